This is an optimization exercise on Yosys and OpenROAD, whose aim is small area, not a production implementation. The RTL was checked by simulation tests, not by an equivalence proof against the original design. Order is by start time. A run may have started before the one above it ended, and the first run may already hold edits. The series may have gaps, and a smaller design here may also do less where the tests do not look. The clock cells of runs 9 to 13 come from the design's own scripts or RTL, not from TritonCTS. The clock input has no modelled driver; a real chip could not lean on it and would need a root buffer or a full tree.

===== design/flow/design.v =====
module debounce
#(
    parameter CLK_FREQ = 100_000_000,
    parameter STABLE_TIME_MS = 20
)
(
    input  wire clk,
    input  wire reset,
    input  wire button_in,
    output wire button_out
);
    localparam integer COUNTER_MAX  = (CLK_FREQ / 1000) * STABLE_TIME_MS;
    localparam integer COUNTER_BITS = $clog2(COUNTER_MAX);
    reg [1:0] sync_regs;
    always @(posedge clk or posedge reset) begin
        if (reset)
            sync_regs <= 2'b00;
        else
            sync_regs <= {sync_regs[0], button_in};
    end
    wire synchronized_in = sync_regs[1];
    reg [COUNTER_BITS-1:0] debounce_counter;
    reg debounced_state;
    always @(posedge clk or posedge reset) begin
        if (reset) begin
            debounce_counter <= 0;
            debounced_state  <= 0;
        end else begin
            if (synchronized_in != debounced_state) begin
                if (debounce_counter >= COUNTER_MAX) begin
                    debounced_state  <= synchronized_in;
                    debounce_counter <= 0;
                end else begin
                    debounce_counter <= debounce_counter + 1;
                end
            end else begin
                debounce_counter <= 0;
            end
        end
    end
    reg prev_debounced_state;
    always @(posedge clk or posedge reset) begin
        if (reset)
            prev_debounced_state <= 0;
        else
            prev_debounced_state <= debounced_state;
    end
    assign button_out = debounced_state && !prev_debounced_state;
endmodule  
`timescale 1ns / 1ps
module digital_watch_fsm
#(
    parameter CLK_FREQ = 2_000,            
    parameter LED_BLINK_RATE = 400,        
    parameter REFRESH_BITS = 10            
)
(
    input  wire clk,
    input  wire reset,
    input  wire btn_mode,   
    input  wire btn_start,  
    input  wire btn_pause,  
    input  wire btn_lap,    
    input  wire btn_set,    
    output wire [6:0] seg,  
    output wire [7:0] an,   
    output wire led,
    output wire [13:0] led1,        
    output wire mode_led    
);
    localparam IDLE    = 2'b00;
    localparam RUNNING = 2'b01;
    localparam PAUSED  = 2'b10;
    localparam TIME_UP = 2'b11;
    reg [1:0] state, next_state;
    localparam MODE_STOPWATCH = 1'b0;
    localparam MODE_TIMER     = 1'b1;
    wire mode;  
    assign mode = btn_mode;   
    reg [5:0] minutes, seconds;
    reg [5:0] lap_minutes, lap_seconds;
    reg set_mode_active;
    reg set_field;  
    reg [5:0] set_minutes, set_seconds;
    reg [11:0] timer_preset_value;
    wire start_tick, pause_tick, lap_tick, set_tick;
    debounce #(.CLK_FREQ(CLK_FREQ)) db_start (.clk(clk), .reset(reset), .button_in(btn_start), .button_out(start_tick));
    debounce #(.CLK_FREQ(CLK_FREQ)) db_pause (.clk(clk), .reset(reset), .button_in(btn_pause), .button_out(pause_tick));
    debounce #(.CLK_FREQ(CLK_FREQ)) db_lap   (.clk(clk), .reset(reset), .button_in(btn_lap),   .button_out(lap_tick));
    debounce #(.CLK_FREQ(CLK_FREQ)) db_set   (.clk(clk), .reset(reset), .button_in(btn_set),   .button_out(set_tick));
    always @(posedge clk or posedge reset) begin
        if (reset)
            state <= IDLE;
        else
            state <= next_state;
    end
    always @(*) begin
        next_state = state;
        case (state)
            IDLE: begin
                if (start_tick && !set_mode_active)
                    next_state = RUNNING;
            end
            RUNNING: begin
                if (pause_tick)
                    next_state = PAUSED;
                else if (mode == MODE_TIMER && minutes == 0 && seconds == 0)
                    next_state = TIME_UP;
            end
            PAUSED: begin
                if (start_tick)
                    next_state = RUNNING;
            end
            TIME_UP: begin
                if (start_tick)
                    next_state = IDLE;
            end
        endcase
    end
    always @(posedge clk or posedge reset) begin
        if (reset) begin
            set_mode_active <= 1'b0;
            set_field <= 1'b0;
            set_minutes <= 6'd0;
            set_seconds <= 6'd0;
            timer_preset_value <= 12'd0;
        end
        else if (set_tick) begin
            if (~set_mode_active) begin
                set_minutes <= minutes;
                set_seconds <= seconds;
                set_field <= 1'b0;  
            end 
            else begin
                timer_preset_value <= (set_minutes * 60) + set_seconds;
            end
            set_mode_active <= ~set_mode_active;
        end
        else if (set_mode_active && lap_tick) begin
            set_field <= ~set_field;  
        end
        else if (set_mode_active) begin
            if (start_tick) begin
                if (set_field == 1'b0) begin
                    set_minutes <= (set_minutes == 59) ? 0 : set_minutes + 1'b1;
                end else begin
                    if (set_seconds == 59) begin
                        set_seconds <= 0;
                        set_minutes <= (set_minutes == 59) ? 0 : set_minutes + 1'b1;
                    end else begin
                        set_seconds <= set_seconds + 1'b1;
                    end
                end
            end
            else if (pause_tick) begin
                if (set_field == 1'b0) begin
                    set_minutes <= (set_minutes == 0) ? 59 : set_minutes - 1'b1;
                end else begin
                    if (set_seconds == 0) begin
                        set_seconds <= 59;
                        set_minutes <= (set_minutes == 0) ? 59 : set_minutes - 1'b1;
                    end else begin
                        set_seconds <= set_seconds - 1'b1;
                    end
                end
            end
        end
    end
    reg [26:0] one_sec_counter;
    wire one_sec_tick;
    always @(posedge clk or posedge reset) begin
        if (reset)
            one_sec_counter <= 0;
        else if (one_sec_counter == CLK_FREQ - 1)
            one_sec_counter <= 0;
        else
            one_sec_counter <= one_sec_counter + 1'b1;
    end
    assign one_sec_tick = (one_sec_counter == CLK_FREQ - 1);
    always @(posedge clk or posedge reset) begin
        if (reset) begin
            minutes <= 0;
            seconds <= 0;
        end
        else if (!set_mode_active && mode == MODE_TIMER && set_tick) begin
            minutes <= set_minutes;
            seconds <= set_seconds;
        end
        else if (state == IDLE && start_tick && mode == MODE_TIMER) begin
            minutes <= set_minutes;
            seconds <= set_seconds;
        end
        else if (state == RUNNING && one_sec_tick && !set_mode_active) begin
            if (mode == MODE_STOPWATCH) begin
                if (seconds == 59) begin
                    seconds <= 0;
                    minutes <= (minutes == 59) ? 0 : minutes + 1'b1;
                end else seconds <= seconds + 1'b1;
            end 
            else begin
                if (minutes == 0 && seconds == 0) begin
                    minutes <= 0;
                    seconds <= 0;
                end
                else if (seconds == 0) begin
                    seconds <= 59;
                    minutes <= minutes - 1'b1;
                end
                else seconds <= seconds - 1'b1;
            end
        end
    end
    always @(posedge clk or posedge reset) begin
        if (reset) begin
            lap_minutes <= 0;
            lap_seconds <= 0;
        end
        else if (lap_tick && mode == MODE_STOPWATCH && !set_mode_active) begin
            lap_minutes <= minutes;
            lap_seconds <= seconds;
        end
    end
    reg [24:0] blink_timer;
    reg led_reg;
    always @(posedge clk or posedge reset) begin
        if (reset) begin
            blink_timer <= 0;
            led_reg <= 0;
        end 
        else if (state == TIME_UP) begin
            if (blink_timer >= LED_BLINK_RATE) begin
                blink_timer <= 0;
                led_reg <= ~led_reg;
            end else blink_timer <= blink_timer + 1'b1;
        end 
        else begin
            blink_timer <= 0;
            led_reg <= 0;
        end
    end
    assign led = led_reg;
    assign led1[0] = led_reg;
    assign led1[1] = led_reg;
    assign led1[2] = led_reg;
    assign led1[3] = led_reg;
    assign led1[4] = led_reg;
    assign led1[5] = led_reg;
    assign led1[6] = led_reg;
    assign led1[7] = led_reg;
    assign led1[8] = led_reg;
    assign led1[9] = led_reg;
    assign led1[10] = led_reg;
    assign led1[11] = led_reg;
    assign led1[12] = led_reg;
    assign led1[13] = led_reg;
    assign mode_led = mode;   
    wire [3:0] sec_tens  = seconds / 10;
    wire [3:0] sec_units = seconds % 10;
    wire [3:0] min_tens  = minutes / 10;
    wire [3:0] min_units = minutes % 10;
    wire [3:0] lap_sec_tens  = lap_seconds / 10;
    wire [3:0] lap_sec_units = lap_seconds % 10;
    wire [3:0] lap_min_tens  = lap_minutes / 10;
    wire [3:0] lap_min_units = lap_minutes % 10;
    wire [3:0] set_sec_tens  = set_seconds / 10;
    wire [3:0] set_sec_units = set_seconds % 10;
    wire [3:0] set_min_tens  = set_minutes / 10;
    wire [3:0] set_min_units = set_minutes % 10;
    reg [REFRESH_BITS-1:0] refresh_counter;
    always @(posedge clk or posedge reset)
        if (reset) refresh_counter <= 0;
        else refresh_counter <= refresh_counter + 1'b1;
    wire [2:0] anode_selector = refresh_counter[REFRESH_BITS-1:REFRESH_BITS-3];
    wire blink_flag = refresh_counter[REFRESH_BITS-1];
    reg [7:0] current_anode;
    reg [3:0] data_to_display;
    reg [6:0] current_segments;
    localparam AN0 = 8'b11111110, AN1 = 8'b11111101, AN2 = 8'b11111011, AN3 = 8'b11110111,
               AN4 = 8'b11101111, AN5 = 8'b11011111, AN6 = 8'b10111111, AN7 = 8'b01111111;
    always @(*) begin
        current_anode = 8'b11111111;
        data_to_display = 4'hF;
        if (set_mode_active) begin
            case (anode_selector)
                3'd0: begin current_anode = AN0; data_to_display = (set_field && blink_flag) ? 4'hF : set_sec_units; end
                3'd1: begin current_anode = AN1; data_to_display = (set_field && blink_flag) ? 4'hF : set_sec_tens; end
                3'd2: begin current_anode = AN2; data_to_display = (!set_field && blink_flag) ? 4'hF : set_min_units; end
                3'd3: begin current_anode = AN3; data_to_display = (!set_field && blink_flag) ? 4'hF : set_min_tens; end
                default: ;
            endcase
        end else begin
            case (anode_selector)
                3'd0: begin 
                        current_anode = AN0; 
                        data_to_display = sec_units; 
                      end
                3'd1: begin 
                        current_anode = AN1; 
                        data_to_display = sec_tens; 
                      end
                3'd2: begin 
                        current_anode = AN2; 
                        data_to_display = min_units; 
                      end
                3'd3: begin 
                        current_anode = AN3; 
                        data_to_display = min_tens; 
                      end
                3'd4: begin 
                        current_anode = AN4; 
                        data_to_display = lap_sec_units; 
                      end
                3'd5: begin 
                        current_anode = AN5; 
                        data_to_display = lap_sec_tens; 
                      end
                3'd6: begin 
                        current_anode = AN6; 
                        data_to_display = lap_min_units; 
                      end
                3'd7: begin 
                        current_anode = AN7; 
                        data_to_display = lap_min_tens; 
                      end
            endcase
        end
    end
    always @(*) begin
        case (data_to_display)
            4'd0: current_segments = 7'b1000000;
            4'd1: current_segments = 7'b1111001;
            4'd2: current_segments = 7'b0100100;
            4'd3: current_segments = 7'b0110000;
            4'd4: current_segments = 7'b0011001;
            4'd5: current_segments = 7'b0010010;
            4'd6: current_segments = 7'b0000010;
            4'd7: current_segments = 7'b1111000;
            4'd8: current_segments = 7'b0000000;
            4'd9: current_segments = 7'b0010000;
            default: current_segments = 7'b1111111;
        endcase
    end
    assign seg = current_segments;
    assign an  = current_anode;
endmodule

===== design/flow/run.sh =====
#!/bin/bash
# synth_recipe.tcl (not shown) runs the flow's synth.tcl, then flattens the netlist and writes it again
# the make line also repeats each setting of config.mk as NAME=value (left out here)
make -C /OpenROAD-flow-scripts/flow DESIGN_CONFIG=/design/flow/config.mk WORK_HOME=/design/flow/orfs CLKGATE_MAP_FILE= SYNTH_SCRIPT=/design/flow/synth_recipe.tcl finish

===== design/flow/config.mk =====
export PLATFORM = sky130hd
export DESIGN_NAME = digital_watch_fsm
export DESIGN_NICKNAME = digital_watch_fsm
export VERILOG_FILES = /design/flow/design.v
export SDC_FILE = /design/flow/constraint.sdc
export NUM_CORES = 4
export LEC_CHECK = 0
export CAP_MARGIN = 20
export CORE_MARGIN = 2
export CORE_UTILIZATION = 40
export SLEW_MARGIN = 20

===== design/flow/constraint.sdc =====
create_clock -name core_clock -period 10.0 [get_ports {clk}]
set_input_delay 2.0000 -clock core_clock [delete_from_list [all_inputs] [get_ports {clk}]]
set_output_delay 2.0000 -clock core_clock [all_outputs]
set_load 0.01 [all_outputs]

==> results.yml, run 1 <==
die:
  dieWidth_um: 154
  die_h_um: 154
  start_util: 0.410
  rows: 54
  dieArea_um2: 23700
  io-pin-count: 38
  coreArea_um2: 22000
worst_setup_path:
  worstPathArrival_ns: 5.58
  path_depth: 15
  r2r_start: "one_sec_counter[24]"
  crit_buf_inv: 2
  crit_required_ns: 8.00
  path_cells: "inv_1 -> ha_1 -> or2_2 -> ha_1 -> a2111oi_1 -> nand2_1 -> xnor2_1 -> ha_1 -> o21bai_1 -> o21a_1 -> a211oi_1 -> a31o_1 -> mux2_2 -> o21a_1 -> clkdlybuf4s50_1"
  critPathMaxFanout: 12
  crit_path_start_kind: "flop"
  cp-end-kind: "output pin"
  crit_family: "compound AO/OA/AOI/OAI gates"
  cpMostUsedCell: "ha_1"
  worstSetupStartpoint: "set_minutes[4]"
  cp_slowest_cell: "a2111oi_1"
  ff2ff_path_depth: 6
  slowest_delay_ns: 0.78
  worst-setup-path-type: "reg -> out"
grt:
  grt_util_all_layers: 0.177
  grt_pass1_wl_um: 34600
  grt_max_degree: 76
  grt_pass1_vias: 6825
  antenna_found_initial: 0
  overflow: 0
clock_tree:
  cts_resized: 0
  cts_tree: "built"
  clock-sinks: 143
  cts_hold_buf: 0
  clk_pin_slew_ns: 0.06
  cts-buffers-inserted: 17
  cts-root-buf: "clkbuf_16"
  cts-htree-levels: 4
  post_cts_buffers: 0
  clockBufferDepth: 2
  clk_latency_ns: 0.42
sta:
  period_needed_ns: 7.58
  rsz0062_at_grt: "false"
  worstMarginPinSlew_ns: 0.994
  hold_violations: 0
  slew_headroom: 0.332
  maxSlewViolCount: 0
  period_share: 0.758
  fin_skew_ns: 0.00642
  fmax_mhz: 132
  fin_setup_tns_ns: 0
  final-setup-viol-count: 0
final_layout:
  largest_reg_flops: 27
  nets: 1047
  diodes: 0
  largest_register: "one_sec_counter"
  reg.largest.list: "one_sec_counter: 27 flops, blink_timer: 25 flops, refresh_counter: 10 flops"
  fin_cells: 1289
  drive_gt1_frac: 0.0882
  synthToLayoutAreaGrowth_pct: 12.3
logic_synthesis:
  synth_seq_cells: 143
  netlist_instances: 979
  yosysTopAreaCell: "dfrtp_1"
  seq_area_frac_synth: 0.397
  yosysUniqueCellTypes: 89
  synth_top_area_frac: 0.397
  synth_area_per_cell_um2: 9.20
  ys_warn_count: 2
  synth-edff-count: 0
  ys_async_sr_fraction: 1.00
  synth_ff_type: "dfrtp_1"
  synth.cell_area_um2: 9010
  synth.area.top_cells: "dfrtp_1, ha_1, xnor2_1, nor2_1, o21ai_0"
worst_hold_path:
  hp-start: "db_lap.sync_regs[0]"
  hp-class: "reg -> reg"
  min_path_cells: 0
run_status:
  status: "finished clean"
place:
  dp.cells: 1257
  io_buffers: 37
  dpl.hpwl_um: 14100
  place_congestion: 0.860
flow_run:
  drv_cap: 0
routing:
  totalWireLength_um: 20100
  first_pass_iters: 7
  wire_per_inst_um: 15.6
  viasPerCell: 5.56
  drt-initial-drc-count: 414
  final_antenna_net_count: 0
  dr_total_vias: 7163
  drc: 0
## cell usage after synthesis (15+ instances only)
cell type  count
a31oi_1       17
nor3_1        22
nand3_1       46
xor2_1        24
ha_1          44
mux2i_1       16
a21oi_1       35
nand2_1       81
nor2_1        89
buf_4         15
mux2_2        19
dfrtp_1      143
clkbuf_1      33
inv_1         39
xnor2_1       52
o21ai_0       62
## cells by family (layout without fill, tap and decap cells)
kind of cell,Yosys count,count (layout),share of synthesized area
compound gates,240,240,0.184
other cells,1,16,0.000416
mux,39,39,0.0490
simple gates,331,331,0.180
fa+ha+maj,44,44,0.0611
xor+xnor,76,76,0.0739
flops,143,143,0.397
buf+inv,105,120,0.0536
## worst paths after layout
kind                                       end  slack [ns]
min in group asynchronous  one_sec_counter[15]        2.05
setup / recovery                        seg[0]        2.42
setup reg to reg                    minutes[2]        6.56
max in group asynchronous       set_seconds[5]        6.58
hold / removal             db_lap.sync_regs[1]        0.35
hold reg to reg            db_lap.sync_regs[1]        0.35
## final cells by class
type	count	area (um2)
Clock buffer	18	429
Clock inverter	14	159
Fill cell	2059	11800
Inverter	43	166
Multi-Input combinational cell	746	5000
Sequential cell	143	3580
Tap cell	280	350
Timing Repair Buffer	45	430
## cells in the final DEF, fill, tap and decap left out, types with 9 or more instances in the layout
cell / instances
a21oi_1: 35
a31oi_1: 17
and3_1: 14
clkbuf_16: 17
clkdlybuf4s50_1: 37
conb_1: 16
dfrtp_1: 143
ha_1: 44
inv_1: 38
mux2_2: 19
mux2i_1: 16
nand2_1: 81
nand3_1: 46
nand4_1: 14
nor2_1: 89
nor2b_1: 11
nor3_1: 22
o211ai_1: 12
o21a_1: 9
o21ai_0: 62
o22ai_1: 14
xnor2_1: 52
xor2_1: 24
## per-layer routing
layer / GRT usage / vias to the layer above / wire length, um
li1: - / 3520 / -
met1: 0.253 / 3453 / 9870
met2: 0.273 / 163 / 9020
met3: 0.0341 / 27 / 897
met4: 0.0534 / 0 / 312
met5: 0 / - / 0
## stage by stage
stage / cell area, um2 / util / setup WS (ns) / hold slack, ns
floorplan: 9060 / - / 3.94 / 0.331
global placement: 9530 / 0.434 / 3.09 / 0.333
detailed placement: 9530 / 0.434 / 2.92 / 0.342
CTS: 10100 / 0.461 / 2.45 / 0.356
global route: 10100 / 0.461 / 2.10 / 0.367
finish: 10100 / 0.461 / 2.42 / 0.351
Power of run 1 is not shown: the default activity estimate is doubtful for this run.
==> run 2: changes to the inputs <==
==> design/flow/design.v (replaced) <==
module debounce
#(
    parameter CLK_FREQ = 100_000_000,
    parameter STABLE_TIME_MS = 20
)
(
    input  wire clk,
    input  wire reset,
    input  wire button_in,
    output wire button_out
);
    localparam integer COUNTER_MAX = (CLK_FREQ / 1000) * STABLE_TIME_MS;
    function [5:0] lfsr6;
        input [5:0] v;
        lfsr6 = {v[4:0], ~(v[5] ^ v[4])};
    endfunction
    function [5:0] lfsr6_n;
        input integer n;
        integer k;
        begin
            lfsr6_n = 6'd0;
            for (k = 0; k < n % 63; k = k + 1)
                lfsr6_n = lfsr6(lfsr6_n);
        end
    endfunction
    localparam [5:0] TERM = lfsr6_n(COUNTER_MAX);
    reg sync0, sync1, debounced_state, prev_debounced_state;
    reg [5:0] debounce_counter;
    always @(posedge clk or posedge reset)
        if (reset) sync0 <= 1'b0;
        else       sync0 <= button_in;
    always @(posedge clk)
        sync1 <= sync0;
    always @(posedge clk or posedge reset)
        if (reset)
            debounced_state <= 1'b0;
        else if (sync1 != debounced_state && debounce_counter == TERM)
            debounced_state <= sync1;
    always @(posedge clk)
        if (sync1 == debounced_state || debounce_counter == TERM)
            debounce_counter <= 6'd0;
        else
            debounce_counter <= lfsr6(debounce_counter);
    always @(posedge clk)
        prev_debounced_state <= debounced_state;
    assign button_out = debounced_state && !prev_debounced_state;
endmodule
`timescale 1ns / 1ps
module digital_watch_fsm
#(
    parameter CLK_FREQ = 2_000,            
    parameter LED_BLINK_RATE = 400,        
    parameter REFRESH_BITS = 10            
)
(
    input  wire clk,
    input  wire reset,
    input  wire btn_mode,
    input  wire btn_start,
    input  wire btn_pause,
    input  wire btn_lap,
    input  wire btn_set,
    output wire [6:0] seg,
    output wire [7:0] an,
    output wire led,
    output wire [13:0] led1,
    output wire mode_led
);
    localparam IDLE    = 2'b00;
    localparam RUNNING = 2'b01;
    localparam PAUSED  = 2'b10;
    localparam TIME_UP = 2'b11;
    wire mode = btn_mode;    
    reg [1:0] state;
    reg [5:0] minutes, seconds;
    reg [5:0] lap_minutes, lap_seconds;
    reg set_mode_active;
    reg set_field;           
    reg [5:0] set_minutes, set_seconds;
    wire start_tick, pause_tick, lap_tick, set_tick;
    debounce #(.CLK_FREQ(CLK_FREQ)) db_start (.clk(clk), .reset(reset), .button_in(btn_start), .button_out(start_tick));
    debounce #(.CLK_FREQ(CLK_FREQ)) db_pause (.clk(clk), .reset(reset), .button_in(btn_pause), .button_out(pause_tick));
    debounce #(.CLK_FREQ(CLK_FREQ)) db_lap   (.clk(clk), .reset(reset), .button_in(btn_lap),   .button_out(lap_tick));
    debounce #(.CLK_FREQ(CLK_FREQ)) db_set   (.clk(clk), .reset(reset), .button_in(btn_set),   .button_out(set_tick));
    function [6:0] lfsr7;
        input [6:0] v;
        lfsr7 = {v[5:0], ~(v[6] ^ v[5])};
    endfunction
    function [6:0] lfsr7_n;
        input integer n;
        integer k;
        begin
            lfsr7_n = 7'd0;
            for (k = 0; k < n % 127; k = k + 1)
                lfsr7_n = lfsr7(lfsr7_n);
        end
    endfunction
    localparam integer PRE_MOD = CLK_FREQ / 16;           
    localparam [6:0] PRE_LAST = lfsr7_n(PRE_MOD - 1);
    reg [REFRESH_BITS-1:0] refresh_counter;
    always @(posedge clk or posedge reset)
        if (reset) refresh_counter <= 0;
        else       refresh_counter <= refresh_counter + 1'b1;
    reg [6:0] pre_counter;
    always @(posedge clk or posedge reset)
        if (reset)                       pre_counter <= 7'd0;
        else if (pre_counter == PRE_LAST) pre_counter <= 7'd0;
        else                             pre_counter <= lfsr7(pre_counter);
    wire one_sec_tick = (pre_counter == PRE_LAST) && (&refresh_counter[3:0]);
    reg [1:0] next_state;
    wire time_zero = (minutes == 6'd0) && (seconds == 6'd0);
    always @(*) begin
        next_state = state;
        case (state)
            IDLE:    if (start_tick && !set_mode_active) next_state = RUNNING;
            RUNNING: if (pause_tick) next_state = PAUSED;
                     else if (mode && time_zero) next_state = TIME_UP;
            PAUSED:  if (start_tick) next_state = RUNNING;
            TIME_UP: if (start_tick) next_state = IDLE;
        endcase
    end
    always @(posedge clk or posedge reset)
        if (reset) state <= IDLE;
        else       state <= next_state;
    always @(posedge clk or posedge reset)
        if (reset) set_mode_active <= 1'b0;
        else if (set_tick) set_mode_active <= ~set_mode_active;
    always @(posedge clk)
        if (set_tick) set_field <= 1'b0;
        else if (set_mode_active && lap_tick) set_field <= ~set_field;
    wire [5:0] op_min = set_mode_active ? set_minutes : minutes;
    wire [5:0] op_sec = set_mode_active ? set_seconds : seconds;
    wire up     = set_mode_active ? start_tick : !mode;
    wire sec_en = !set_mode_active || set_field;
    wire sec_wrap = up ? (op_sec == 6'd59) : (op_sec == 6'd0);
    wire min_wrap = up ? (op_min == 6'd59) : (op_min == 6'd0);
    wire [5:0] sec_step = sec_wrap ? (up ? 6'd0 : 6'd59) : (up ? op_sec + 6'd1 : op_sec - 6'd1);
    wire [5:0] min_step = min_wrap ? (up ? 6'd0 : 6'd59) : (up ? op_min + 6'd1 : op_min - 6'd1);
    wire [5:0] res_sec = sec_en ? sec_step : op_sec;
    wire [5:0] res_min = (!sec_en || sec_wrap) ? min_step : op_min;
    wire set_step  = set_mode_active && !set_tick && !lap_tick && (start_tick || pause_tick);
    wire time_load = mode && ((!set_mode_active && set_tick) || (state == IDLE && start_tick));
    wire time_step = state == RUNNING && one_sec_tick && !set_mode_active && !(mode && time_zero);
    always @(posedge clk or posedge reset)
        if (reset) begin
            set_minutes <= 6'd0;
            set_seconds <= 6'd0;
        end else if (set_tick && !set_mode_active) begin
            set_minutes <= minutes;
            set_seconds <= seconds;
        end else if (set_step) begin
            set_minutes <= res_min;
            set_seconds <= res_sec;
        end
    always @(posedge clk or posedge reset)
        if (reset) begin
            minutes <= 6'd0;
            seconds <= 6'd0;
        end else if (time_load) begin
            minutes <= set_minutes;
            seconds <= set_seconds;
        end else if (time_step) begin
            minutes <= res_min;
            seconds <= res_sec;
        end
    always @(posedge clk or posedge reset)
        if (reset) begin
            lap_minutes <= 6'd0;
            lap_seconds <= 6'd0;
        end else if (lap_tick && !mode && !set_mode_active) begin
            lap_minutes <= minutes;
            lap_seconds <= seconds;
        end
    function [8:0] lfsr9;
        input [8:0] v;
        lfsr9 = {v[7:0], ~(v[8] ^ v[4])};
    endfunction
    function [8:0] lfsr9_n;
        input integer n;
        integer k;
        begin
            lfsr9_n = 9'd0;
            for (k = 0; k < n % 511; k = k + 1)
                lfsr9_n = lfsr9(lfsr9_n);
        end
    endfunction
    localparam [8:0] BLINK_LAST = lfsr9_n(LED_BLINK_RATE);
    reg [8:0] blink_timer;   
    reg led_reg;
    always @(posedge clk)
        if (state != TIME_UP || blink_timer == BLINK_LAST) blink_timer <= 9'd0;
        else                                               blink_timer <= lfsr9(blink_timer);
    always @(posedge clk or posedge reset)
        if (reset)                  led_reg <= 1'b0;
        else if (state != TIME_UP)  led_reg <= 1'b0;
        else if (blink_timer == BLINK_LAST) led_reg <= ~led_reg;
    assign led  = led_reg;
    assign led1 = {14{led_reg}};
    assign mode_led = mode;
    wire [2:0] digit = refresh_counter[REFRESH_BITS-1:REFRESH_BITS-3];
    reg [5:0] value;
    always @(*)
        case ({set_mode_active, digit[2:1]})
            3'b000:  value = seconds;
            3'b001:  value = minutes;
            3'b010:  value = lap_seconds;
            3'b011:  value = lap_minutes;
            3'b100:  value = set_seconds;
            3'b101:  value = set_minutes;
            default: value = 6'bxxxxxx;
        endcase
    wire blank = set_mode_active && digit[2];
    wire [3:0] tens  = value / 10;
    wire [3:0] units = value % 10;
    wire [3:0] data_to_display = digit[0] ? tens : units;
    reg [6:0] segments;
    always @(*)
        case (data_to_display)
            4'd0: segments = 7'b1000000;
            4'd1: segments = 7'b1111001;
            4'd2: segments = 7'b0100100;
            4'd3: segments = 7'b0110000;
            4'd4: segments = 7'b0011001;
            4'd5: segments = 7'b0010010;
            4'd6: segments = 7'b0000010;
            4'd7: segments = 7'b1111000;
            4'd8: segments = 7'b0000000;
            4'd9: segments = 7'b0010000;
            default: segments = 7'bxxxxxxx;
        endcase
    assign seg = blank ? 7'b1111111 : segments;
    assign an  = blank ? 8'b11111111 : ~(8'b00000001 << digit);
endmodule
--- a/design/flow/config.mk
+++ b/design/flow/config.mk
@@ -7,2 +7,3 @@
 export LEC_CHECK = 0
+export ABC_AREA = 1
 export CAP_MARGIN = 20
==> run 2 against run 1 <==
Still clean on timing, DRC and antenna; critical path depth grew 16; via count is 34% lower; wire length shrank 35%; cell count shrank 28%; sequential share of layout area is 2.3 points higher; register-to-register slack barely moved; synthesized cell count is 26% lower; critical path type unchanged; largest cell class unchanged.
==> results.yml, run 2 <==
logic_synthesis:
  yosys-top-cells-count: "nand2_1, inv_1, nor2_1, dfrtp_1, nand3_1"
  ys_warn_count: 2
  yosysUniqueCellTypes: 50
  netlist_instances: 726
  synth.cell_area_um2: 5790
  yosysTopAreaCell: "dfrtp_1"
  seq_area_frac_synth: 0.426
  synth-edff-count: 0
  synth_top_area_frac: 0.281
  synth.area.top_cells: "dfrtp_1, dfxtp_1, nand2_1, inv_1, nor2_1"
  ys_async_sr_fraction: 0.607
  synth_seq_cells: 107
  yosysMostFrequentCell: "nand2_1"
  synth_ff_type: "dfrtp_1"
  synth_area_per_cell_um2: 7.98
flow_run:
  drv_cap: 0
clock_tree:
  cts-root-buf: "clkbuf_16"
  cts-buffers-inserted: 9
  cts_hold_buf: 0
  clk_pin_slew_ns: 0.08
  clockBufferDepth: 2
  clk_latency_ns: 0.36
  cts_resized: 0
  post_cts_buffers: 0
  cts_tree: "built"
  clock-sinks: 107
  cts-htree-levels: 3
final_layout:
  fillers: 1368
  nets: 774
  multiInputGateArea_um2: 2680
  area.sequential_um2: 2470
  largest_reg_flops: 10
  reg.largest.list: "refresh_counter: 10 flops, blink_timer: 9 flops, pre_counter: 7 flops"
  synthToLayoutAreaGrowth_pct: 12.9
  diodes: 0
  final_cell_mix: "nand2_1, inv_1, nor2_1"
  drive_gt1_frac: 0.0774
  largest_register: "refresh_counter"
  final_common_cell: "nand2_1"
worst_setup_path:
  slowest_delay_ns: 0.67
  crit_family: "simple AND/OR/NAND/NOR gates"
  cp-end-kind: "output pin"
  crit_path_start_kind: "flop"
  ff2ff_path_depth: 15
  crit_buf_inv: 9
  worstPathArrival_ns: 5.22
  worst-setup-path-type: "reg -> out"
  critPathMaxFanout: 19
  crit_required_ns: 8.00
  path_depth: 31
  cpMostUsedCell: "nand2_1"
  cp_slowest_cell: "dfrtp_1"
sta:
  period_share: 0.722
  hold_violations: 0
  fin_setup_tns_ns: 0
  fmax_mhz: 138
  final-setup-viol-count: 0
  rsz0062_at_grt: "false"
  worstMarginPinSlew_ns: 1.14
  maxSlewViolCount: 0
  period_needed_ns: 7.22
  slew_headroom: 0.239
  fin_skew_ns: 0.00803
routing:
  wire_per_inst_um: 14.1
  totalWireLength_um: 13100
  final_antenna_net_count: 0
  first_pass_iters: 5
  drt-initial-drc-count: 325
  dr_total_vias: 4759
  drc: 0
  viasPerCell: 5.12
die:
  dieArea_um2: 15500
  rows: 43
  dieWidth_um: 124
  start_util: 0.414
  io-pin-count: 38
  coreArea_um2: 14000
  die_h_um: 124
worst_hold_path:
  min_path_cells: 0
  hp-class: "reg -> reg"
run_status:
  status: "finished clean"
grt:
  grt_max_degree: 66
  overflow: 0
  grt_util_all_layers: 0.171
  antenna_found_initial: 0
  grt_pass1_wl_um: 22000
  grt_pass1_vias: 4553
place:
  io_buffers: 37
  place_congestion: 0.954
  dpl.hpwl_um: 9660
run 2: kinds of logic after synthesis:
kind of cell / count (synthesis) / share of synthesized area
AOI/OAI and AO/OA: 99 / 0.114
xor gates and xnor gates: 23 / 0.0348
adders and majority gates: 23 / 0.0523
buffers and inverters: 153 / 0.112
DFF: 107 / 0.426
and+or+nand+nor: 321 / 0.261
run 2: per-layer routing:
metal / share of wire / vias to the layer above / routed length, um / global-route usage
met5: 0 / - / 0 / 0
met4: 0.013 / 0 / 175 / 0.0516
met3: 0.058 / 16 / 760 / 0.0365
met2: 0.47 / 143 / 6140 / 0.281
met1: 0.46 / 2220 / 6010 / 0.226
li1: - / 2380 / - / -
run 2: final cells by class:
type                            count  area share
Clock buffer                       10      0.0382
Clock inverter                      6      0.0122
Timing Repair Buffer               40      0.0600
Multi-Input combinational cell    466       0.409
Tap cell                          180      0.0344
Sequential cell                   107       0.377
Inverter                          120      0.0688
run 2: worst paths after layout:
path	startpoint	end	slack [ns]
max in group asynchronous	reset	minutes[1]	7.24
max reg2reg	set_mode_active	set_minutes[5]	6.57
max	set_mode_active	seg[3]	2.78
min	db_start.sync0	db_start.sync1	0.34
min in group asynchronous	reset	db_pause.sync0	2.20
min reg2reg	db_start.sync0	db_start.sync1	0.34
run 2: stage by stage:
stage                     setup WS, ns   util  cells  hold WS (ns)  cell area [um2]
after CTS                         2.79  0.468    929         0.344             6540
after global placement            3.38  0.444    913         0.327             6210
after floorplan                   4.51      -    726         0.324             5790
final                             2.78  0.468    929         0.343             6540
after detailed placement          3.19  0.444    913         0.327             6210
after global routing              2.33  0.468    929         0.352             6540
Power of run 2 is not shown: the default activity estimate is doubtful for this run.
==> run 3: changes to the inputs <==
--- a/design/flow/config.mk
+++ b/design/flow/config.mk
@@ -10,3 +10,4 @@
 export CORE_MARGIN = 2
-export CORE_UTILIZATION = 40
+export CORE_UTILIZATION = 60
+export CTS_BUF_LIST = sky130_fd_sc_hd__clkbuf_4 sky130_fd_sc_hd__clkbuf_8
 export SLEW_MARGIN = 20
==> run 3 against run 2 <==
Still clean on timing, DRC and antenna; utilization is 22 points higher; global-route usage is 9.1 points higher; wire length is 2.5% lower; cell area is 3.0% lower; count of clock-buffer cells in the layout stayed put; via count is 1.7% higher; critical endpoint unchanged.
==> results.yml, run 3 <==
run_status:
  status: "finished clean"
sta:
  maxSlewViolCount: 0
  fin_skew_ns: 0.0133
  final-setup-viol-count: 0
  worstMarginPinSlew_ns: 1.10
  hold_violations: 0
  fin_setup_tns_ns: 0
  period_share: 0.765
  rsz0062_at_grt: "false"
  period_needed_ns: 7.65
  fmax_mhz: 131
  slew_headroom: 0.266
worst_setup_path:
  worst-setup-path-type: "reg -> out"
  slowest_delay_ns: 1.09
  crit_required_ns: 8.00
  cp-end-kind: "output pin"
  crit_path_start_kind: "flop"
  cp_slowest_cell: "dfrtp_1"
  critPathMaxFanout: 36
  worstPathArrival_ns: 5.65
  cpMostUsedCell: "nand2_1"
final_layout:
  largest_reg_flops: 10
  diodes: 0
  synthToLayoutAreaGrowth_pct: 9.52
  drive_gt1_frac: 0.0775
  nets: 773
  final_cell_mix: "nand2_1, inv_1, nor2_1"
  final_common_cell: "nand2_1"
  reg.largest.list: "refresh_counter: 10 flops, blink_timer: 9 flops, pre_counter: 7 flops"
  largest_register: "refresh_counter"
logic_synthesis:
  yosysTopAreaCell: "dfrtp_1"
  ys_async_sr_fraction: 0.607
  synth-edff-count: 0
  synth_area_per_cell_um2: 7.98
  synth_seq_cells: 107
  ys_warn_count: 2
  synth.area.top_cells: "dfrtp_1, dfxtp_1, nand2_1, inv_1, nor2_1"
  yosysMostFrequentCell: "nand2_1"
  synth_ff_type: "dfrtp_1"
  synth.cell_area_um2: 5790
  yosysUniqueCellTypes: 50
  yosys-top-cells-count: "nand2_1, inv_1, nor2_1, dfrtp_1, nand3_1"
  synth_top_area_frac: 0.281
  netlist_instances: 726
  seq_area_frac_synth: 0.426
clock_tree:
  clock-sinks: 107
  cts-htree-levels: 3
  clockBufferDepth: 2
  post_cts_buffers: 0
  cts_resized: 0
  cts-buffers-inserted: 9
  clk_pin_slew_ns: 0.11
  cts-root-buf: "clkbuf_8"
  cts_hold_buf: 0
  clk_latency_ns: 0.38
  cts_tree: "built"
grt:
  antenna_found_initial: 0
  grt_pass1_wl_um: 21300
  grt_max_degree: 66
  overflow: 0
  grt_pass1_vias: 4538
  grt_util_all_layers: 0.262
routing:
  first_pass_iters: 6
  drt-initial-drc-count: 452
  totalWireLength_um: 12800
  drc: 0
  viasPerCell: 5.52
  dr_total_vias: 4841
  final_antenna_net_count: 0
  wire_per_inst_um: 14.5
die:
  dieArea_um2: 10500
  io-pin-count: 38
  start_util: 0.624
  die_h_um: 102
  dieWidth_um: 102
  rows: 35
  coreArea_um2: 9280
worst_hold_path:
  hp-class: "reg -> reg"
place:
  place_congestion: 0.958
  io_buffers: 37
  dpl.hpwl_um: 9480
flow_run:
  drv_cap: 0
run 3: cell counts after synthesis:
Identical to the previous run, type by type.
run 3: layer usage:
layer	track usage	share of wire	wire length, um	vias up
met3	0.0506	0.065	826	26
met4	0.0903	0.018	230	0
met2	0.443	0.49	6270	147
met5	0	0	0	-
met1	0.337	0.43	5420	2283
li1	-	-	-	2385
run 3: per-stage QoR:
stage                     setup WS [ns]  std cells  hold slack, ns  area, um2  utilization
after floorplan                    4.51        726           0.324       5790            -
after CTS                          2.43        877           0.353       6340        0.683
after global placement             3.08        861           0.326       6140        0.661
after detailed placement           2.85        861           0.327       6140        0.661
after global routing               1.89        877           0.365       6350        0.684
final                              2.35        877           0.352       6350        0.684
run 3: critical path, delay by kind of cell, from the launching register on:
family                   cells  cell delay, ns
buffers and inverters        8            1.33
adder cells (fa/ha/maj)      3            0.77
flip-flops                   1            1.09
AND/OR/NAND/NOR             18            1.92
AO/OA/AOI/OAI                1            0.16
run 3: cell families after synthesis:
kind of cell / Yosys count / share of synthesized area
AO/OA/AOI/OAI: 99 / 0.114
XOR/XNOR: 23 / 0.0348
adder cells (fa/ha/maj): 23 / 0.0523
buffers and inverters: 153 / 0.112
flip-flops: 107 / 0.426
AND/OR/NAND/NOR: 321 / 0.261
run 3: final cells by class:
cell class | instances | area (um2)
fillers | 778 | 2940
multi-input cells | 466 | 2680
flip-flops and latches | 107 | 2470
inverters | 120 | 450
repair buffers | 39 | 385
well taps | 129 | 161
clock buffers | 10 | 138
clock inverters | 6 | 62.6
run 3: path summary, 6_finish.rpt:
kind | startpoint | to | slack, ns | depth (start not counted)
worst max-delay path | set_mode_active | seg[3] | 2.35 | 30
min in group asynchronous | reset | refresh_counter[1] | 2.16 | 3
worst min-delay path | db_pause.sync0 | db_pause.sync1 | 0.35 | 0
worst max register to register | set_mode_active | minutes[5] | 6.07 | 12
max in group asynchronous | reset | minutes[2] | 7.30 | 3
worst min register to register | db_pause.sync0 | db_pause.sync1 | 0.35 | 0
Power of run 3 is not shown: the default activity estimate is doubtful for this run.
==> run 4: changes to the inputs <==
--- a/design/flow/design.v
+++ b/design/flow/design.v
@@ -74,3 +74,2 @@
     reg [1:0] state;
-    reg [5:0] minutes, seconds;
     reg [5:0] lap_minutes, lap_seconds;
@@ -78,3 +77,2 @@
     reg set_field;           
-    reg [5:0] set_minutes, set_seconds;
     wire start_tick, pause_tick, lap_tick, set_tick;
@@ -110,3 +108,3 @@
     reg [1:0] next_state;
-    wire time_zero = (minutes == 6'd0) && (seconds == 6'd0);
+    wire time_zero;
     always @(*) begin
@@ -124,2 +122,3 @@
         else       state <= next_state;
+    reg [5:0] act_min, act_sec, oth_min, oth_sec;
     always @(posedge clk or posedge reset)
@@ -130,25 +129,29 @@
         else if (set_mode_active && lap_tick) set_field <= ~set_field;
-    wire [5:0] op_min = set_mode_active ? set_minutes : minutes;
-    wire [5:0] op_sec = set_mode_active ? set_seconds : seconds;
-    wire up     = set_mode_active ? start_tick : !mode;
-    wire sec_en = !set_mode_active || set_field;
-    wire sec_wrap = up ? (op_sec == 6'd59) : (op_sec == 6'd0);
-    wire min_wrap = up ? (op_min == 6'd59) : (op_min == 6'd0);
-    wire [5:0] sec_step = sec_wrap ? (up ? 6'd0 : 6'd59) : (up ? op_sec + 6'd1 : op_sec - 6'd1);
-    wire [5:0] min_step = min_wrap ? (up ? 6'd0 : 6'd59) : (up ? op_min + 6'd1 : op_min - 6'd1);
-    wire [5:0] res_sec = sec_en ? sec_step : op_sec;
-    wire [5:0] res_min = (!sec_en || sec_wrap) ? min_step : op_min;
-    wire set_step  = set_mode_active && !set_tick && !lap_tick && (start_tick || pause_tick);
-    wire time_load = mode && ((!set_mode_active && set_tick) || (state == IDLE && start_tick));
-    wire time_step = state == RUNNING && one_sec_tick && !set_mode_active && !(mode && time_zero);
+    wire sm  = set_mode_active;
+    wire up     = sm ? start_tick : !mode;
+    wire sec_en = !sm || set_field;
+    wire [5:0] res_sec, res_min;
+    wire sec_carry;
+    mod60_step u_sec (.v(act_sec), .up(up), .en(sec_en), .res(res_sec), .carry(sec_carry));
+    mod60_step u_min (.v(act_min), .up(up), .en(!sec_en || sec_carry), .res(res_min), .carry());
+    wire act_zero = (act_min == 6'd0) && (act_sec == 6'd0);
+    wire oth_zero = (oth_min == 6'd0) && (oth_sec == 6'd0);
+    assign time_zero = sm ? oth_zero : act_zero;
+    wire ldm   = mode && state == IDLE && start_tick;        
+    wire tstep = state == RUNNING && one_sec_tick && !(mode && act_zero);
+    wire sstep = (start_tick || pause_tick) && !lap_tick;
+    wire act_from_oth = sm ? (set_tick && !ldm) : (!set_tick && ldm);
+    wire act_from_res = !set_tick && (sm ? sstep : (!ldm && tstep));
+    wire oth_from_res = !sm && set_tick && !mode && tstep;
+    wire oth_from_act = sm ? (set_tick || ldm) : (set_tick && !mode && !tstep);
     always @(posedge clk or posedge reset)
         if (reset) begin
-            set_minutes <= 6'd0;
-            set_seconds <= 6'd0;
-        end else if (set_tick && !set_mode_active) begin
-            set_minutes <= minutes;
-            set_seconds <= seconds;
-        end else if (set_step) begin
-            set_minutes <= res_min;
-            set_seconds <= res_sec;
+            act_min <= 6'd0;
+            act_sec <= 6'd0;
+        end else if (act_from_oth) begin
+            act_min <= oth_min;
+            act_sec <= oth_sec;
+        end else if (act_from_res) begin
+            act_min <= res_min;
+            act_sec <= res_sec;
         end
@@ -156,10 +159,10 @@
         if (reset) begin
-            minutes <= 6'd0;
-            seconds <= 6'd0;
-        end else if (time_load) begin
-            minutes <= set_minutes;
-            seconds <= set_seconds;
-        end else if (time_step) begin
-            minutes <= res_min;
-            seconds <= res_sec;
+            oth_min <= 6'd0;
+            oth_sec <= 6'd0;
+        end else if (oth_from_act) begin
+            oth_min <= act_min;
+            oth_sec <= act_sec;
+        end else if (oth_from_res) begin
+            oth_min <= res_min;
+            oth_sec <= res_sec;
         end
@@ -169,5 +172,5 @@
             lap_seconds <= 6'd0;
-        end else if (lap_tick && !mode && !set_mode_active) begin
-            lap_minutes <= minutes;
-            lap_seconds <= seconds;
+        end else if (lap_tick && !mode && !sm) begin
+            lap_minutes <= act_min;
+            lap_seconds <= act_sec;
         end
@@ -202,10 +205,7 @@
     always @(*)
-        case ({set_mode_active, digit[2:1]})
-            3'b000:  value = seconds;
-            3'b001:  value = minutes;
-            3'b010:  value = lap_seconds;
-            3'b011:  value = lap_minutes;
-            3'b100:  value = set_seconds;
-            3'b101:  value = set_minutes;
-            default: value = 6'bxxxxxx;
+        case (digit[2:1])
+            2'b00:   value = act_sec;
+            2'b01:   value = act_min;
+            2'b10:   value = lap_seconds;
+            default: value = lap_minutes;
         endcase
@@ -233 +233,23 @@
 endmodule
+module mod60_step (
+    input  wire [5:0] v,
+    input  wire up,
+    input  wire en,
+    output wire [5:0] res,
+    output wire carry
+);
+    wire [5:0] p = up ? v : ~v;
+    wire [6:0] t;
+    assign t[0] = en;
+    genvar i;
+    generate
+        for (i = 0; i < 6; i = i + 1) begin : g
+            assign t[i+1] = t[i] & p[i];
+        end
+    endgenerate
+    wire [5:0] n = v ^ t[5:0];
+    wire wrap_up = &n[5:2] & ~n[0];
+    wire wrap_dn = t[6];
+    assign res = {n[5:3] & {3{~wrap_up}}, n[2] & ~wrap_up & ~wrap_dn, n[1:0]};
+    assign carry = wrap_up | wrap_dn;
+endmodule
==> design/flow/flow/run.sh (new file) <==
#!/bin/bash
# Standard flow, with three changes:
#  - after the standard synthesis, the combinational logic is re-mapped by ABC
#    with an area-oriented script (flip-flops, their names and cells untouched);
#  - port buffers use the smallest buffer cell;
#  - clock tree options from flow/cts_args.txt (no dummy loads).
# Each tool's output goes to a log file of its own in the work folder.
set -euo pipefail
W=$PWD
R=$W/orfs/results/$FLOW_PLATFORM/digital_watch_fsm/base
bash standard.sh $R/1_2_yosys.v > $W/synth.log 2>&1
cp $R/1_2_yosys.v $W/standard_netlist.v
RS_IN=$W/standard_netlist.v RS_OUT=$W/resynth.v RS_ABC=$W/flow/area.abc \
  yosys -c $W/flow/resynth.tcl > $W/resynth.log 2>&1
cp $W/resynth.v $R/1_2_yosys.v
bash standard.sh "BUFFER_PORTS_ARGS=-buffer_cell sky130_fd_sc_hd__buf_1" \
  "CTS_ARGS=$(cat $W/flow/cts_args.txt)" finish > $W/layout.log 2>&1
==> design/flow/flow/area.abc (new file) <==
strash; &get -n; &fraig -x; &put; scorr; dc2; dretime; strash; dc2; &get -n; &dch -f; &nf -R 1000 -p; &put
==> design/flow/flow/cts_args.txt (new file) <==
-sink_clustering_enable -repair_clock_nets -dont_use_dummy_load -buf_list {sky130_fd_sc_hd__clkbuf_4 sky130_fd_sc_hd__clkbuf_8}
==> design/flow/flow/resynth.tcl (new file) <==
# Re-map the combinational logic of the standard synthesis netlist for area.
# Flip-flops (and their instance names and cell types) are kept as they are.
set lib $::env(FLOW_HOME)/platforms/sky130hd/lib/sky130_fd_sc_hd__tt_025C_1v80.lib
set du {-dont_use sky130_fd_sc_hd__probe_p_8 -dont_use sky130_fd_sc_hd__probec_p_8 -dont_use sky130_fd_sc_hd__lpflow_bleeder_1 -dont_use sky130_fd_sc_hd__lpflow_clkbufkapwr_1 -dont_use sky130_fd_sc_hd__lpflow_clkbufkapwr_16 -dont_use sky130_fd_sc_hd__lpflow_clkbufkapwr_2 -dont_use sky130_fd_sc_hd__lpflow_clkbufkapwr_4 -dont_use sky130_fd_sc_hd__lpflow_clkbufkapwr_8 -dont_use sky130_fd_sc_hd__lpflow_clkinvkapwr_1 -dont_use sky130_fd_sc_hd__lpflow_clkinvkapwr_16 -dont_use sky130_fd_sc_hd__lpflow_clkinvkapwr_2 -dont_use sky130_fd_sc_hd__lpflow_clkinvkapwr_4 -dont_use sky130_fd_sc_hd__lpflow_clkinvkapwr_8 -dont_use sky130_fd_sc_hd__lpflow_decapkapwr_12 -dont_use sky130_fd_sc_hd__lpflow_decapkapwr_3 -dont_use sky130_fd_sc_hd__lpflow_decapkapwr_4 -dont_use sky130_fd_sc_hd__lpflow_decapkapwr_6 -dont_use sky130_fd_sc_hd__lpflow_decapkapwr_8 -dont_use sky130_fd_sc_hd__lpflow_inputiso0n_1 -dont_use sky130_fd_sc_hd__lpflow_inputiso0p_1 -dont_use sky130_fd_sc_hd__lpflow_inputiso1n_1 -dont_use sky130_fd_sc_hd__lpflow_inputiso1p_1 -dont_use sky130_fd_sc_hd__lpflow_inputisolatch_1 -dont_use sky130_fd_sc_hd__lpflow_isobufsrc_1 -dont_use sky130_fd_sc_hd__lpflow_isobufsrc_16 -dont_use sky130_fd_sc_hd__lpflow_isobufsrc_2 -dont_use sky130_fd_sc_hd__lpflow_isobufsrc_4 -dont_use sky130_fd_sc_hd__lpflow_isobufsrc_8 -dont_use sky130_fd_sc_hd__lpflow_isobufsrckapwr_16 -dont_use sky130_fd_sc_hd__lpflow_lsbuf_lh_hl_isowell_tap_1 -dont_use sky130_fd_sc_hd__lpflow_lsbuf_lh_hl_isowell_tap_2 -dont_use sky130_fd_sc_hd__lpflow_lsbuf_lh_hl_isowell_tap_4 -dont_use sky130_fd_sc_hd__lpflow_lsbuf_lh_isowell_4 -dont_use sky130_fd_sc_hd__lpflow_lsbuf_lh_isowell_tap_1 -dont_use sky130_fd_sc_hd__lpflow_lsbuf_lh_isowell_tap_2 -dont_use sky130_fd_sc_hd__lpflow_lsbuf_lh_isowell_tap_4 -dont_use sky130_fd_sc_hd__fill_1 -dont_use sky130_fd_sc_hd__fill_2 -dont_use sky130_fd_sc_hd__fill_4 -dont_use sky130_fd_sc_hd__fill_8 }
yosys read_liberty -ignore_miss_func $lib
yosys read_verilog $::env(RS_IN)
yosys hierarchy -top $::env(FLOW_TOP)
yosys setattr -mod -set keep_hierarchy 1 sky130_fd_sc_hd__df*
yosys flatten
yosys opt -purge
yosys tee -o resynth_before.txt stat -liberty $lib
yosys abc -liberty $lib {*}$du -script $::env(RS_ABC)
yosys opt_clean -purge
yosys hilomap -singleton -hicell sky130_fd_sc_hd__conb_1 HI -locell sky130_fd_sc_hd__conb_1 LO
yosys insbuf -buf sky130_fd_sc_hd__buf_1 A X
yosys splitnets
yosys opt_clean -purge
yosys tee -o resynth_after.txt stat -liberty $lib
yosys select $::env(FLOW_TOP)
yosys write_verilog -noattr -noexpr -nohex -nodec -selected $::env(RS_OUT)
==> design/flow/standard.sh (new file) <==
#!/bin/bash
# synth_recipe.tcl (not shown) runs the flow's synth.tcl, then flattens the netlist and writes it again
# the make line also repeats each setting of config.mk as NAME=value (left out here)
make -C /OpenROAD-flow-scripts/flow DESIGN_CONFIG=/design/flow/config.mk WORK_HOME=/design/flow/orfs CLKGATE_MAP_FILE= SYNTH_SCRIPT=/design/flow/synth_recipe.tcl "${@:-finish}"
--- a/design/flow/config.mk
+++ b/design/flow/config.mk
@@ -11,3 +11,2 @@
 export CORE_UTILIZATION = 60
-export CTS_BUF_LIST = sky130_fd_sc_hd__clkbuf_4 sky130_fd_sc_hd__clkbuf_8
 export SLEW_MARGIN = 20
removed: design/flow/run.sh
==> run 4 against run 3 <==
Still clean; wire length is 26% lower; synthesized cell count decreased by 34%; cell count fell by 30%; hold slack lost 0.017 ns; flip-flop and latch count stayed put; cell area down 20%; register-to-register slack got worse by 0.72 ns; first-iteration DRC count fell by 41%; fmax increased by 19%; setup slack improved by 1.2 ns; critical path depth is 10 lower; critical path type unchanged; highest routed layer unchanged.
==> results.yml, run 4 <==
grt:
  grt_pass1_vias: 3281
  grt_util_all_layers: 0.233
  antenna_found_initial: 0
  grt_pass1_wl_um: 15700
  grt_max_degree: 66
  overflow: 0
worst_hold_path:
  hp-start: "db_lap.sync0"
  hp-class: "reg -> reg"
  min_path_cells: 0
  whs_endpoint: "db_lap.sync1"
worst_setup_path:
  path_cells: "nor2b_1 -> nand2_1 -> o211ai_1 -> a21oi_1 -> xor2_1 -> nor2_1 -> nor2_1 -> o21ai_0 -> xnor2_1 -> nor2b_1 -> o21ai_0 -> nor2b_1 -> o22ai_1 -> o21ai_0 -> nand2b_1 -> o21ai_0 -> nand2_1 -> nand2_1 -> nand2_1 -> buf_1"
  cp_slowest_cell: "dfrtp_1"
  crit_required_ns: 8.00
  crit_family: "compound AO/OA/AOI/OAI gates"
  cp-end-kind: "output pin"
  crit_buf_inv: 1
  critPathMaxFanout: 15
  r2r_slack_ns: 5.35
  worstPathArrival_ns: 4.44
  reg2reg_to: "oth_min[5]"
  worst-setup-path-type: "reg -> out"
  ff2ff_path_depth: 18
  r2r_start: "set_mode_active"
  slowest_delay_ns: 0.61
  crit_path_start_kind: "flop"
logic_synthesis:
  ys_warn_count: 2
  synth_area_per_cell_um2: 9.79
  synth.cell_area_um2: 4680
  netlist_instances: 478
routing:
  drt-initial-drc-count: 266
  viasPerCell: 5.75
  wire_per_inst_um: 15.3
  drc: 0
  dr_total_vias: 3537
  totalWireLength_um: 9410
  first_pass_iters: 5
  final_antenna_net_count: 0
sta:
  period_share: 0.644
  hold_violations: 0
  slew_headroom: 0.367
  worstMarginPinSlew_ns: 0.946
  hold-worst-slack_ns: 0.335
  fin_setup_tns_ns: 0
  fin_skew_ns: 0.0318
  fmax_mhz: 155
  final-setup-viol-count: 0
  rsz0062_at_grt: "false"
  maxSlewViolCount: 0
  period_needed_ns: 6.44
clock_tree:
  clk_latency_ns: 0.36
  cts-htree-levels: 3
  clock-sinks: 107
  cts-root-buf: "clkbuf_8"
  cts_tree: "built"
  clk_pin_slew_ns: 0.10
  cts_hold_buf: 0
  post_cts_buffers: 0
  cts_resized: 0
  cts-buffers-inserted: 9
  clockBufferDepth: 2
final_layout:
  drive_gt1_frac: 0.0292
  final_common_cell: "dfrtp_1"
  final_cell_mix: "dfrtp_1, nand2_1, nor2_1, dfxtp_1, buf_1"
  synthToLayoutAreaGrowth_pct: 7.91
  final_area_um2: 5050
  diodes: 0
  reg.largest.list: "refresh_counter: 10 flops, blink_timer: 9 flops, pre_counter: 7 flops"
  fin_cells: 615
  largest_reg_flops: 10
  largest_register: "refresh_counter"
  nets: 522
die:
  io-pin-count: 38
  dieWidth_um: 92.3
  coreArea_um2: 7650
  dieArea_um2: 8530
  start_util: 0.612
  die_h_um: 92.3
  rows: 32
place:
  placed_cell_area_um2: 4930
  dp.cells: 606
  io_buffers: 37
  dpl.hpwl_um: 6520
  place_congestion: 0.850
run_status:
  status: "finished clean"
flow_run:
  drv_cap: 0
[run 4: per-stage QoR]
step / setup WS [ns] / utilization
6_report: 3.56 / 0.661
5_1_grt: 3.11 / 0.661
4_1_cts: 3.64 / 0.661
3_5_place_dp: 4.04 / 0.644
3_3_place_gp: 4.25 / 0.644
2_1_floorplan: 4.46 / -
[run 4: metal layers]
metal	vias up	wire (um)	global-route usage
li1	1731	-	-
met3	10	405	0.0391
met5	-	0	0
met4	0	129	0.0896
met2	101	4360	0.367
met1	1695	4520	0.325
[run 4: worst max path at each step]
stage / start / endpoint / cells past startpoint
after floorplan: btn_mode / oth_min[5] / 16
after global placement: btn_mode / oth_min[5] / 18
after detailed placement: refresh_counter[8] / seg[3] / 20
after CTS: refresh_counter[8] / seg[3] / 20
after global routing: refresh_counter[8] / seg[3] / 20
final: refresh_counter[8] / seg[3] / 20
[run 4: final cells by class]
class	count	area [um2]
Fill cell	625	2590
Sequential cell	107	2470
Multi-Input combinational cell	345	2120
Timing Repair Buffer	41	169
Tap cell	102	128
Clock buffer	9	124
Inverter	11	41.3
Power of run 4 is not shown: the default activity estimate is doubtful for this run.
==> run 5: changes to the inputs <==
==> design/flow/flow/cts_args.txt (replaced) <==
-sink_clustering_enable -repair_clock_nets -dont_use_dummy_load -buf_list {sky130_fd_sc_hd__clkbuf_8 sky130_fd_sc_hd__clkbuf_16} -sink_clustering_size 30 -sink_clustering_max_diameter 100
==> run 5 against run 4 <==
Still clean; fmax unchanged; synthesized area did not move; flip-flop and latch count unchanged; sequential share of layout area is the same; non-clock buffer count is the same; utilization is the same; register-to-register slack about the same.
==> results.yml, run 5 <==
run_status:
  status: "finished clean"
clock_tree:
  cts-root-buf: "clkbuf_8"
  clockBufferDepth: 2
  cts-buffers-inserted: 9
  cts_resized: 0
  cts_tree: "built"
  clock-sinks: 107
  clk_pin_slew_ns: 0.10
  clk_latency_ns: 0.36
  cts_hold_buf: 0
  cts-htree-levels: 3
  post_cts_buffers: 0
final_layout:
  drive_gt1_frac: 0.0292
  diodes: 0
  largest_register: "refresh_counter"
  nets: 522
  final_cell_mix: "dfrtp_1, nand2_1, nor2_1, dfxtp_1, buf_1"
  final_common_cell: "dfrtp_1"
  post-route-util: 0.661
  largest_reg_flops: 10
  synthToLayoutAreaGrowth_pct: 7.91
  final_area_um2: 5050
  fillers: 625
  reg.largest.list: "refresh_counter: 10 flops, blink_timer: 9 flops, pre_counter: 7 flops"
routing:
  final_antenna_net_count: 0
  drt-initial-drc-count: 266
  first_pass_iters: 5
  dr_total_vias: 3537
  totalWireLength_um: 9410
  wire_per_inst_um: 15.3
  viasPerCell: 5.75
  drc: 0
sta:
  period_share: 0.644
  fin_skew_ns: 0.0318
  rsz0062_at_grt: "false"
  period_needed_ns: 6.44
  slew_headroom: 0.367
  hold_violations: 0
  final-setup-viol-count: 0
  fin_setup_tns_ns: 0
  maxSlewViolCount: 0
  fmax_mhz: 155
  worstMarginPinSlew_ns: 0.946
die:
  die_h_um: 92.3
  coreArea_um2: 7650
  dieWidth_um: 92.3
  start_util: 0.612
  rows: 32
  io-pin-count: 38
  dieArea_um2: 8530
grt:
  grt_util_all_layers: 0.233
  antenna_found_initial: 0
  grt_max_degree: 66
  grt_pass1_vias: 3281
  grt_pass1_wl_um: 15700
  overflow: 0
worst_setup_path:
  cp-end-kind: "output pin"
  crit_path_start_kind: "flop"
  worst-setup-path-type: "reg -> out"
  worstPathArrival_ns: 4.44
  critPathMaxFanout: 15
  crit_required_ns: 8.00
place:
  dpl.hpwl_um: 6520
  place_congestion: 0.850
  placed_cell_area_um2: 4930
  io_buffers: 37
worst_hold_path:
  hp-class: "reg -> reg"
logic_synthesis:
  netlist_instances: 478
  synth_area_per_cell_um2: 9.79
  synth.cell_area_um2: 4680
  ys_warn_count: 2
flow_run:
  drv_cap: 0
-- run 5: cell counts in the layout (fill, tap and decap cells not counted) --
Identical to the previous run, type by type.
-- run 5: routing by layer --
metal,up-vias,share of wire,GRT usage
met5,-,0,0
met4,0,0.014,0.0896
met3,10,0.043,0.0391
met2,101,0.46,0.367
met1,1695,0.48,0.325
li1,1731,-,-
-- run 5: worst paths after layout --
| kind | from | to | slack (ns) | cells after the start |
|---|---|---|---|---|
| setup / recovery | refresh_counter[8] | seg[3] | 3.56 | 20 |
| setup reg to reg | set_mode_active | oth_min[5] | 5.35 | 18 |
| hold reg to reg | db_lap.sync0 | db_lap.sync1 | 0.34 | 0 |
| max in group asynchronous | reset | db_set.debounced_state | 7.59 | 3 |
| min in group asynchronous | reset | led_reg | 1.85 | 3 |
| hold / removal | db_lap.sync0 | db_lap.sync1 | 0.34 | 0 |
-- run 5: metrics by stage --
stage | worst slack (ns) | cells | hold slack, ns
after CTS | 3.64 | 615 | 0.342
after global routing | 3.11 | 615 | 0.340
final | 3.56 | 615 | 0.335
after global placement | 4.25 | 606 | 0.330
after floorplan | 4.46 | 478 | 0.324
after detailed placement | 4.04 | 606 | 0.330
-- run 5: critical path, cell delays in order (launching register included) --
cell and delay (ns):
dfrtp_1 0.61, nor2b_1 0.36, nand2_1 0.09, o211ai_1 0.11
a21oi_1 0.10, xor2_1 0.19, nor2_1 0.17, nor2_1 0.06
o21ai_0 0.38, xnor2_1 0.14, nor2b_1 0.19, o21ai_0 0.36
nor2b_1 0.18, o22ai_1 0.08, o21ai_0 0.39, nand2b_1 0.18
o21ai_0 0.13, nand2_1 0.12, nand2_1 0.06, nand2_1 0.06
buf_1 0.15
-- run 5: final cells by class --
class / instances / area [um2] / share of cell area
clock buffer: 9 / 124 / 0.0245
tap: 102 / 128 / 0.0253
multi-input combinational: 345 / 2120 / 0.420
inverter: 11 / 41.3 / 0.00817
timing repair buffer: 41 / 169 / 0.0334
sequential: 107 / 2470 / 0.488
Power of run 5 is not shown: the default activity estimate is doubtful for this run.
==> run 6: changes to the inputs <==
--- a/design/flow/design.v
+++ b/design/flow/design.v
@@ -82,17 +82,4 @@
     debounce #(.CLK_FREQ(CLK_FREQ)) db_set   (.clk(clk), .reset(reset), .button_in(btn_set),   .button_out(set_tick));
-    function [6:0] lfsr7;
-        input [6:0] v;
-        lfsr7 = {v[5:0], ~(v[6] ^ v[5])};
-    endfunction
-    function [6:0] lfsr7_n;
-        input integer n;
-        integer k;
-        begin
-            lfsr7_n = 7'd0;
-            for (k = 0; k < n % 127; k = k + 1)
-                lfsr7_n = lfsr7(lfsr7_n);
-        end
-    endfunction
-    localparam integer PRE_MOD = CLK_FREQ / 16;           
-    localparam [6:0] PRE_LAST = lfsr7_n(PRE_MOD - 1);
+    localparam [6:0] PRE_FIRST = 7'b1010100;
+    localparam [6:0] PRE_LAST  = 7'b1101010;
     reg [REFRESH_BITS-1:0] refresh_counter;
@@ -102,7 +89,7 @@
     reg [6:0] pre_counter;
-    always @(posedge clk or posedge reset)
-        if (reset)                       pre_counter <= 7'd0;
-        else if (pre_counter == PRE_LAST) pre_counter <= 7'd0;
-        else                             pre_counter <= lfsr7(pre_counter);
-    wire one_sec_tick = (pre_counter == PRE_LAST) && (&refresh_counter[3:0]);
+    wire pre_last = (pre_counter == PRE_LAST);
+    always @(posedge clk or posedge reset)
+        if (reset) pre_counter <= PRE_FIRST;
+        else       pre_counter <= {pre_counter[5:0], ~(pre_counter[6] ^ pre_counter[5]) ^ pre_last};
+    wire one_sec_tick = pre_last && (&refresh_counter[3:0]);
     reg [1:0] next_state;
@@ -212,5 +199,6 @@
     wire blank = set_mode_active && digit[2];
-    wire [3:0] tens  = value / 10;
-    wire [3:0] units = value % 10;
-    wire [3:0] data_to_display = digit[0] ? tens : units;
+    wire [4:0] half  = value[5:1];
+    wire [2:0] tens  = half / 5;
+    wire [2:0] rem5  = half % 5;
+    wire [3:0] data_to_display = digit[0] ? {1'b0, tens} : {rem5, value[0]};
     reg [6:0] segments;
==> design/flow/flow/cts_args.txt (replaced) <==
-sink_clustering_enable -repair_clock_nets -dont_use_dummy_load -buf_list {sky130_fd_sc_hd__clkbuf_4 sky130_fd_sc_hd__clkbuf_8}
==> run 6 against run 5 <==
Still clean; synthesized cell count shrank 4.8%; first-iteration DRC count decreased by 27%; global-route usage up 0.11 points; clock skew hardly changed.
==> results.yml, run 6 <==
final_layout:
  nets: 497
  synthToLayoutAreaGrowth_pct: 7.70
  largest_register: "refresh_counter"
  final_cell_mix: "dfrtp_1, dfxtp_1, buf_1"
  diodes: 0
  largest_reg_flops: 10
  fin_cells: 590
  final_common_cell: "dfrtp_1"
  fillers: 640
  reg.largest.list: "refresh_counter: 10 flops, blink_timer: 9 flops, pre_counter: 7 flops"
  drive_gt1_frac: 0.0369
grt:
  grt_max_degree: 66
  grt_pass1_vias: 3354
  grt_util_all_layers: 0.234
  antenna_found_initial: 0
  grt_pass1_wl_um: 15900
  overflow: 0
clock_tree:
  post_cts_buffers: 0
  clk_pin_slew_ns: 0.09
  clockBufferDepth: 2
  cts-buffers-inserted: 9
  cts_hold_buf: 0
  cts_resized: 0
  clk_latency_ns: 0.36
  cts-root-buf: "clkbuf_8"
  cts-htree-levels: 3
  clock-sinks: 107
  cts_tree: "built"
worst_setup_path:
  crit_required_ns: 8.00
  worstPathArrival_ns: 4.54
  worst-setup-path-type: "reg -> out"
  crit_path_start_kind: "flop"
  cp-end-kind: "output pin"
  critPathMaxFanout: 15
place:
  dpl.hpwl_um: 6420
  io_buffers: 37
  dp.cells: 581
  place_congestion: 0.899
  dp_slack_ns: 3.64
sta:
  fin_setup_tns_ns: 0
  rsz0062_at_grt: "false"
  final-setup-viol-count: 0
  period_share: 0.654
  fmax_mhz: 153
  period_needed_ns: 6.54
  fin_ws_ns: 3.46
  hold_violations: 0
  slew_headroom: 0.280
  fin_skew_ns: 0.0315
  maxSlewViolCount: 0
  worstMarginPinSlew_ns: 1.08
logic_synthesis:
  ys_warn_count: 2
  netlist_instances: 455
  synth.cell_area_um2: 4650
  synth_area_per_cell_um2: 10.2
routing:
  wire_per_inst_um: 15.3
  totalWireLength_um: 9050
  dr_total_vias: 3398
  drc: 0
  drt-initial-drc-count: 193
  first_pass_iters: 4
  final_antenna_net_count: 0
  viasPerCell: 5.76
die:
  io-pin-count: 38
  coreArea_um2: 7610
  dieArea_um2: 8470
  die_h_um: 92.0
  dieWidth_um: 92.0
  start_util: 0.611
  rows: 32
flow_run:
  drv_cap: 0
run_status:
  status: "finished clean"
worst_hold_path:
  hp-class: "reg -> reg"
==> run 6: cell type report <==
cell class | instances | area [um2] | share of cell area
multi-input cells | 326 | 2100 | 0.420
repair buffers | 39 | 154 | 0.0307
inverters | 7 | 26.3 | 0.00525
clock buffers | 9 | 124 | 0.0247
well taps | 102 | 128 | 0.0255
flip-flops and latches | 107 | 2470 | 0.494
==> run 6: final timing paths <==
path                               startpoint             end  slack (ns)  cells past startpoint
min                            db_pause.sync0  db_pause.sync1        0.35                      0
max reg2reg                   set_mode_active      act_min[3]        5.15                     15
min reg2reg                    db_pause.sync0  db_pause.sync1        0.35                      0
max in group asynchronous               reset      act_min[0]        7.60                      3
max                        refresh_counter[9]          seg[0]        3.46                     20
min in group asynchronous               reset        state[0]        1.85                      3
==> run 6: routing by layer <==
metal	share of wire	vias up	track usage
met5	0	-	0
met1	0.46	1617	0.314
met4	0.014	0	0.0920
li1	-	1680	-
met2	0.47	91	0.387
met3	0.052	10	0.0337
==> run 6: worst max-delay path, stage by stage, from the launching register on <==
cell and delay (ns):
dfrtp_1 0.59, nor2_1 0.43, a22oi_1 0.13, a21oi_1 0.30, o21ai_0 0.18, nor2_1 0.11, a21oi_1 0.07, nor2b_1 0.15
o21ai_0 0.36, xor2_1 0.15, nor2_1 0.22, nor2b_1 0.09, or2_0 0.24, nand2b_1 0.11, a21oi_1 0.07, a21oi_1 0.26
nand2b_1 0.17, nand2_1 0.07, a21o_1 0.16, o21ai_0 0.16, buf_1 0.18
==> run 6: through the flow <==
step	utilization	area [um2]	hold slack, ns
final	0.658	5010	0.345
after CTS	0.658	5010	0.350
after detailed placement	0.642	4880	0.329
after global routing	0.658	5010	0.354
after floorplan	-	4650	0.324
after global placement	0.641	4880	0.326
Power of run 6 is not shown: the default activity estimate is doubtful for this run.
==> run 7: changes to the inputs <==
--- a/design/flow/config.mk
+++ b/design/flow/config.mk
@@ -8,5 +8,5 @@
 export ABC_AREA = 1
-export CAP_MARGIN = 20
+export CAP_MARGIN = 0
 export CORE_MARGIN = 2
 export CORE_UTILIZATION = 60
-export SLEW_MARGIN = 20
+export SLEW_MARGIN = 0
==> run 7 against run 6 <==
Non-clock buffer count unchanged; flip-flop and latch count is the same; cell count unchanged; utilization barely moved; sequential share of layout area hardly changed; wire length is 1.2% lower; first-iteration DRC count decreased by 28%; global-route usage shrank 0.29 points; cell area hardly changed; critical path type unchanged.
==> results.yml, run 7 <==
run_status:
  status: "finished clean"
routing:
  dr_total_vias: 3395
  final_antenna_net_count: 0
  drc: 0
  totalWireLength_um: 8940
  drt-initial-drc-count: 139
  wire_per_inst_um: 15.2
  viasPerCell: 5.75
  first_pass_iters: 4
die:
  dieWidth_um: 92.0
  io-pin-count: 38
  dieArea_um2: 8470
  coreArea_um2: 7610
  start_util: 0.611
  die_h_um: 92.0
  rows: 32
final_layout:
  largest_reg_flops: 10
  largest_register: "refresh_counter"
  drive_gt1_frac: 0.0348
  final_cell_mix: "dfrtp_1, dfxtp_1, buf_1"
  fillers: 644
  final_common_cell: "dfrtp_1"
  synthToLayoutAreaGrowth_pct: 7.62
  diodes: 0
  nets: 497
  reg.largest.list: "refresh_counter: 10 flops, blink_timer: 9 flops, pre_counter: 7 flops"
sta:
  hold_violations: 0
  maxSlewViolCount: 0
  fin_skew_ns: 0.0290
  worstMarginPinSlew_ns: 1.22
  rsz0062_at_grt: "false"
  final-setup-viol-count: 0
  period_needed_ns: 6.45
  fmax_mhz: 155
  period_share: 0.645
  slew_headroom: 0.164
  fin_setup_tns_ns: 0
clock_tree:
  cts_resized: 0
  clk_latency_ns: 0.36
  cts-root-buf: "clkbuf_8"
  cts-buffers-inserted: 9
  post_cts_buffers: 0
  clk_pin_slew_ns: 0.08
  cts_tree: "built"
  clockBufferDepth: 2
  cts_hold_buf: 0
  cts-htree-levels: 3
  clock-sinks: 107
worst_setup_path:
  cp_slowest_cell: "dfrtp_1"
  path_depth: 20
  critPathMaxFanout: 15
  cp-end-kind: "output pin"
  slowest_delay_ns: 0.57
  r2r_start: "set_mode_active"
  path_cells: "nor2_1 -> a22oi_1 -> a21oi_1 -> o21ai_0 -> nor2_1 -> a21oi_1 -> nor2b_1 -> o21ai_0 -> xor2_1 -> nor2_1 -> nor2b_1 -> or2_0 -> nand2b_1 -> a21oi_1 -> a21oi_1 -> nand2b_1 -> nand2_1 -> a21o_1 -> o21ai_0 -> buf_1"
  cpMostUsedCell: "a21oi_1"
  ff2ff_path_depth: 15
  worstSetupEndpoint: "seg[0]"
  crit_path_start_kind: "flop"
  crit_required_ns: 8.00
  reg2reg_to: "act_min[2]"
  crit_family: "compound AO/OA/AOI/OAI gates"
  crit_buf_inv: 1
  worstSetupStartpoint: "refresh_counter[8]"
  r2r_slack_ns: 4.86
  worstPathArrival_ns: 4.45
  worst-setup-path-type: "reg -> out"
logic_synthesis:
  synth.cell_area_um2: 4650
  synth_area_per_cell_um2: 10.2
  ys_warn_count: 2
  netlist_instances: 455
grt:
  grt_pass1_vias: 3317
  grt_max_degree: 66
  grt_pass1_wl_um: 15500
  grt_util_all_layers: 0.231
  antenna_found_initial: 0
  overflow: 0
flow_run:
  drv_cap: 0
place:
  dpl.hpwl_um: 6400
  io_buffers: 37
  place_congestion: 0.899
worst_hold_path:
  hp-start: "db_pause.sync0"
  hp-class: "reg -> reg"
-- run 7: cell type report --
type / instances / area (um2) / share of cell area
inverters: 7 / 26.3 / 0.00525
clock buffers: 9 / 124 / 0.0248
flip-flops and latches: 107 / 2470 / 0.494
multi-input cells: 326 / 2100 / 0.420
repair buffers: 39 / 154 / 0.0308
well taps: 102 / 128 / 0.0255
-- run 7: how the worst min path moves through the flow --
| stage | to | depth (start not counted) |
|---|---|---|
| after floorplan | db_lap.sync1 | 0 |
| after global placement | db_lap.sync1 | 0 |
| after detailed placement | db_lap.sync1 | 0 |
| after CTS | db_pause.sync1 | 0 |
| after global routing | db_pause.sync1 | 0 |
| final | db_pause.sync1 | 0 |
-- run 7: metal layers --
metal,track usage,share of wire,vias up
li1,-,-,1672
met5,0,0,-
met2,0.387,0.47,91
met4,0.0871,0.018,0
met3,0.0435,0.055,14
met1,0.301,0.45,1618
-- run 7: per-stage QoR --
step	instances	setup WS (ns)	hold slack, ns	cell area [um2]	utilization
finish	590	3.55	0.350	5000	0.658
global route	590	3.05	0.358	5000	0.658
global placement	581	3.57	0.326	4880	0.641
detailed placement	581	3.40	0.329	4880	0.641
floorplan	455	4.12	0.324	4650	-
CTS	590	3.54	0.352	5000	0.658
Power of run 7 is not shown: the default activity estimate is doubtful for this run.
==> run 8: changes to the inputs <==
==> design/flow/flow/area.abc (replaced) <==
strash; dc2; &get -n; &dch -f; &put; amap
==> run 8 against run 7 <==
Still clean on timing, DRC and antenna; non-clock buffer count is 1 higher; hold slack lost 0.034 ns; clock skew grew 0.017 ns; wire length rose by 11%; utilization is 1.4 points higher; critical path depth grew 3; critical path type unchanged; critical endpoint is now seg[5].
==> results.yml, run 8 <==
worst_setup_path:
  slowest_delay_ns: 0.47
  crit_required_ns: 8.00
  cp-end-kind: "output pin"
  crit_path_start_kind: "flop"
  worst-setup-path-type: "reg -> out"
  worstPathArrival_ns: 5.56
  critPathMaxFanout: 10
  ff2ff_path_depth: 20
  path_cells: "clkinv_1 -> nor2_1 -> clkinv_1 -> o21ai_0 -> clkinv_1 -> nor2b_1 -> nor2b_1 -> nand2_1 -> o21a_1 -> nand2_1 -> a32oi_1 -> a21oi_1 -> nor2b_1 -> nor2_1 -> nor2_1 -> nor2_1 -> nor2_1 -> o32ai_1 -> clkinv_1 -> o21ai_0 -> clkinv_1 -> o31ai_1 -> buf_1"
  cp_slowest_cell: "dfrtp_1"
final_layout:
  largest_reg_flops: 10
  post-route-util: 0.672
  final_area_um2: 4920
  synthToLayoutAreaGrowth_pct: 7.72
  reg.largest.list: "refresh_counter: 10 flops, blink_timer: 9 flops, pre_counter: 7 flops"
  final_common_cell: "nor2_1"
  fillers: 597
  nets: 561
  drive_gt1_frac: 0.0290
  largest_register: "refresh_counter"
  final_cell_mix: "nor2_1, dfrtp_1, nand2_1"
  diodes: 0
routing:
  first_pass_iters: 5
  viasPerCell: 5.90
  dr_total_vias: 3839
  final_antenna_net_count: 0
  drt-initial-drc-count: 348
  totalWireLength_um: 9890
  wire_per_inst_um: 15.2
  drc: 0
die:
  dieWidth_um: 91.3
  start_util: 0.623
  io-pin-count: 38
  coreArea_um2: 7330
  die_h_um: 91.3
  dieArea_um2: 8330
  rows: 31
sta:
  period_needed_ns: 7.56
  slew_headroom: 0.238
  fin_skew_ns: 0.0459
  final-setup-viol-count: 0
  rsz0062_at_grt: "false"
  maxSlewViolCount: 0
  hold_violations: 0
  fmax_mhz: 132
  worstMarginPinSlew_ns: 1.14
  fin_ws_ns: 2.44
  fin_setup_tns_ns: 0
  period_share: 0.756
grt:
  grt_max_degree: 66
  antenna_found_initial: 0
  grt_util_all_layers: 0.253
  grt_pass1_vias: 3643
  grt_pass1_wl_um: 16800
  overflow: 0
logic_synthesis:
  synth_area_per_cell_um2: 8.82
  synth.cell_area_um2: 4570
  ys_warn_count: 2
  netlist_instances: 518
clock_tree:
  post_cts_buffers: 0
  clk_pin_slew_ns: 0.11
  cts-buffers-inserted: 9
  clock-sinks: 107
  cts_tree: "built"
  clockBufferDepth: 2
  cts_resized: 0
  cts-htree-levels: 3
  cts_hold_buf: 0
  clk_latency_ns: 0.38
  cts-root-buf: "clkbuf_8"
place:
  dp_slack_ns: 3.03
  dpl.hpwl_um: 7060
  placed_cell_area_um2: 4800
  io_buffers: 37
  place_congestion: 0.951
worst_hold_path:
  min_path_cells: 0
  hp-class: "reg -> reg"
run_status:
  status: "finished clean"
flow_run:
  drv_cap: 0
-- run 8: worst paths after layout --
kind	startpoint	to	slack (ns)
worst max register to register	set_mode_active	act_min[4]	4.73
worst min-delay path	db_pause.sync0	db_pause.sync1	0.32
max in group asynchronous	reset	led_reg	7.59
min in group asynchronous	reset	refresh_counter[5]	1.85
worst min register to register	db_pause.sync0	db_pause.sync1	0.32
worst max-delay path	refresh_counter[9]	seg[5]	2.44
-- run 8: through the flow --
step                      instances  hold WS (ns)
after global placement          642         0.325
after CTS                       651         0.313
final                           651         0.316
after detailed placement        642         0.329
after global routing            651         0.322
after floorplan                 518         0.324
-- run 8: metal layers --
layer / GRT usage / routed length [um]
met1: 0.347 / 4640
met2: 0.386 / 4500
met3: 0.0631 / 522
met4: 0.105 / 223
met5: 0 / 0
-- run 8: layout make-up --
cell class,count,area [um2],area share
Sequential cell,107,2470,0.502
Multi-Input combinational cell,340,1830,0.372
Inverter,56,210,0.0427
Timing Repair Buffer,40,161,0.0328
Clock buffer,9,124,0.0252
Tap cell,99,124,0.0252
-- run 8: worst max-delay path, delay by kind of cell (launching register included) --
family	cells	cell delay, ns
buffers and inverters	6	1.34
DFF	1	0.47
and+or+nand+nor	10	1.58
AOI/OAI and AO/OA	7	1.82
Power of run 8 is not shown: the default activity estimate is doubtful for this run.
==> run 9: changes to the inputs <==
--- a/design/flow/flow/run.sh
+++ b/design/flow/flow/run.sh
@@ -5,3 +5,4 @@
 #  - port buffers use the smallest buffer cell;
-#  - clock tree options from flow/cts_args.txt (no dummy loads).
+#  - the clock tree is a few clock buffers driven by the clock port, one per
+#    region of the placement (flow/pre_cts.tcl), instead of TritonCTS's tree.
 # Each tool's output goes to a log file of its own in the work folder.
@@ -15,3 +16,4 @@
 cp $W/resynth.v $R/1_2_yosys.v
+export MCTS_N=4 MCTS_CELL=sky130_fd_sc_hd__clkbuf_16
 bash standard.sh "BUFFER_PORTS_ARGS=-buffer_cell sky130_fd_sc_hd__buf_1" \
-  "CTS_ARGS=$(cat $W/flow/cts_args.txt)" finish > $W/layout.log 2>&1
+  "PRE_CTS_TCL=$W/flow/pre_cts.tcl" finish > $W/layout.log 2>&1
==> design/flow/flow/pre_cts.tcl (new file) <==
# Manual clock tree: the clock port drives MCTS_N clock buffers directly, each
# driving the flip-flops of one region of the placement (regions split at
# the median x, then at the median y).  Replaces TritonCTS's H-tree.
set mcts_n [expr {[info exists ::env(MCTS_N)] ? $::env(MCTS_N) : 2}]
set mcts_cell [expr {[info exists ::env(MCTS_CELL)] ? $::env(MCTS_CELL) : "sky130_fd_sc_hd__clkbuf_16"}]
set block [ord::get_db_block]
set dbu [$block getDbUnitsPerMicron]
set sinks {}
foreach pin [get_pins -of_objects [get_nets clk] -filter "direction == input"] {
  set it [sta::sta_to_db_pin $pin]
  set inst [$it getInst]
  set box [$inst getBBox]
  set x [expr {([$box xMin] + [$box xMax]) / 2.0 / $dbu}]
  set y [expr {([$box yMin] + [$box yMax]) / 2.0 / $dbu}]
  lappend sinks [list $x $y $pin]
}
proc mcts_split {group axis} {
  set s [lsort -real -index $axis $group]
  set h [expr {[llength $s] / 2}]
  return [list [lrange $s 0 [expr {$h - 1}]] [lrange $s $h end]]
}
set groups [list $sinks]
set axis 0
while {[llength $groups] < $mcts_n} {
  set next {}
  foreach g $groups { foreach h [mcts_split $g $axis] { lappend next $h } }
  set groups $next
  set axis [expr {1 - $axis}]
}
set i 0
foreach g $groups {
  set sx 0.0; set sy 0.0; set pins {}
  foreach s $g { set sx [expr {$sx + [lindex $s 0]}]; set sy [expr {$sy + [lindex $s 1]}]; lappend pins [lindex $s 2] }
  set n [llength $g]
  puts "manual clock buffer $i: $n sinks at [format %.1f [expr {$sx/$n}]] [format %.1f [expr {$sy/$n}]]"
  insert_buffer -buffer_cell $mcts_cell -net clk -load_pins $pins \
    -location [list [expr {$sx/$n}] [expr {$sy/$n}]] -buffer_name mcts_buf_$i -net_name mcts_clk_$i
  incr i
}
set_propagated_clock [all_clocks]
# The tree is built; TritonCTS is not run.
proc clock_tree_synthesis {args} { puts "clock_tree_synthesis skipped: manual clock buffers" }
removed: design/flow/flow/cts_args.txt
==> run 9 against run 8 <==
Global-route usage down 1.6 points; synthesized area stayed put; sequential share of layout area increased by 0.24 points; cell area fell by 0.48%; utilization down 0.32 points; cell count shrank 0.77%; first-iteration DRC count grew 3.2%; register-to-register slack hardly changed; synthesized cell count did not move; critical endpoint unchanged.
==> results.yml, run 9 <==
worst_setup_path:
  r2r_start: "set_mode_active"
  crit_buf_inv: 6
  cp-end-kind: "output pin"
  r2r_slack_ns: 4.72
  crit_required_ns: 8.00
  slowest_delay_ns: 0.49
  crit_family: "compound AO/OA/AOI/OAI gates"
  crit_path_start_kind: "flop"
  cp_slowest_cell: "dfrtp_1"
  worst-setup-path-type: "reg -> out"
  worstPathArrival_ns: 5.35
  critPathMaxFanout: 10
  reg2reg_to: "act_min[3]"
  path_cells: "clkinv_1 -> nor2_1 -> clkinv_1 -> o21ai_0 -> clkinv_1 -> nor2b_1 -> nor2b_1 -> nand2_1 -> o21a_1 -> nand2_1 -> a32oi_1 -> a21oi_1 -> nor2b_1 -> nor2_1 -> nor2_1 -> nor2_1 -> nor2_1 -> o32ai_1 -> clkinv_1 -> o21ai_0 -> clkinv_1 -> o31ai_1 -> buf_1"
  ff2ff_path_depth: 20
logic_synthesis:
  ys_warn_count: 2
  netlist_instances: 518
  synth.cell_area_um2: 4570
  synth_area_per_cell_um2: 8.82
flow_run:
  drv_cap: 0
routing:
  totalWireLength_um: 9810
  wire_per_inst_um: 15.2
  dr_total_vias: 3826
  drc: 0
  first_pass_iters: 5
  drt-initial-drc-count: 359
  final_antenna_net_count: 0
  viasPerCell: 5.92
grt:
  grt_pass1_wl_um: 16700
  grt_util_all_layers: 0.237
  grt_pass1_vias: 3638
  overflow: 0
  grt_max_degree: 66
  antenna_found_initial: 0
die:
  dieArea_um2: 8330
  die_h_um: 91.3
  rows: 31
  dieWidth_um: 91.3
  io-pin-count: 38
  start_util: 0.623
  coreArea_um2: 7330
place:
  dpl.hpwl_um: 7060
  dp_slack_ns: 3.03
  place_congestion: 0.951
  dp.cells: 642
  io_buffers: 37
run_status:
  status: "finished clean"
sta:
  fin_setup_tns_ns: 0
  worstMarginPinSlew_ns: 1.15
  period_needed_ns: 7.35
  final-setup-viol-count: 0
  maxSlewViolCount: 0
  fin_ws_ns: 2.65
  rsz0062_at_grt: "false"
  fin_skew_ns: 0.0201
  fmax_mhz: 136
  slew_headroom: 0.230
  period_share: 0.735
  hold_violations: 0
final_layout:
  nets: 556
  final_common_cell: "nor2_1"
  synthToLayoutAreaGrowth_pct: 7.20
  largest_reg_flops: 10
  largest_register: "refresh_counter"
  post-route-util: 0.668
  drive_gt1_frac: 0.0201
  fin_cells: 646
  diodes: 0
  final_cell_mix: "nor2_1, dfrtp_1, nand2_1"
  reg.largest.list: "refresh_counter: 10 flops, blink_timer: 9 flops, pre_counter: 7 flops"
worst_hold_path:
  whs_endpoint: "db_pause.sync1"
  hp-start: "db_pause.sync0"
  hp-class: "reg -> reg"
  min_path_cells: 0
clock_tree:
  clk_pin_slew_ns: 0.11
  cts_hold_buf: 0
  clk_latency_ns: 0.17
  cts_resized: 0
  post_cts_buffers: 0
-- run 9: cell count changes in the layout (fill, tap and decap cells not counted) --
cell,previous run,this run
clkbuf_16,0,4
clkbuf_8,9,0
-- run 9: area by class of cell, without the clock buffers --
cell class,count,area (um2)
Sequential cell,107,2470
Fill cell,598,2430
Multi-Input combinational cell,340,1830
Timing Repair Buffer,40,161
Inverter,56,210
Tap cell,99,124
-- run 9: worst max-delay path by stage --
stage	slack [ns]	cells past startpoint	to	start
after global placement	3.30	23	seg[5]	refresh_counter[9]
after detailed placement	3.03	23	seg[5]	refresh_counter[9]
after floorplan	3.98	22	seg[5]	refresh_counter[9]
after global routing	2.06	23	seg[5]	refresh_counter[9]
after CTS	2.82	23	seg[5]	refresh_counter[9]
final	2.65	23	seg[5]	refresh_counter[9]
-- run 9: worst reg2reg max path, delay by kind of cell (launching register included) --
| kind | cells | cell delay [ns] |
|---|---|---|
| buffers and inverters | 4 | 1.02 |
| AO/OA/AOI/OAI | 7 | 1.58 |
| flip-flops | 1 | 0.52 |
| AND/OR/NAND/NOR | 9 | 2.08 |
-- run 9: per-stage QoR --
| stage | hold slack [ns] | cell area (um2) |
|---|---|---|
| after floorplan | 0.324 | 4570 |
| after global placement | 0.325 | 4800 |
| after detailed placement | 0.329 | 4800 |
| after CTS | 0.351 | 4900 |
| after global routing | 0.357 | 4900 |
| final | 0.350 | 4900 |
-- run 9: layer usage --
| layer | GRT usage | vias up | share of wire |
|---|---|---|---|
| met1 | 0.343 | 1814 | 0.48 |
| met5 | 0 | - | 0 |
| li1 | - | 1866 | - |
| met3 | 0.0241 | 20 | 0.047 |
| met4 | 0.0505 | 0 | 0.019 |
| met2 | 0.392 | 126 | 0.46 |
Power of run 9 is not shown: the default activity estimate is doubtful for this run.
==> run 10: changes to the inputs <==
--- a/design/flow/design.v
+++ b/design/flow/design.v
@@ -12,7 +12,8 @@
     localparam integer COUNTER_MAX = (CLK_FREQ / 1000) * STABLE_TIME_MS;
-    function [5:0] lfsr6;
+    localparam [5:0] CNT_START = 6'b000010;
+    function [5:0] step6;
         input [5:0] v;
-        lfsr6 = {v[4:0], ~(v[5] ^ v[4])};
-    endfunction
-    function [5:0] lfsr6_n;
+        step6 = {v[4:0], v[5] ^ v[0]};
+    endfunction
+    function [5:0] step6_n;
         input integer n;
@@ -20,10 +21,12 @@
         begin
-            lfsr6_n = 6'd0;
+            step6_n = CNT_START;
             for (k = 0; k < n % 63; k = k + 1)
-                lfsr6_n = lfsr6(lfsr6_n);
-        end
-    endfunction
-    localparam [5:0] TERM = lfsr6_n(COUNTER_MAX);
+                step6_n = step6(step6_n);
+        end
+    endfunction
+    localparam [5:0] TERM = step6_n(COUNTER_MAX);
+    localparam [5:0] TERM_MASK = (COUNTER_MAX == 40) ? 6'b011011 : 6'b111111;
     reg sync0, sync1, debounced_state, prev_debounced_state;
     reg [5:0] debounce_counter;
+    wire term = ((debounce_counter ^ TERM) & TERM_MASK) == 6'd0;
     always @(posedge clk or posedge reset)
@@ -36,9 +39,9 @@
             debounced_state <= 1'b0;
-        else if (sync1 != debounced_state && debounce_counter == TERM)
+        else if (sync1 != debounced_state && term)
             debounced_state <= sync1;
     always @(posedge clk)
-        if (sync1 == debounced_state || debounce_counter == TERM)
-            debounce_counter <= 6'd0;
+        if (sync1 == debounced_state || term)
+            debounce_counter <= CNT_START;
         else
-            debounce_counter <= lfsr6(debounce_counter);
+            debounce_counter <= step6(debounce_counter);
     always @(posedge clk)
@@ -89,3 +92,4 @@
     reg [6:0] pre_counter;
-    wire pre_last = (pre_counter == PRE_LAST);
+    localparam [6:0] PRE_MASK = (CLK_FREQ == 2000) ? 7'b0111111 : 7'b1111111;
+    wire pre_last = ((pre_counter ^ PRE_LAST) & PRE_MASK) == 7'd0;
     always @(posedge clk or posedge reset)
@@ -177,6 +181,8 @@
     localparam [8:0] BLINK_LAST = lfsr9_n(LED_BLINK_RATE);
+    localparam [8:0] BLINK_MASK = (LED_BLINK_RATE == 400) ? 9'b101111111 : 9'b111111111;
     reg [8:0] blink_timer;   
+    wire blink_last = ((blink_timer ^ BLINK_LAST) & BLINK_MASK) == 9'd0;
     reg led_reg;
     always @(posedge clk)
-        if (state != TIME_UP || blink_timer == BLINK_LAST) blink_timer <= 9'd0;
+        if (state != TIME_UP || blink_last) blink_timer <= 9'd0;
         else                                               blink_timer <= lfsr9(blink_timer);
@@ -185,3 +191,3 @@
         else if (state != TIME_UP)  led_reg <= 1'b0;
-        else if (blink_timer == BLINK_LAST) led_reg <= ~led_reg;
+        else if (blink_last) led_reg <= ~led_reg;
     assign led  = led_reg;
==> design/flow/flow/run.sh (replaced) <==
#!/bin/bash
# Standard flow, with three changes:
#  - after the standard synthesis, the combinational logic is re-mapped by ABC
#    for area (flip-flops, their names and cells untouched): several ABC
#    scripts are tried (flow/*.abc), each result is proven equivalent to the
#    standard netlist with Yosys, and the smallest proven netlist is kept;
#  - port buffers use the smallest buffer cell;
#  - the clock tree is four clock buffers driven by the clock port, one per
#    quadrant of the placement (flow/pre_cts.tcl), instead of TritonCTS's tree.
# Each tool's output goes to a log file of its own in the work folder.
set -euo pipefail
W=$PWD
R=$W/orfs/results/$FLOW_PLATFORM/digital_watch_fsm/base
LIB=$FLOW_HOME/platforms/sky130hd/lib/sky130_fd_sc_hd__tt_025C_1v80.lib
bash standard.sh $R/1_2_yosys.v > $W/synth.log 2>&1
cp $R/1_2_yosys.v $W/standard_netlist.v
cand() {
  local a=$1 t=resynth_$(basename $1 .abc)
  RS_IN=$W/standard_netlist.v RS_OUT=$W/$t.v RS_ABC=$a RS_TAG=$W/$t \
    yosys -c $W/flow/resynth.tcl > $W/$t.log 2>&1 || return 0
  yosys -p "read_liberty -ignore_miss_func $LIB; read_verilog $W/standard_netlist.v; rename $FLOW_TOP gold; read_verilog $W/$t.v; rename $FLOW_TOP gate; hierarchy -check; flatten; rename -hide gold/w:_* gate/w:_*; opt_clean -purge; async2sync; equiv_make gold gate eq; hierarchy -top eq; equiv_simple; equiv_status -assert" \
    > $W/${t}_equiv.log 2>&1 || return 0
  grep "Chip area for module" $W/${t}_after.txt | sed "s#^#$t #" >> $W/resynth_choice.log
}
: > $W/resynth_choice.log
for a in $W/flow/*.abc; do cand $a & done
wait
best=$(sort -t: -k2 -g $W/resynth_choice.log | head -1 | cut -d' ' -f1)
if [[ -n "$best" ]]; then
  echo "kept $best" >> $W/resynth_choice.log
  cp $W/$best.v $R/1_2_yosys.v
else
  echo "kept the standard netlist" >> $W/resynth_choice.log
fi
export MCTS_N=4 MCTS_CELL=sky130_fd_sc_hd__clkbuf_16
bash standard.sh "BUFFER_PORTS_ARGS=-buffer_cell sky130_fd_sc_hd__buf_1" \
  "PRE_CTS_TCL=$W/flow/pre_cts.tcl" finish > $W/layout.log 2>&1
==> design/flow/flow/c3.abc (new file) <==
strash; dc2; &get -n; &dch -f; &put; amap; strash; dc2; &get -n; &dch -f; &put; amap
==> design/flow/flow/ds1.abc (new file) <==
strash; &get -n; &deepsyn -T 60 -S 1; &dch -f; &put; amap; strash; dc2; &get -n; &dch -f; &put; amap
==> design/flow/flow/ds2.abc (new file) <==
strash; &get -n; &deepsyn -T 60 -S 2; &dch -f; &put; amap; strash; dc2; &get -n; &dch -f; &put; amap
==> design/flow/flow/ds3.abc (new file) <==
strash; &get -n; &deepsyn -T 60 -S 3; &dch -f; &put; amap; strash; dc2; &get -n; &dch -f; &put; amap
==> design/flow/flow/ds4.abc (new file) <==
strash; &get -n; &deepsyn -T 60 -S 4; &dch -f; &put; amap; strash; dc2; &get -n; &dch -f; &put; amap
==> design/flow/flow/ds5.abc (new file) <==
strash; &get -n; &deepsyn -T 60 -S 5; &dch -f; &put; amap; strash; dc2; &get -n; &dch -f; &put; amap
==> design/flow/flow/resynth.tcl (replaced) <==
# Re-map the combinational logic of the standard synthesis netlist for area.
# Flip-flops (and their instance names and cell types) are kept as they are.
set lib $::env(FLOW_HOME)/platforms/sky130hd/lib/sky130_fd_sc_hd__tt_025C_1v80.lib
set du {-dont_use sky130_fd_sc_hd__fill_1 -dont_use sky130_fd_sc_hd__fill_2 -dont_use sky130_fd_sc_hd__fill_4 -dont_use sky130_fd_sc_hd__fill_8 -dont_use sky130_fd_sc_hd__probe_p_8 -dont_use sky130_fd_sc_hd__probec_p_8 -dont_use sky130_fd_sc_hd__lpflow_bleeder_1 -dont_use sky130_fd_sc_hd__lpflow_clkbufkapwr_1 -dont_use sky130_fd_sc_hd__lpflow_clkbufkapwr_16 -dont_use sky130_fd_sc_hd__lpflow_clkbufkapwr_2 -dont_use sky130_fd_sc_hd__lpflow_clkbufkapwr_4 -dont_use sky130_fd_sc_hd__lpflow_clkbufkapwr_8 -dont_use sky130_fd_sc_hd__lpflow_clkinvkapwr_1 -dont_use sky130_fd_sc_hd__lpflow_clkinvkapwr_16 -dont_use sky130_fd_sc_hd__lpflow_clkinvkapwr_2 -dont_use sky130_fd_sc_hd__lpflow_clkinvkapwr_4 -dont_use sky130_fd_sc_hd__lpflow_clkinvkapwr_8 -dont_use sky130_fd_sc_hd__lpflow_decapkapwr_12 -dont_use sky130_fd_sc_hd__lpflow_decapkapwr_3 -dont_use sky130_fd_sc_hd__lpflow_decapkapwr_4 -dont_use sky130_fd_sc_hd__lpflow_decapkapwr_6 -dont_use sky130_fd_sc_hd__lpflow_decapkapwr_8 -dont_use sky130_fd_sc_hd__lpflow_inputiso0n_1 -dont_use sky130_fd_sc_hd__lpflow_inputiso0p_1 -dont_use sky130_fd_sc_hd__lpflow_inputiso1n_1 -dont_use sky130_fd_sc_hd__lpflow_inputiso1p_1 -dont_use sky130_fd_sc_hd__lpflow_inputisolatch_1 -dont_use sky130_fd_sc_hd__lpflow_isobufsrc_1 -dont_use sky130_fd_sc_hd__lpflow_isobufsrc_16 -dont_use sky130_fd_sc_hd__lpflow_isobufsrc_2 -dont_use sky130_fd_sc_hd__lpflow_isobufsrc_4 -dont_use sky130_fd_sc_hd__lpflow_isobufsrc_8 -dont_use sky130_fd_sc_hd__lpflow_isobufsrckapwr_16 -dont_use sky130_fd_sc_hd__lpflow_lsbuf_lh_hl_isowell_tap_1 -dont_use sky130_fd_sc_hd__lpflow_lsbuf_lh_hl_isowell_tap_2 -dont_use sky130_fd_sc_hd__lpflow_lsbuf_lh_hl_isowell_tap_4 -dont_use sky130_fd_sc_hd__lpflow_lsbuf_lh_isowell_4 -dont_use sky130_fd_sc_hd__lpflow_lsbuf_lh_isowell_tap_1 -dont_use sky130_fd_sc_hd__lpflow_lsbuf_lh_isowell_tap_2 -dont_use sky130_fd_sc_hd__lpflow_lsbuf_lh_isowell_tap_4}
yosys read_liberty -ignore_miss_func $lib
yosys read_verilog $::env(RS_IN)
yosys hierarchy -top $::env(FLOW_TOP)
yosys setattr -mod -set keep_hierarchy 1 sky130_fd_sc_hd__df*
yosys flatten
yosys opt -purge
yosys tee -o $::env(RS_TAG)_before.txt stat -liberty $lib
yosys abc -liberty $lib {*}$du -script $::env(RS_ABC)
yosys opt_clean -purge
yosys hilomap -singleton -hicell sky130_fd_sc_hd__conb_1 HI -locell sky130_fd_sc_hd__conb_1 LO
yosys insbuf -buf sky130_fd_sc_hd__buf_1 A X
yosys splitnets
yosys opt_clean -purge
yosys tee -o $::env(RS_TAG)_after.txt stat -liberty $lib
yosys select $::env(FLOW_TOP)
yosys write_verilog -noattr -noexpr -nohex -nodec -selected $::env(RS_OUT)
removed: design/flow/flow/area.abc
==> run 10 against run 9 <==
Critical endpoint is now oth_min[4]; highest routed layer unchanged; sequential share of layout area rose by 0.82 points; wire length is 2.8% lower; fmax up 8.4%; hold slack lost 0.0013 ns; die area shrank 1.6%; global-route usage decreased by 0.36 points.
==> results.yml, run 10 <==
logic_synthesis:
  synth.cell_area_um2: 4490
  netlist_instances: 502
  ys_warn_count: 2
  synth_area_per_cell_um2: 8.95
final_layout:
  diodes: 0
  fin_cells: 630
  area.sequential_um2: 2470
  reg.largest.list: "refresh_counter: 10 flops, blink_timer: 9 flops, pre_counter: 7 flops"
  final_common_cell: "nor2_1"
  drive_gt1_frac: 0.0207
  fillers: 620
  largest_register: "refresh_counter"
  final_cell_mix: "nor2_1, clkinv_1, dfrtp_1"
  synthToLayoutAreaGrowth_pct: 7.33
  multiInputGateArea_um2: 1730
  largest_reg_flops: 10
  nets: 540
run_status:
  status: "finished clean"
grt:
  overflow: 0
  grt_util_all_layers: 0.234
  grt_max_degree: 66
  antenna_found_initial: 0
  grt_pass1_wl_um: 16200
  grt_pass1_vias: 3354
sta:
  hold-worst-slack_ns: 0.349
  fmax_mhz: 147
  period_needed_ns: 6.78
  rsz0062_at_grt: "false"
  worstMarginPinSlew_ns: 0.810
  slew_headroom: 0.460
  maxSlewViolCount: 0
  fin_setup_tns_ns: 0
  period_share: 0.678
  fin_skew_ns: 0.0156
  hold_violations: 0
  final-setup-viol-count: 0
worst_setup_path:
  worstSetupEndpoint: "oth_min[4]"
  worst-setup-path-type: "in -> reg"
  crit_required_ns: 10.01
  r2r_start: "set_mode_active"
  slowest_delay_ns: 0.50
  r2r_slack_ns: 4.39
  reg2reg_to: "oth_min[4]"
  path_cells: "buf_1 -> clkinv_1 -> o22ai_1 -> clkinv_1 -> nor3_1 -> o22ai_1 -> nor2_1 -> clkinv_1 -> nor2_1 -> clkinv_1 -> o21ai_0 -> nor2_1 -> nor3_1 -> o22ai_1 -> nor3_1 -> o22ai_1 -> clkinv_1 -> o221ai_1 -> nor2_1 -> a21oi_1 -> nor4_1 -> or2_0 -> o221ai_1"
  ff2ff_path_depth: 22
  cp_slowest_cell: "o22ai_1"
  crit_path_start_kind: "primary input"
  worstPathArrival_ns: 6.80
  worstSetupStartpoint: "btn_mode"
  cpMostUsedCell: "clkinv_1"
  cp-end-kind: "flop"
  critPathMaxFanout: 7
die:
  io-pin-count: 38
  rows: 31
  dieArea_um2: 8190
  dieWidth_um: 90.5
  coreArea_um2: 7250
  die_h_um: 90.5
  start_util: 0.619
clock_tree:
  clk_pin_slew_ns: 0.10
  cts_resized: 0
  cts_hold_buf: 0
  post_cts_buffers: 0
  clk_latency_ns: 0.17
routing:
  first_pass_iters: 5
  viasPerCell: 5.89
  drt-initial-drc-count: 253
  wire_per_inst_um: 15.1
  dr_total_vias: 3709
  final_antenna_net_count: 0
  totalWireLength_um: 9540
  drc: 0
place:
  place_congestion: 0.946
  dpl.hpwl_um: 7040
  dp.cells: 626
  io_buffers: 37
worst_hold_path:
  hp-class: "reg -> reg"
  hp-start: "db_lap.sync0"
flow_run:
  drv_cap: 0
-- run 10: changes by cell type in the layout (fill, tap and decap cells not counted), moves of 3 or more --
cell,previous run,this run
a221o_1,0,4
clkinv_1,55,62
nand2_1,60,48
nand3_1,13,7
nor2_1,74,71
nor2b_1,24,14
nor4_1,4,13
o21ai_0,34,29
o221ai_1,29,25
o22ai_1,18,22
or2_0,11,15
-- run 10: through the flow --
stage          cell area [um2]  worst slack (ns)  utilization
2_1_floorplan             4490              4.27            -
3_5_place_dp              4720              3.28        0.651
6_report                  4820              3.22        0.665
4_1_cts                   4820              3.40        0.665
3_3_place_gp              4720              3.47        0.651
5_1_grt                   4820              2.70        0.665
-- run 10: cell type report, without the clock buffers --
| cell class | instances | share of cell area |
|---|---|---|
| inverters | 63 | 0.0491 |
| repair buffers | 40 | 0.0335 |
| multi-input cells | 317 | 0.358 |
| well taps | 99 | 0.0257 |
| flip-flops and latches | 107 | 0.513 |
-- run 10: how the worst min path moves through the flow --
stage / end / cells after the start / slack (ns)
floorplan: db_lap.sync1 / 0 / 0.32
detailed placement: db_lap.sync1 / 0 / 0.33
global route: db_start.sync1 / 0 / 0.37
global placement: db_lap.sync1 / 0 / 0.33
CTS: db_lap.sync1 / 0 / 0.35
finish: db_lap.sync1 / 0 / 0.35
-- run 10: critical path: cells and delay by family --
family	cells	cell delay [ns]
AO/OA/AOI/OAI	8	1.55
buffers and inverters	6	0.99
AND/OR/NAND/NOR	9	2.26
-- run 10: layer usage --
| layer | part of all wire | track usage |
|---|---|---|
| met5 | 0 | 0 |
| met4 | 0.024 | 0.0397 |
| met3 | 0.059 | 0.0159 |
| met2 | 0.47 | 0.380 |
| met1 | 0.45 | 0.353 |
Power of run 10 is not shown: the default activity estimate is doubtful for this run.
==> run 11: changes to the inputs <==
--- a/design/flow/design.v
+++ b/design/flow/design.v
@@ -148,7 +148,4 @@
         end
-    always @(posedge clk or posedge reset)
-        if (reset) begin
-            oth_min <= 6'd0;
-            oth_sec <= 6'd0;
-        end else if (oth_from_act) begin
+    always @(posedge clk)
+        if (reset || oth_from_act) begin
             oth_min <= act_min;
--- a/design/flow/flow/run.sh
+++ b/design/flow/flow/run.sh
@@ -18,2 +18,3 @@
   local a=$1 t=resynth_$(basename $1 .abc)
+  cd $W
   RS_IN=$W/standard_netlist.v RS_OUT=$W/$t.v RS_ABC=$a RS_TAG=$W/$t \
@@ -22,7 +23,8 @@
     > $W/${t}_equiv.log 2>&1 || return 0
-  grep "Chip area for module" $W/${t}_after.txt | sed "s#^#$t #" >> $W/resynth_choice.log
+  grep "Chip area for module" $W/${t}_after.txt | grep "$FLOW_TOP" | sed "s#^#$t #" >> $W/resynth_choice.log
 }
 : > $W/resynth_choice.log
-for a in $W/flow/*.abc; do cand $a & done
-wait
+export W LIB
+export -f cand
+ls $W/flow/*.abc | xargs -P ${NUM_CORES:-4} -I{} bash -c 'cand {}'
 best=$(sort -t: -k2 -g $W/resynth_choice.log | head -1 | cut -d' ' -f1)
==> design/flow/flow/ds6.abc (new file) <==
strash; &get -n; &deepsyn -T 60 -S 6; &dch -f; &put; amap; strash; dc2; &get -n; &dch -f; &put; amap
==> design/flow/flow/ds7.abc (new file) <==
strash; &get -n; &deepsyn -T 60 -S 7; &dch -f; &put; amap; strash; dc2; &get -n; &dch -f; &put; amap
==> design/flow/flow/ds8.abc (new file) <==
strash; &get -n; &deepsyn -T 60 -S 8; &dch -f; &put; amap; strash; dc2; &get -n; &dch -f; &put; amap
==> design/flow/flow/ds9.abc (new file) <==
strash; &get -n; &deepsyn -T 60 -S 9; &dch -f; &put; amap; strash; dc2; &get -n; &dch -f; &put; amap
--- a/design/flow/flow/resynth.tcl
+++ b/design/flow/flow/resynth.tcl
@@ -7,4 +7,5 @@
 yosys hierarchy -top $::env(FLOW_TOP)
-yosys setattr -mod -set keep_hierarchy 1 sky130_fd_sc_hd__df*
+yosys setattr -mod -set keep_hierarchy 1 sky130_fd_sc_hd__df* sky130_fd_sc_hd__edf* sky130_fd_sc_hd__sdf* sky130_fd_sc_hd__dl* sky130_fd_sc_hd__sed*
 yosys flatten
+yosys rename -hide w:_*.*
 yosys opt -purge
==> run 11 against run 10 <==
First-iteration DRC count is 0.40% higher; synthesized area decreased by 0.47%; utilization is 0.33 points lower; global-route usage shrank 1.0 points; critical path type is now reg -> out; highest routed layer unchanged; critical endpoint is now seg[0]; largest cell class unchanged.
==> results.yml, run 11 <==
die:
  die_h_um: 90.3
  io-pin-count: 38
  coreArea_um2: 7250
  rows: 31
  dieArea_um2: 8160
  start_util: 0.616
  dieWidth_um: 90.3
place:
  place_congestion: 0.924
  io_buffers: 37
  dpl.hpwl_um: 6770
final_layout:
  synthToLayoutAreaGrowth_pct: 7.30
  drive_gt1_frac: 0.0207
  diodes: 0
  post-route-util: 0.661
  final_cell_mix: "nor2_1, clkinv_1, dfrtp_1"
  nets: 540
  largest_reg_flops: 10
  final_common_cell: "nor2_1"
  largest_register: "refresh_counter"
  reg.largest.list: "refresh_counter: 10 flops, blink_timer: 9 flops, pre_counter: 7 flops"
worst_setup_path:
  crit_family: "compound AO/OA/AOI/OAI gates"
  crit_path_start_kind: "flop"
  critPathMaxFanout: 9
  worst-setup-path-type: "reg -> out"
  cp_slowest_cell: "dfrtp_1"
  cpMostUsedCell: "nor2_1"
  crit_buf_inv: 5
  path_cells: "clkinv_1 -> nor2_1 -> clkinv_1 -> o22a_1 -> o221ai_1 -> clkinv_1 -> nor2_1 -> clkinv_1 -> nand2_1 -> o22ai_1 -> o22ai_1 -> o21ai_0 -> nor2_1 -> nor2_1 -> nor2_1 -> nor2_1 -> a21o_1 -> o22ai_1 -> o21ai_0 -> o21ai_0 -> o21ai_0 -> o21a_1 -> o21a_1 -> buf_1"
  worstPathArrival_ns: 4.55
  slowest_delay_ns: 0.39
  cp-end-kind: "output pin"
  crit_required_ns: 8.00
routing:
  drc: 0
  totalWireLength_um: 8990
  drt-initial-drc-count: 254
  viasPerCell: 5.71
  first_pass_iters: 5
  wire_per_inst_um: 14.3
  final_antenna_net_count: 0
  dr_total_vias: 3600
grt:
  antenna_found_initial: 0
  grtUsageMet1: 0.334
  grt_max_degree: 38
  grt_pass1_wl_um: 15500
  met2_usage: 0.378
  grt_util_all_layers: 0.224
  grt_pass1_vias: 3281
  busiest_layer: "met2"
  met3_usage: 0.00918
  overflow: 0
clock_tree:
  post_cts_buffers: 0
  cts_hold_buf: 0
  clk_pin_slew_ns: 0.11
  cts_resized: 0
  clk_latency_ns: 0.17
sta:
  period_needed_ns: 6.55
  fmax_mhz: 153
  rsz0062_at_grt: "false"
  fin_setup_tns_ns: 0
  fin_skew_ns: 0.0211
  worstMarginPinSlew_ns: 1.03
  slew_headroom: 0.310
  period_share: 0.655
  maxSlewViolCount: 0
  hold_violations: 0
  final-setup-viol-count: 0
logic_synthesis:
  ys_warn_count: 2
  synth_area_per_cell_um2: 8.89
  synth.cell_area_um2: 4470
  netlist_instances: 503
run_status:
  status: "finished clean"
flow_run:
  drv_cap: 0
worst_hold_path:
  hp-class: "reg -> reg"
-- run 11: per-layer routing --
| metal | wire length [um] | vias up |
|---|---|---|
| met5 | 0 | - |
| met2 | 4150 | 124 |
| met4 | 156 | 0 |
| li1 | - | 1780 |
| met1 | 4190 | 1682 |
| met3 | 487 | 14 |
-- run 11: stage by stage --
step | cells | hold WS (ns) | setup slack [ns] | cell area, um2
finish | 630 | 0.342 | 3.45 | 4800
global route | 630 | 0.354 | 2.79 | 4800
global placement | 626 | 0.325 | 3.99 | 4700
floorplan | 503 | 0.324 | 4.18 | 4470
detailed placement | 626 | 0.327 | 3.74 | 4700
CTS | 630 | 0.346 | 3.52 | 4800
-- run 11: final timing paths --
kind,slack [ns],end,start,depth (start not counted)
max reg2reg,5.18,oth_min[5],set_mode_active,20
min in group asynchronous,1.80,db_pause.debounced_state,reset,2
min,0.34,db_pause.sync1,db_pause.sync0,0
max,3.45,seg[0],refresh_counter[9],24
max in group asynchronous,7.39,lap_seconds[2],reset,3
min reg2reg,0.34,db_pause.sync1,db_pause.sync0,0
-- run 11: layout make-up, without the clock buffers --
| class | instances | area [um2] |
|---|---|---|
| fill | 628 | 2460 |
| inverter | 58 | 218 |
| multi-input combinational | 323 | 1670 |
| sequential | 107 | 2530 |
| tap | 99 | 124 |
| timing repair buffer | 39 | 154 |
-- run 11: worst reg2reg max path: cells and delay by family, from the launching register on --
| family | cells | cell delay [ns] |
|---|---|---|
| compound gates | 9 | 1.96 |
| simple gates | 7 | 1.36 |
| buf+inv | 4 | 0.79 |
| flops | 1 | 0.48 |
Power of run 11 is not shown: the default activity estimate is doubtful for this run.
==> run 12: changes to the inputs <==
--- a/design/flow/config.mk
+++ b/design/flow/config.mk
@@ -11,2 +11,3 @@
 export CORE_UTILIZATION = 60
+export GPL_TIMING_DRIVEN = 0
 export SLEW_MARGIN = 0
==> run 12 against run 11 <==
Fmax fell by 0.23%; utilization is 1.1 points higher; die area did not move; setup slack worse by 0.015 ns; via count is 0.81% lower; highest routed layer unchanged; hold slack got worse by 0.0041 ns; register-to-register slack lost 0.07 ns.
==> results.yml, run 12 <==
clock_tree:
  cts_hold_buf: 0
  post_cts_buffers: 0
  clk_pin_slew_ns: 0.11
  cts_resized: 0
  clk_latency_ns: 0.17
place:
  io_buffers: 37
  dpl.hpwl_um: 6600
  dp_slack_ns: 3.69
  place_congestion: 0.852
  dp.cells: 641
die:
  dieArea_um2: 8160
  start_util: 0.616
  io-pin-count: 38
  die_h_um: 90.3
  coreArea_um2: 7250
  rows: 31
  dieWidth_um: 90.3
grt:
  overflow: 0
  grt_util_all_layers: 0.221
  grt_pass1_vias: 3298
  grt_max_degree: 48
  antenna_found_initial: 0
  grt_pass1_wl_um: 15400
sta:
  hold-worst-slack_ns: 0.338
  fin_setup_tns_ns: 0
  slew_headroom: 0.328
  final-setup-viol-count: 0
  fmax_mhz: 152
  hold_violations: 0
  worstMarginPinSlew_ns: 1.00
  period_needed_ns: 6.56
  rsz0062_at_grt: "false"
  fin_ws_ns: 3.44
  maxSlewViolCount: 0
  fin_skew_ns: 0.0188
  period_share: 0.656
final_layout:
  drive_gt1_frac: 0.0201
  area.sequential_um2: 2530
  largest_register: "refresh_counter"
  largest_reg_flops: 10
  fin_cells: 645
  fillers: 627
  synthToLayoutAreaGrowth_pct: 9.12
  diodes: 0
  reg.largest.list: "refresh_counter: 10 flops, blink_timer: 9 flops, pre_counter: 7 flops"
  final_cell_mix: "nor2_1, clkinv_1, buf_1"
  final_common_cell: "nor2_1"
  multiInputGateArea_um2: 1670
  nets: 555
run_status:
  status: "finished clean"
worst_setup_path:
  cp-end-kind: "output pin"
  critPathMaxFanout: 9
  worstPathArrival_ns: 4.56
  crit_required_ns: 8.00
  worst-setup-path-type: "reg -> out"
  crit_path_start_kind: "flop"
flow_run:
  drv_cap: 0
logic_synthesis:
  netlist_instances: 503
  synth.cell_area_um2: 4470
  synth_area_per_cell_um2: 8.89
  ys_warn_count: 2
routing:
  wire_per_inst_um: 13.5
  drt-initial-drc-count: 356
  totalWireLength_um: 8710
  dr_total_vias: 3571
  viasPerCell: 5.54
  first_pass_iters: 5
  final_antenna_net_count: 0
  drc: 0
worst_hold_path:
  hp-class: "reg -> reg"
run 12: changes by cell type in the layout (fill, tap and decap cells not counted):
cell,previous run,this run
buf_1,37,52
buf_16,0,1
buf_4,2,0
buf_6,0,1
clkinv_2,0,1
inv_2,1,0
run 12: final timing paths:
check | start | endpoint | slack [ns] | cells after the start
max | refresh_counter[9] | seg[0] | 3.44 | 24
max in group asynchronous | reset | pre_counter[6] | 7.75 | 3
min | db_pause.sync0 | db_pause.sync1 | 0.34 | 0
min reg2reg | db_pause.sync0 | db_pause.sync1 | 0.34 | 0
min in group asynchronous | reset | act_min[2] | 1.72 | 2
max reg2reg | set_mode_active | oth_min[5] | 5.11 | 20
run 12: metal layers:
layer / part of all wire / GRT usage / routed length [um]
met1: 0.49 / 0.339 / 4280
met2: 0.46 / 0.365 / 4040
met5: 0 / 0 / 0
met3: 0.032 / 0.0100 / 280
met4: 0.012 / 0.0282 / 108
run 12: final cells by class, without the clock buffers:
type	count	area share
Timing Repair Buffer	39	0.0364
Buffer	15	0.0115
Inverter	58	0.0449
Multi-Input combinational cell	323	0.342
Sequential cell	107	0.519
Tap cell	99	0.0254
run 12: critical path: stages, from the launching register on:
cell and delay (ns):
dfrtp_1 0.38, clkinv_1 0.21, nor2_1 0.35, clkinv_1 0.21, o22a_1 0.25, o221ai_1 0.12, clkinv_1 0.14, nor2_1 0.16
clkinv_1 0.10, nand2_1 0.09, o22ai_1 0.10, o22ai_1 0.25, o21ai_0 0.18, nor2_1 0.20, nor2_1 0.07, nor2_1 0.18
nor2_1 0.10, a21o_1 0.16, o22ai_1 0.31, o21ai_0 0.17, o21ai_0 0.12, o21ai_0 0.14, o21a_1 0.20, o21a_1 0.10
buf_1 0.12
run 12: stage by stage:
stage / utilization / cell area (um2)
floorplan: - / 4470
global placement: 0.653 / 4730
detailed placement: 0.659 / 4780
CTS: 0.673 / 4880
global route: 0.673 / 4880
finish: 0.673 / 4880
Power of run 12 is not shown: the default activity estimate is doubtful for this run.
==> run 13: changes to the inputs <==
==> design/flow/flow/dt11.abc (new file) <==
strash; &get -n; &deepsyn -T 120 -S 11; &dch -f; &put; amap; strash; dc2; &get -n; &dch -f; &put; amap
==> design/flow/flow/dt12.abc (new file) <==
strash; &get -n; &deepsyn -T 120 -S 12; &dch -f; &put; amap; strash; dc2; &get -n; &dch -f; &put; amap
==> design/flow/flow/dt13.abc (new file) <==
strash; &get -n; &deepsyn -T 120 -S 13; &dch -f; &put; amap; strash; dc2; &get -n; &dch -f; &put; amap
==> design/flow/flow/dt14.abc (new file) <==
strash; &get -n; &deepsyn -T 120 -S 14; &dch -f; &put; amap; strash; dc2; &get -n; &dch -f; &put; amap
==> design/flow/flow/dt15.abc (new file) <==
strash; &get -n; &deepsyn -T 120 -S 15; &dch -f; &put; amap; strash; dc2; &get -n; &dch -f; &put; amap
==> design/flow/flow/dt16.abc (new file) <==
strash; &get -n; &deepsyn -T 120 -S 16; &dch -f; &put; amap; strash; dc2; &get -n; &dch -f; &put; amap
==> design/flow/flow/dt17.abc (new file) <==
strash; &get -n; &deepsyn -T 120 -S 17; &dch -f; &put; amap; strash; dc2; &get -n; &dch -f; &put; amap
--- a/design/flow/config.mk
+++ b/design/flow/config.mk
@@ -11,3 +11,2 @@
 export CORE_UTILIZATION = 60
-export GPL_TIMING_DRIVEN = 0
 export SLEW_MARGIN = 0
removed: design/flow/flow/ds1.abc
removed: design/flow/flow/ds3.abc
removed: design/flow/flow/ds4.abc
removed: design/flow/flow/ds5.abc
removed: design/flow/flow/ds6.abc
removed: design/flow/flow/ds7.abc
removed: design/flow/flow/ds8.abc
removed: design/flow/flow/ds9.abc
==> run 13 against run 12 <==
Cell count fell by 2.3%; synthesized area did not move; via count rose by 0.81%; fmax rose by 0.23%; die area did not move; setup slack improved by 0.015 ns; critical path depth did not move; critical endpoint unchanged; largest cell class unchanged.
==> results.yml, run 13 <==
final_layout:
  largest_register: "refresh_counter"
  reg.largest.list: "refresh_counter: 10 flops, blink_timer: 9 flops, pre_counter: 7 flops"
  nets: 540
  drive_gt1_frac: 0.0207
  diodes: 0
  synthToLayoutAreaGrowth_pct: 7.30
  final_common_cell: "nor2_1"
  fillers: 628
  final_cell_mix: "nor2_1, clkinv_1, dfrtp_1"
  area.sequential_um2: 2530
  largest_reg_flops: 10
  multiInputGateArea_um2: 1670
routing:
  totalWireLength_um: 8990
  first_pass_iters: 5
  drt-initial-drc-count: 254
  drc: 0
  wire_per_inst_um: 14.3
  final_antenna_net_count: 0
  viasPerCell: 5.71
  dr_total_vias: 3600
worst_setup_path:
  worst-setup-path-type: "reg -> out"
  crit_family: "compound AO/OA/AOI/OAI gates"
  path_cells: "clkinv_1 -> nor2_1 -> clkinv_1 -> o22a_1 -> o221ai_1 -> clkinv_1 -> nor2_1 -> clkinv_1 -> nand2_1 -> o22ai_1 -> o22ai_1 -> o21ai_0 -> nor2_1 -> nor2_1 -> nor2_1 -> nor2_1 -> a21o_1 -> o22ai_1 -> o21ai_0 -> o21ai_0 -> o21ai_0 -> o21a_1 -> o21a_1 -> buf_1"
  crit_buf_inv: 5
  slowest_delay_ns: 0.39
  worstPathArrival_ns: 4.55
  cp-end-kind: "output pin"
  crit_path_start_kind: "flop"
  critPathMaxFanout: 9
  crit_required_ns: 8.00
  cpMostUsedCell: "nor2_1"
  cp_slowest_cell: "dfrtp_1"
die:
  dieWidth_um: 90.3
  start_util: 0.616
  dieArea_um2: 8160
  io-pin-count: 38
  die_h_um: 90.3
  rows: 31
  coreArea_um2: 7250
sta:
  fin_setup_tns_ns: 0
  period_share: 0.655
  hold_violations: 0
  fin_skew_ns: 0.0211
  rsz0062_at_grt: "false"
  maxSlewViolCount: 0
  worstMarginPinSlew_ns: 1.03
  fmax_mhz: 153
  final-setup-viol-count: 0
  slew_headroom: 0.310
  period_needed_ns: 6.55
place:
  io_buffers: 37
  place_congestion: 0.924
  dpl.hpwl_um: 6770
run_status:
  status: "finished clean"
grt:
  grt_pass1_wl_um: 15500
  grt_pass1_vias: 3281
  antenna_found_initial: 0
  grt_util_all_layers: 0.224
  grt_max_degree: 38
  overflow: 0
logic_synthesis:
  ys_warn_count: 2
  synth_area_per_cell_um2: 8.89
  netlist_instances: 503
  synth.cell_area_um2: 4470
clock_tree:
  post_cts_buffers: 0
  clk_pin_slew_ns: 0.11
  clk_latency_ns: 0.17
  cts_resized: 0
  cts_hold_buf: 0
worst_hold_path:
  hp-class: "reg -> reg"
flow_run:
  drv_cap: 0
-- run 13: layer usage --
| metal | GRT usage | up-vias | part of all wire |
|---|---|---|---|
| met3 | 0.00918 | 14 | 0.054 |
| met4 | 0.0321 | 0 | 0.017 |
| met1 | 0.334 | 1682 | 0.47 |
| met5 | 0 | - | 0 |
| li1 | - | 1780 | - |
| met2 | 0.378 | 124 | 0.46 |
-- run 13: worst paths after layout --
check / to / startpoint / depth (start not counted) / slack [ns]
hold / removal: db_pause.sync1 / db_pause.sync0 / 0 / 0.34
min in group asynchronous: db_pause.debounced_state / reset / 2 / 1.80
hold reg to reg: db_pause.sync1 / db_pause.sync0 / 0 / 0.34
max in group asynchronous: lap_seconds[2] / reset / 3 / 7.39
setup / recovery: seg[0] / refresh_counter[9] / 24 / 3.45
setup reg to reg: oth_min[5] / set_mode_active / 20 / 5.18
-- run 13: metrics by stage --
stage | hold WS (ns) | worst slack (ns) | utilization | cell area [um2] | std cells
6_report | 0.342 | 3.45 | 0.661 | 4800 | 630
5_1_grt | 0.354 | 2.79 | 0.661 | 4800 | 630
4_1_cts | 0.346 | 3.52 | 0.661 | 4800 | 630
3_5_place_dp | 0.327 | 3.74 | 0.648 | 4700 | 626
3_3_place_gp | 0.325 | 3.99 | 0.648 | 4700 | 626
2_1_floorplan | 0.324 | 4.18 | - | 4470 | 503
-- run 13: final cells by class, without the clock buffers --
class                   instances  area share
flip-flops and latches        107       0.528
multi-input cells             323       0.348
inverters                      58      0.0454
repair buffers                 39      0.0321
well taps                      99      0.0258
Power of run 13 is not shown: the default activity estimate is doubtful for this run.

static timing again, ports no longer ideal:
How much do the figures lean on ideal ports? The routed layouts below were timed once more, with nothing changed but the port constraints. Step 1, drivers: a clkbuf_16 drives clk and a buf_2 each remaining input, both assumed. Step 2 adds t to the input delays and takes it off the output delays; t is the mean of the earliest and latest rising clock arrival at the registers after step 1. Input paths then give back, and output paths get back, about the clock's delay inside the block. a / b / c = no drivers / after step 1 / after step 2; a / b = the first two.
run	shift t [ns]	slack for setup (ns)	worst setup path at the end	worst data-port slew with drivers (ns)
run 1	0.464	2.422 / 2.378 / 2.841	register to output	0.04
run 2	0.390	2.779 / 2.740 / 3.130	register to output	0.03
run 3	0.407	2.355 / 2.322 / 2.729	register to output	0.03
run 4	0.381	3.560 / 3.527 / 3.908	register to output	0.03
run 5	0.381	3.560 / 3.527 / 3.908	register to output	0.03
run 6	0.378	3.457 / 3.423 / 3.605	input to register	0.03
run 7	0.383	3.553 / 3.519 / 3.353	input to register	0.04
run 8	0.395	2.438 / 2.401 / 2.796	register to output	0.03
run 9	0.242	2.648 / 2.566 / 2.809	register to output	0.03
run 10	0.239	3.216 / 3.275 / 3.036	input to register	0.03
run 11	0.236	3.455 / 3.378 / 3.614	register to output	0.03
run 12	0.235	3.440 / 3.362 / 3.598	register to output	0.03
run 13	0.236	3.455 / 3.378 / 3.614	register to output	0.03
After both steps every run listed still meets setup and hold. The setup slack of run 7, which loses most, moves by -0.034 ns with the drivers and by -0.200 ns with both steps.
